From an optimization exercise on the open Yosys and OpenROAD flow, aimed at small area; shortcuts taken in it are not production practice.
Function was checked by simulation only, so behaviour that the tests miss may differ from the original.
The runs stand in the order in which they began. Some may have run side by side, so a run need not build on the results above it, and the first need not be the original design.
The series may have gaps, and a smaller design here may also do less where the tests do not look.
Power figures rest on the tool's default switching activity, not on a simulated workload.

## flow/config.mk

```make
export PLATFORM = sky130hd
export DESIGN_NAME = soc_top
export DESIGN_NICKNAME = soc_top
export VERILOG_FILES = /design/flow/design.v
export SDC_FILE = /design/flow/constraint.sdc
export NUM_CORES = 4
export LEC_CHECK = 0
export CAP_MARGIN = 20
export CORE_MARGIN = 2
export CORE_UTILIZATION = 35
export PLACE_DENSITY = 0.5
export SLEW_MARGIN = 20
```

## flow/constraint.sdc

```tcl
create_clock -name core_clock -period 10.0 [get_ports {clk}]
set_input_delay 2.0000 -clock core_clock [delete_from_list [all_inputs] [get_ports {clk}]]
set_output_delay 2.0000 -clock core_clock [all_outputs]
set_load 0.01 [all_outputs]
```

## flow/design.v

```verilog
module timer_peripheral (
    input wire clk,
    input wire reset_n,
    input wire [15:0] addr,
    input wire [31:0] data_in,
    output reg [31:0] data_out,
    input wire write_enable,
    input wire read_enable,
    output reg interrupt,
    input wire interrupt_ack,
    output wire ready,
    output wire [7:0] timer_count
);
    reg [7:0] count_reg;
    reg [7:0] load_value;
    reg timer_enable;
    reg interrupt_enable;
    reg interrupt_flag;
    reg [15:0] prescaler;
    reg [15:0] prescaler_counter;
    localparam TIMER_COUNT_REG = 16'h0000;   
    localparam TIMER_LOAD_REG  = 16'h0004;   
    localparam TIMER_CTRL_REG  = 16'h0008;   
    localparam TIMER_CLEAR_REG = 16'h000C;   
    localparam TIMER_STATUS_REG = 16'h0010;  
    assign ready = 1'b1;
    assign timer_count = count_reg;
    always @(posedge clk or negedge reset_n) begin
        if (!reset_n) begin
            count_reg <= 8'h0F;            
            load_value <= 8'h0F;
            timer_enable <= 1'b1;          
            interrupt_enable <= 1'b1;      
            interrupt_flag <= 1'b0;
            prescaler <= 16'h00FF;         
            prescaler_counter <= 16'h0000;
            interrupt <= 1'b0;
            data_out <= 32'h00000000;
        end else begin
            if (timer_enable) begin
                if (prescaler_counter >= prescaler) begin
                    prescaler_counter <= 16'h0000;
                    if (count_reg == 8'h00) begin
                        interrupt_flag <= 1'b1;
                        if (interrupt_enable) begin
                            interrupt <= 1'b1;
                        end
                        count_reg <= load_value;  
                    end else begin
                        count_reg <= count_reg - 1'b1;
                    end
                end else begin
                    prescaler_counter <= prescaler_counter + 1'b1;
                end
            end
            if (interrupt_ack) begin
                interrupt <= 1'b0;
                interrupt_flag <= 1'b0;
            end
            if (read_enable) begin
                case (addr)
                    TIMER_COUNT_REG: begin
                        data_out <= {24'h000000, count_reg};
                    end
                    TIMER_LOAD_REG: begin
                        data_out <= {24'h000000, load_value};
                    end
                    TIMER_CTRL_REG: begin
                        data_out <= {30'h00000000, interrupt_enable, timer_enable};
                    end
                    TIMER_STATUS_REG: begin
                        data_out <= {31'h00000000, interrupt_flag};
                    end
                    default: begin
                        data_out <= 32'h00000000;
                    end
                endcase
            end else if (write_enable) begin
                case (addr)
                    TIMER_LOAD_REG: begin
                        load_value <= data_in[7:0];
                    end
                    TIMER_CTRL_REG: begin
                        timer_enable <= data_in[0];
                        interrupt_enable <= data_in[1];
                    end
                    TIMER_CLEAR_REG: begin
                        if (data_in[0]) begin
                            interrupt <= 1'b0;
                            interrupt_flag <= 1'b0;
                        end
                    end
                    default: begin
                    end
                endcase
                data_out <= 32'h00000000;
            end else begin
                data_out <= 32'h00000000;
            end
        end
    end
endmodule
module led_gpio_peripheral (
    input wire clk,
    input wire reset_n,
    input wire [15:0] addr,
    input wire [31:0] data_in,
    output reg [31:0] data_out,
    input wire write_enable,
    input wire read_enable,
    output reg [7:0] led_out,
    output wire ready
);
    reg [7:0] led_data_reg;
    reg [7:0] led_direction_reg;   
    reg [7:0] led_input_reg;       
    localparam LED_DATA_REG = 16'h0000;       
    localparam LED_DIR_REG  = 16'h0004;       
    localparam LED_INPUT_REG = 16'h0008;      
    assign ready = 1'b1;
    always @(posedge clk or negedge reset_n) begin
        if (!reset_n) begin
            led_data_reg <= 8'h00;
            led_direction_reg <= 8'hFF;     
            led_out <= 8'h00;
            data_out <= 32'h00000000;
            led_input_reg <= 8'h00;
        end else begin
            led_out <= led_data_reg & led_direction_reg;
            if (read_enable) begin
                case (addr)
                    LED_DATA_REG: begin
                        data_out <= {24'h000000, led_data_reg};
                    end
                    LED_DIR_REG: begin
                        data_out <= {24'h000000, led_direction_reg};
                    end
                    LED_INPUT_REG: begin
                        data_out <= {24'h000000, led_out};
                    end
                    default: begin
                        data_out <= 32'h00000000;
                    end
                endcase
            end else if (write_enable) begin
                case (addr)
                    LED_DATA_REG: begin
                        led_data_reg <= data_in[7:0];
                    end
                    LED_DIR_REG: begin
                        led_direction_reg <= data_in[7:0];
                    end
                    default: begin
                    end
                endcase
                data_out <= 32'h00000000;
            end else begin
                data_out <= 32'h00000000;
            end
        end
    end
endmodule
module memory_peripheral (
    input wire clk,
    input wire reset_n,
    input wire [15:0] addr,
    input wire [31:0] data_in,
    output reg [31:0] data_out,
    input wire write_enable,
    input wire read_enable,
    output wire ready
);
    reg [31:0] ram_memory [0:63];
    reg [5:0] ram_addr;
    integer i;   
    assign ready = 1'b1;
    always @(*) begin
        ram_addr = addr[7:2];   
    end
    always @(posedge clk or negedge reset_n) begin
        if (!reset_n) begin
            data_out <= 32'h00000000;
            for (i = 0; i < 64; i = i + 1) begin
                ram_memory[i] <= 32'h00000000;
            end
        end else begin
            if (write_enable) begin
                ram_memory[ram_addr] <= data_in;
                data_out <= 32'h00000000;   
            end else if (read_enable) begin
                data_out <= ram_memory[ram_addr];
            end else begin
                data_out <= 32'h00000000;
            end
        end
    end
    wire [31:0] mem_loc_0 = ram_memory[0];
    wire [31:0] mem_loc_1 = ram_memory[1];
    wire [31:0] mem_loc_2 = ram_memory[2];
    wire [31:0] mem_loc_3 = ram_memory[3];
endmodule
module soc_top (
    input wire clk,
    input wire reset_n,
    input wire [31:0] cpu_addr,
    input wire [31:0] cpu_data_out,
    input wire cpu_write_enable,
    input wire cpu_read_enable,
    input wire cpu_interrupt_ack,
    output wire [31:0] cpu_data_in,
    output wire [7:0] led_out,
    output wire timer_interrupt,
    output wire [7:0] timer_count,
    output wire [31:0] ram_data_out,
    output wire [7:0] ram_addr_debug
);
    wire timer_select;
    wire led_select;
    wire ram_select;
    wire [31:0] timer_data_out;
    wire timer_ready;
    wire [31:0] led_data_out;
    wire led_ready;
    wire [31:0] ram_data_out_int;
    wire ram_ready;
    assign timer_select = (cpu_addr[31:16] == 16'h4000);   
    assign led_select   = (cpu_addr[31:16] == 16'h4001);   
    assign ram_select   = (cpu_addr[31:16] == 16'h2000);   
    assign cpu_data_in = timer_select ? timer_data_out :
                        led_select   ? led_data_out :
                        ram_select   ? ram_data_out_int :
                        32'h00000000;
    timer_peripheral timer_inst (
        .clk(clk),
        .reset_n(reset_n),
        .addr(cpu_addr[15:0]),
        .data_in(cpu_data_out),
        .data_out(timer_data_out),
        .write_enable(cpu_write_enable & timer_select),
        .read_enable(cpu_read_enable & timer_select),
        .interrupt(timer_interrupt),
        .interrupt_ack(cpu_interrupt_ack),
        .ready(timer_ready),
        .timer_count(timer_count)
    );
    led_gpio_peripheral led_inst (
        .clk(clk),
        .reset_n(reset_n),
        .addr(cpu_addr[15:0]),
        .data_in(cpu_data_out),
        .data_out(led_data_out),
        .write_enable(cpu_write_enable & led_select),
        .read_enable(cpu_read_enable & led_select),
        .led_out(led_out),
        .ready(led_ready)
    );
    memory_peripheral ram_inst (
        .clk(clk),
        .reset_n(reset_n),
        .addr(cpu_addr[15:0]),
        .data_in(cpu_data_out),
        .data_out(ram_data_out_int),
        .write_enable(cpu_write_enable & ram_select),
        .read_enable(cpu_read_enable & ram_select),
        .ready(ram_ready)
    );
    assign ram_data_out = ram_data_out_int;
    assign ram_addr_debug = cpu_addr[7:0];
endmodule
```

## flow/run.sh

```bash
#!/bin/bash
# synth_recipe.tcl (not shown) runs the flow's synth.tcl, then flattens the netlist and writes it again
# the make line also repeats each setting of config.mk as NAME=value (left out here)
make -C /OpenROAD-flow-scripts/flow DESIGN_CONFIG=/design/flow/config.mk WORK_HOME=/design/flow/orfs CLKGATE_MAP_FILE= SYNTH_SCRIPT=/design/flow/synth_recipe.tcl finish
```

==> results of run 1 <==
==> cell families (layout without fill, tap and decap cells) <==
logic type	count (synthesis)	count (layout)
flops	2156	2156
xor+xnor	4	4
buf+inv	713	799
compound gates	1075	1075
simple gates	771	771
mux	2138	2138
other cells	0	16
fa+ha+maj	3	3
==> worst paths after layout <==
kind | endpoint | start | slack (ns) | cells past startpoint
max reg2reg | ram_inst.data_out[22] | ram_inst.ram_memory[45][22] | 7.26 | 5
min reg2reg | timer_inst.count_reg[0] | timer_inst.load_value[0] | 0.48 | 2
min in group asynchronous | ram_inst.ram_memory[50][7] | reset_n | 1.07 | 1
max | cpu_data_in[25] | cpu_addr[22] | 2.75 | 7
min | timer_inst.count_reg[0] | timer_inst.load_value[0] | 0.48 | 2
max in group asynchronous | ram_inst.ram_memory[17][28] | reset_n | 6.51 | 3
==> per-stage QoR <==
stage	power, mW	cells	cell area, um^2
after floorplan	9.036	6860	93600
after global placement	9.401	10050	98760
after detailed placement	9.408	10060	98870
after CTS	18.23	10480	106700
after global routing	18.64	10480	106800
final	18.15	10500	106800
==> Yosys cell counts (6+ instances only) <==
| cell | n |
|---|---|
| buf_2 | 253 |
| o2bb2ai_1 | 9 |
| nand4_1 | 170 |
| o21ai_0 | 41 |
| mux2_2 | 275 |
| a21oi_1 | 60 |
| a31oi_1 | 11 |
| nor2_1 | 56 |
| nor2b_1 | 7 |
| dfrtp_1 | 2138 |
| a22o_1 | 22 |
| inv_1 | 13 |
| nor3_1 | 19 |
| a22oi_1 | 790 |
| mux2i_1 | 63 |
| a2bb2oi_1 | 47 |
| clkbuf_1 | 354 |
| and3_1 | 136 |
| nand2_1 | 103 |
| o21a_1 | 6 |
| a2111oi_0 | 42 |
| buf_1 | 76 |
| buf_4 | 16 |
| nand2b_1 | 8 |
| or4_1 | 8 |
| dfstp_2 | 18 |
| mux2_1 | 1800 |
| nand3_1 | 78 |
| and4_1 | 10 |
| and2_0 | 8 |
| and4b_1 | 6 |
| a221oi_1 | 9 |
| a222oi_1 | 17 |
| and2_1 | 82 |
| nor4_1 | 56 |
==> layer usage <==
layer / wire, um / share of wire / vias to the layer above / track usage
li1: - / - / 25360 / -
met3: 35990 / 0.086 / 952 / 0.06752
met4: 22740 / 0.054 / 6 / 0.1478
met2: 185300 / 0.44 / 3487 / 0.4586
met1: 176100 / 0.42 / 35910 / 0.4163
met5: 48 / 0.00011 / - / 0
==> layout make-up <==
cell class,count,area [um^2]
tap,3533,4420
sequential,2156,53970
clock inverter,57,860.8
inverter,13,48.80
fill,24720,158700
timing repair buffer,365,3197
antenna,16,40.04
clock buffer,364,6980
multi-input combinational,3991,37310
==> power by group through the flow <==
| stage | Combinational (mW) | Clock (mW) | Sequential (mW) |
|---|---|---|---|
| floorplan | 0.150 | 0 | 8.89 |
| global placement | 0.517 | 0 | 8.88 |
| detailed placement | 0.525 | 0 | 8.88 |
| CTS | 0.526 | 8.98 | 8.72 |
| global route | 0.567 | 9.36 | 8.72 |
| finish | 0.531 | 8.89 | 8.72 |
==> worst max-delay path, delay by kind of cell <==
kind / cells / cell delay (ns)
buffers and inverters: 3 / 1.47
AND/OR/NAND/NOR: 4 / 1.74
==> impl_metrics.toml, run 1 <==
[setup_path]
worstPathArrival_ns = 5.25
worstSetupPathType = "in2out"
cp_max_fo = 13
cp_common_cell = "clkdlybuf4s50_1"
cp_cell_sequence = "clkdlybuf4s50_1, nor4_1, nand4b_1, nor4_4, buf_4, and2_1, clkdlybuf4s50_1"
cp-end-kind = "output pin"
start_kind = "input port"
critPathMaxStageDelay_ns = 0.92
cp_slowest_cell = "nor4_4"
required_ns = 8.00

[power]
internal_power_mw = 13.87
power.share.switching = 0.2358
clockPowerShare = 0.490
p_sw_mw = 4.279
peakVddDrop_v = 0.0001950
combPwrFrac = 0.029
seqPwrFrac = 0.481
p_per_area_nw_per_um2 = 169.9
p_leak_nw = 54.82

[timing]
slew_headroom = 0.1729
rsz0062_at_grt = "no"
max_freq_ghz = 0.1380
setup_viol = 0
hold_violations = 0
hold_slack_ns = 0.4820
period_share = 0.7247
fin_skew_ns = 0.07256
fin_crit_ns = 7.247
setup_tns_ns = 0
worst_pin_slew_ns = 1.241
drv_slew = 0
setup_slack_ns = 2.753

[cts]
post-cts-setup-buffers = 0
postCtsHoldBufs = 0
postCtsResizedCells = 0
cts_buffer_depth = 3
htree_num_levels = 4
root_buffer = "clkbuf_16"
cts_tree = "built"
cts_made_buffers = 231
path_clk_slew_ns = 0.06
cts_sinks = 2156
worst_skew_pair.late_latency_ns = 0.92

[logic_synthesis]
syn_avg_cell_area_um2 = 13.64
synth.area.mux_share = 0.2564
synth_top_area_share = 0.5716
synth-simple-area-share = 0.04769
yosysTopAreaCell = "dfrtp_1"
yosys.area_share.xor_xnor = 0.0003743
synth_edf_count = 0
yosys.area_share.adder = 0.0004010
ys.flop_type = "dfrtp_1"
syn_nets = 6932
yosysUniqueCellTypes = 65
netlist_area_um2 = 93600
ys_seq_area_frac = 0.5766
synth_top_family_by_area = "multiplexers"
yosys_warnings = 4
async_flop_share = 1.000
synth.area.top_cells = "dfrtp_1, mux2_1, a22oi_1"
ys_ff_latch = 2156
syn_inst = 6860
synth_compound_area_frac = 0.08584

[drt]
route.detailed.drc = 0
drt_first_iter_violations = 8397
wl_um = 420100
postRouteAntennaNets = 0
vias = 65720
vias_per_cell = 6.262
first_pass_iters = 8
wl_per_cell_um = 40.03

[final_layout]
final_common_cell = "dfrtp_1"
area_growth_pct = 14.13
largest_reg_flops = 2048
final_cell_mix = "dfrtp_1, mux2_1, a22oi_1, mux2_2, clkbuf_16"
utilization = 0.4023
fin_nets = 6830
regMostFlops = "ram_inst.ram_memory"
largestRegisters = "ram_inst.ram_memory (2048), ram_inst.data_out (32), timer_inst.prescaler_counter (16)"
post_route_cells_drive_above_1_share = 0.1503

[global_route]
grt_start_max_net_pins = 163
grt.overflow.total = 0
antenna_found_initial = 39
track_usage = 0.3050
grt_pass1_vias = 64000
grt_pass1_wl_um = 568200

[die]
die_area_um2 = 271600
initial_core_util = 0.3525
num_io_pins = 158
core_um2 = 265600
fp.dieH_um = 521.1
rows = 189
fp.dieW_um = 521.1

[min_path]
hold_path.class = "reg2reg"

[placement]
place_ws_ns = 2.821
gp_congestion = 0.8509
hpwl_um = 234400
port_buffers = 157

[flow_run]
drv_cap = 0

[run_status]
status = "finished clean"
==> run 2: changes to the inputs <==
==> flow/design.v (replaced) <==
module ram_rd_aoi3 (
    input wire [2:0] sel,
    input wire [2:0] d,
    output wire y
);
    assign y = ~|(sel & d);
endmodule
module soc_top (
    input wire clk,
    input wire reset_n,
    input wire [31:0] cpu_addr,
    input wire [31:0] cpu_data_out,
    input wire cpu_write_enable,
    input wire cpu_read_enable,
    input wire cpu_interrupt_ack,
    output wire [31:0] cpu_data_in,
    output wire [7:0] led_out,
    output wire timer_interrupt,
    output wire [7:0] timer_count,
    output wire [31:0] ram_data_out,
    output wire [7:0] ram_addr_debug
);
    integer i;
    genvar g;
    wire timer_select = (cpu_addr[31:16] == 16'h4000);
    wire led_select   = (cpu_addr[31:16] == 16'h4001);
    wire ram_select   = (cpu_addr[31:16] == 16'h2000);
    wire timer_rd = cpu_read_enable & timer_select;
    wire timer_wr = cpu_write_enable & timer_select;
    wire led_rd   = cpu_read_enable & led_select;
    wire led_wr   = cpu_write_enable & led_select;
    wire ram_rd   = cpu_read_enable & ram_select;
    wire ram_wr   = cpu_write_enable & ram_select;
    wire off_hi0 = (cpu_addr[15:5] == 11'd0) & (cpu_addr[1:0] == 2'd0);
    wire off_00 = off_hi0 & (cpu_addr[4:2] == 3'd0);
    wire off_04 = off_hi0 & (cpu_addr[4:2] == 3'd1);
    wire off_08 = off_hi0 & (cpu_addr[4:2] == 3'd2);
    wire off_0c = off_hi0 & (cpu_addr[4:2] == 3'd3);
    wire off_10 = off_hi0 & (cpu_addr[4:2] == 3'd4);
    reg [7:0] count_reg;
    reg [7:0] load_value;
    reg timer_enable;
    reg interrupt_enable;
    reg interrupt_flag;
    reg interrupt;
    reg [7:0] prescaler_counter;
    reg [7:0] timer_data_out;
    always @(posedge clk or negedge reset_n) begin
        if (!reset_n) begin
            count_reg <= 8'h0F;
            load_value <= 8'h0F;
            timer_enable <= 1'b1;
            interrupt_enable <= 1'b1;
            interrupt_flag <= 1'b0;
            prescaler_counter <= 8'h00;
            interrupt <= 1'b0;
            timer_data_out <= 8'h00;
        end else begin
            if (timer_enable) begin
                if (&prescaler_counter) begin
                    prescaler_counter <= 8'h00;
                    if (count_reg == 8'h00) begin
                        interrupt_flag <= 1'b1;
                        if (interrupt_enable)
                            interrupt <= 1'b1;
                        count_reg <= load_value;
                    end else begin
                        count_reg <= count_reg - 1'b1;
                    end
                end else begin
                    prescaler_counter <= prescaler_counter + 1'b1;
                end
            end
            if (cpu_interrupt_ack) begin
                interrupt <= 1'b0;
                interrupt_flag <= 1'b0;
            end
            if (timer_rd) begin
                timer_data_out <= ({8{off_00}} & count_reg) |
                                  ({8{off_04}} & load_value) |
                                  {6'd0, off_08 & interrupt_enable,
                                   (off_08 & timer_enable) | (off_10 & interrupt_flag)};
            end else begin
                if (timer_wr) begin
                    if (off_04)
                        load_value <= cpu_data_out[7:0];
                    if (off_08) begin
                        timer_enable <= cpu_data_out[0];
                        interrupt_enable <= cpu_data_out[1];
                    end
                    if (off_0c & cpu_data_out[0]) begin
                        interrupt <= 1'b0;
                        interrupt_flag <= 1'b0;
                    end
                end
                timer_data_out <= 8'h00;
            end
        end
    end
    assign timer_interrupt = interrupt;
    assign timer_count = count_reg;
    reg [7:0] led_data_reg;
    reg [7:0] led_direction_reg;   
    reg [7:0] led_out_reg;
    reg [7:0] led_data_out;
    always @(posedge clk or negedge reset_n) begin
        if (!reset_n) begin
            led_data_reg <= 8'h00;
            led_direction_reg <= 8'hFF;
            led_out_reg <= 8'h00;
            led_data_out <= 8'h00;
        end else begin
            led_out_reg <= led_data_reg & led_direction_reg;
            if (led_rd) begin
                led_data_out <= ({8{off_00}} & led_data_reg) |
                                ({8{off_04}} & led_direction_reg) |
                                ({8{off_08}} & led_out_reg);
            end else begin
                if (led_wr & off_00)
                    led_data_reg <= cpu_data_out[7:0];
                if (led_wr & off_04)
                    led_direction_reg <= cpu_data_out[7:0];
                led_data_out <= 8'h00;
            end
        end
    end
    assign led_out = led_out_reg;
    wire [5:0] ram_index = cpu_addr[7:2];
    reg [63:0] ram_valid;
    reg ram_read_flag;
    reg [5:0] ram_read_index;
    reg [31:0] ram_word [0:63];
    always @(posedge clk or negedge reset_n) begin
        if (!reset_n) begin
            ram_valid <= 64'd0;
            ram_read_flag <= 1'b0;
        end else begin
            ram_read_flag <= ram_rd & ~ram_wr;
            if (ram_wr)
                ram_valid[ram_index] <= 1'b1;
        end
    end
    always @(posedge clk)
        ram_read_index <= ram_index;
    generate
        for (g = 0; g < 64; g = g + 1) begin : ram_w
            always @(posedge clk)
                if (ram_wr && ram_index == g)
                    ram_word[g] <= cpu_data_out;
        end
    endgenerate
    reg [7:0] rsel_lo, rsel_hi;
    always @(*) begin
        for (i = 0; i < 8; i = i + 1) begin
            rsel_lo[i] = ram_read_index[2:0] == i;
            rsel_hi[i] = ram_read_flag & (ram_read_index[5:3] == i);
        end
    end
    wire [63:0] rsel;
    generate
        for (g = 0; g < 64; g = g + 1) begin : ram_s
            assign rsel[g] = ram_valid[g] & rsel_lo[g % 8] & rsel_hi[g / 8];
        end
    endgenerate
    wire [31:0] ram_read_data;
    generate
        for (g = 0; g < 32; g = g + 1) begin : ram_b
            wire [63:0] d;
            wire [21:0] t;
            genvar k;
            for (k = 0; k < 64; k = k + 1) begin : dk
                assign d[k] = ram_word[k][g];
            end
            for (k = 0; k < 21; k = k + 1) begin : tk
                ram_rd_aoi3 u (.sel(rsel[3*k+2:3*k]), .d(d[3*k+2:3*k]), .y(t[k]));
            end
            assign t[21] = ~(rsel[63] & d[63]);
            assign ram_read_data[g] = ~&t;
        end
    endgenerate
    assign ram_data_out = ram_read_data;
    assign ram_addr_debug = cpu_addr[7:0];
    assign cpu_data_in = {24'd0, ({8{timer_select}} & timer_data_out) |
                                 ({8{led_select}} & led_data_out)} |
                         ({32{ram_select}} & ram_read_data);
endmodule
==> flow/flow/run.sh (new file) <==
#!/bin/bash
# The standard layout (standard.sh, all steps, standard synthesis),
# with two changes to how cells are chosen:
#  - every input and output port still gets its own buffer, but a buf_1
#    rather than the larger default pick;
#  - clock tree synthesis uses clkbuf_8 sink clusters of at most 18 flops
#    within 45 um and inserts no dummy loads.
set -euo pipefail
P=sky130_fd_sc_hd__
export BUFFER_PORTS_ARGS="-buffer_cell ${P}buf_1"
export CTS_ARGS="-sink_clustering_enable -repair_clock_nets -dont_use_dummy_load -buf_list {${P}clkbuf_8} -sink_clustering_size 18 -sink_clustering_max_diameter 45"
bash standard.sh finish > flow_make.log 2>&1
==> flow/standard.sh (new file) <==
#!/bin/bash
# synth_recipe.tcl (not shown) runs the flow's synth.tcl, then flattens the netlist and writes it again
# the make line also repeats each setting of config.mk as NAME=value (left out here)
make -C /OpenROAD-flow-scripts/flow DESIGN_CONFIG=/design/flow/config.mk WORK_HOME=/design/flow/orfs CLKGATE_MAP_FILE= SYNTH_SCRIPT=/design/flow/synth_recipe.tcl "${@:-finish}"
--- a/flow/config.mk
+++ b/flow/config.mk
@@ -6,7 +6,8 @@
 export NUM_CORES = 4
 export LEC_CHECK = 0
-export CAP_MARGIN = 20
+export CAP_MARGIN = 0
 export CORE_MARGIN = 2
-export CORE_UTILIZATION = 35
-export PLACE_DENSITY = 0.5
-export SLEW_MARGIN = 20
+export CORE_UTILIZATION = 55
+export PLACE_DENSITY = 0.65
+export SLEW_MARGIN = 0
+export SYNTH_HIERARCHICAL = 1
removed: flow/run.sh
==> run 2 against run 1 <==
  * Utilization up 20 points
  * Cell count down 43%
  * Clock-buffer cell count down 181
  * Sequential share of layout area is 27 points higher
  * Synthesized cell count decreased by 46%
  * Non-clock buffer count decreased by 73
  * Global-route usage increased by 0.37 points
  * Critical endpoint is now cpu_data_in[26]
  * Largest power group is now registers
==> impl_metrics.toml, run 2 <==
[setup_path]
critPathMaxStageDelay_ns = 0.83
cp_cell_sequence = "nand2_1, nor3_1, and3_2, a222oi_1, nand4_1, or4_1, a2111o_1, nor2b_1, buf_1"
worstSetupPathType = "reg2out"
cp_max_fo = 32
rr_worst_depth = 4
start_kind = "flip-flop"
worstPathArrival_ns = 4.93
required_ns = 8.00
cp_slowest_cell = "or4_1"
cp-end-kind = "output pin"

[cts]
cts_buffer_depth = 3
worst_skew_pair.late_latency_ns = 0.94
cts_made_buffers = 183
postCtsResizedCells = 0
cts_tree = "built"
path_clk_slew_ns = 0.08
htree_num_levels = 4
post-cts-setup-buffers = 0
cts_sinks = 2187
postCtsHoldBufs = 0
root_buffer = "clkbuf_8"

[final_layout]
final_cell_mix = "edfxtp_1, a222oi_1, clkbuf_8, buf_4, nand4_1"
regMostFlops = "ram_word"
post_route_cells_drive_above_1_share = 0.1259
fillers = 9995
fin_nets = 4218
final_common_cell = "edfxtp_1"
layout.cells.non_filler = 6023
largest_reg_flops = 2048
area_growth_pct = 8.852
largestRegisters = "ram_word (2048), ram_valid (64)"

[timing]
period_share = 0.6931
slew_headroom = 0.07931
fin_crit_ns = 6.931
rsz0062_at_grt = "no"
drv_slew = 0
setup_viol = 0
max_freq_ghz = 0.1443
setup_tns_ns = 0
hold_violations = 0
fin_skew_ns = 0.05772
worst_pin_slew_ns = 1.381
setup_slack_ns = 3.069
hold_slack_ns = 0.4503

[drt]
vias_per_cell = 7.234
route.detailed.drc = 0
wl_um = 222700
wl_per_cell_um = 36.97
vias = 43570
drt_first_iter_violations = 9707
postRouteAntennaNets = 0
first_pass_iters = 9

[logic_synthesis]
ys_seq_area_frac = 0.8417
syn_nets = 3789
synth_edf_count = 2048
ys_top_cells_by_count = "edfxtp_1, a222oi_1, nand4_1"
netlist_area_um2 = 77190
synthMostInstantiatedCell = "edfxtp_1"
yosysUniqueCellTypes = 65
synth.area.top_cells = "edfxtp_1, a222oi_1, dfrtp_1"
ys.flop_type = "edfxtp_1"
syn_inst = 3712
yosysTopAreaCell = "edfxtp_1"
synth_top_area_share = 0.7967
async_flop_share = 0.06081
syn_avg_cell_area_um2 = 20.79
ys_ff_latch = 2187
yosys_warnings = 8

[placement]
port_buffers = 157
gp_congestion = 0.9308
hpwl_um = 122900
place_ws_ns = 3.785
dp.cells = 5832

[power]
p_leak_nw = 26.71
p_total_mw = 14.56
p_per_area_nw_per_um2 = 173.2
peakVddDrop_v = 0.0001157

[flow_run]
drv_cap = 0

[global_route]
track_usage = 0.3088
grt_pass1_wl_um = 308600
grt_pass1_vias = 41130
antenna_found_initial = 23
grt.overflow.total = 0
grt_start_max_net_pins = 71

[min_path]
hold_path.class = "reg2reg"
hold_depth = 1

[die]
core_um2 = 139400
rows = 137
num_io_pins = 158
fp.dieW_um = 378.6
initial_core_util = 0.5539
fp.dieH_um = 378.6
die_area_um2 = 143400

[run_status]
status = "finished clean"
[run 2: cell count changes after synthesis, moves of 62 or more]
cell / before / now
and3_1: 136 / 71
mux2_2: 275 / 29
a222oi_1: 17 / 673
clkbuf_1: 354 / 31
mux2_1: 1800 / 0
buf_1: 76 / 0
mux2i_1: 63 / 1
a22oi_1: 790 / 15
edfxtp_1: 0 / 2048
and2_1: 82 / 10
buf_2: 253 / 9
dfrtp_1: 2138 / 115
[run 2: logic make-up after synthesis]
| family | after synthesis | share of synthesized area |
|---|---|---|
| buffers and inverters | 65 | 0.003696 |
| multiplexers | 30 | 0.004360 |
| adder cells (fa/ha/maj) | 8 | 0.001297 |
| XOR/XNOR | 8 | 0.0009078 |
| flip-flops | 2187 | 0.8417 |
| AO/OA/AOI/OAI | 839 | 0.1049 |
| AND/OR/NAND/NOR | 575 | 0.04317 |
[run 2: layer usage]
metal,GRT usage,vias up,routed length (um)
met1,0.4323,22480,82670
met3,0.06234,414,26510
li1,-,17630,-
met4,0.1297,14,9864
met2,0.4782,3029,103500
met5,0,-,86
[run 2: critical path, delay by kind of cell, from the launching register on]
kind,cells,cell delay [ns]
AO/OA/AOI/OAI,2,1.16
flip-flops,1,0.40
buffers and inverters,1,0.16
AND/OR/NAND/NOR,6,2.24
[run 2: stage by stage]
| stage | utilization | area, um^2 |
|---|---|---|
| floorplan | - | 77190 |
| global placement | 0.5847 | 81480 |
| detailed placement | 0.5847 | 81480 |
| CTS | 0.6028 | 84000 |
| global route | 0.6028 | 84010 |
| finish | 0.6029 | 84020 |
[run 2: per-module statistics from Yosys, one instance, submodules excluded]
module / cell area (um^2) / flops+latches / cells
soc_top: 70460 / 2187 / 3040
ram_rd_aoi3: 10.01 / 0 / 1
[run 2: layout make-up]
| type | count | area, um^2 | share of cell area |
|---|---|---|---|
| antenna | 8 | 20.02 | 0.0002383 |
| clock buffer | 183 | 2519 | 0.02998 |
| inverter | 17 | 63.81 | 0.0007594 |
| multi-input combinational | 1460 | 12460 | 0.1483 |
| sequential | 2187 | 64970 | 0.7732 |
| tap | 1876 | 2347 | 0.02794 |
| timing repair buffer | 292 | 1647 | 0.01960 |
[run 2: worst paths after layout]
check / startpoint / end / slack [ns]
setup / recovery: ram_read_flag / cpu_data_in[26] / 3.07
hold / removal: ram_valid[53] / ram_valid[53] / 0.45
min in group asynchronous: reset_n / count_reg[5] / 1.21
hold reg to reg: ram_valid[53] / ram_valid[53] / 0.45
max in group asynchronous: reset_n / ram_valid[2] / 7.22
setup reg to reg: timer_enable / count_reg[6] / 7.89
[run 2: power by group]
part,switching (mW),internal (mW),leakage [nW],total [mW]
clock,2.68,1.63,1.32,4.31
sequential,0.00184,9.99,20.2,10.0
combinational,0.226,0.0281,5.15,0.254
==> run 3: changes to the inputs <==
==> flow/run.sh (new file) <==
#!/bin/bash
# synth_recipe.tcl (not shown) runs the flow's synth.tcl, then flattens the netlist and writes it again
# the make line also repeats each setting of config.mk as NAME=value (left out here)
make -C /OpenROAD-flow-scripts/flow DESIGN_CONFIG=/design/flow/config.mk WORK_HOME=/design/flow/orfs CLKGATE_MAP_FILE= SYNTH_SCRIPT=/design/flow/synth_recipe.tcl finish
--- a/flow/config.mk
+++ b/flow/config.mk
@@ -9,4 +9,7 @@
 export CORE_MARGIN = 2
 export CORE_UTILIZATION = 55
+export CTS_BUF_LIST = sky130_fd_sc_hd__clkbuf_16
+export CTS_CLUSTER_DIAMETER = 60
+export CTS_CLUSTER_SIZE = 30
 export PLACE_DENSITY = 0.65
 export SLEW_MARGIN = 0
removed: flow/flow/run.sh
removed: flow/standard.sh
==> run 3 against run 2 <==
  * Highest routed layer unchanged
  * Wire length up 1.4%
  * Die area unchanged
  * Setup slack worse by 0.46 ns
  * Clock skew fell by 0.042 ns
  * Area after synthesis stayed put
  * Maximum frequency decreased by 6.3%
  * First-iteration DRC count is 1.0% higher
  * Worst hold slack improved by 0.0065 ns
  * Clock-buffer cell count down 44
  * Design area increased by 3.5%
  * Cell count up 1.1%
  * Sequential power about the same
==> impl_metrics.toml, run 3 <==
[power]
p_leak_nw = 28.00
peakVddDrop_v = 0.0001787
p_total_mw = 16.32
p_per_area_nw_per_um2 = 187.6

[setup_path]
cp-end-kind = "output pin"
start_kind = "flip-flop"
cp_max_fo = 20
worstPathArrival_ns = 5.40
worstSetupPathType = "reg2out"
startpoint = "ram_read_flag"
required_ns = 8.00
r2r_start = "count_reg[0]"

[die]
die_area_um2 = 143400
rows = 137
fp.dieH_um = 378.6
fp.dieW_um = 378.6
core_um2 = 139400
initial_core_util = 0.5539
num_io_pins = 158

[drt]
postRouteAntennaNets = 0
vias_per_cell = 7.220
route.detailed.drc = 0
vias = 43970
drt_first_iter_violations = 9808
wl_per_cell_um = 37.06
wl_um = 225700
first_pass_iters = 10

[placement]
gp_congestion = 0.9721
place_area_um2 = 82340
hpwl_um = 123800
port_buffers = 157

[timing]
period_share = 0.7396
setup_viol = 0
drv_slew = 0
worst_pin_slew_ns = 1.367
rsz0062_at_grt = "no"
fin_skew_ns = 0.01530
max_freq_ghz = 0.1352
slew_headroom = 0.08871
hold_violations = 0
fin_crit_ns = 7.396
setup_tns_ns = 0

[logic_synthesis]
syn_avg_cell_area_um2 = 20.79
ys.flop_type = "edfxtp_1"
async_flop_share = 0.06081
syn_nets = 3789
yosysUniqueCellTypes = 65
netlist_area_um2 = 77190
synth.area.top_cells = "edfxtp_1, a222oi_1, dfrtp_1"
synth_edf_count = 2048
ys_top_cells_by_count = "edfxtp_1, a222oi_1, nand4_1"
synth_top_area_share = 0.7967
ys_seq_area_frac = 0.8417
synthMostInstantiatedCell = "edfxtp_1"
yosys_warnings = 8
ys_ff_latch = 2187
yosysTopAreaCell = "edfxtp_1"
syn_inst = 3712

[final_layout]
final_common_cell = "edfxtp_1"
largestRegisters = "ram_word (2048), ram_valid (64)"
multi_input_area_um2 = 12450
post_route_cells_drive_above_1_share = 0.1364
fin_nets = 4181
final_cell_mix = "edfxtp_1, a222oi_1, buf_4, clkbuf_16, nand4_1"
regMostFlops = "ram_word"
largest_reg_flops = 2048
register_area_um2 = 64970
area_growth_pct = 12.66
utilization = 0.6240
fillers = 9716
stdcell_area_um2 = 86960

[cts]
cts_tree = "built"
root_buffer = "clkbuf_16"
cts_buffer_depth = 3
path_clk_slew_ns = 0.08
cts_sinks = 2187
postCtsResizedCells = 0
worst_skew_pair.late_latency_ns = 0.80
postCtsHoldBufs = 0
cts_made_buffers = 135
htree_num_levels = 4
post-cts-setup-buffers = 0

[min_path]
hold_path.class = "reg2reg"
hp-start = "ram_valid[56]"

[global_route]
grt.overflow.total = 0
antenna_found_initial = 21
grt_start_max_net_pins = 70
grt_pass1_vias = 41040
grt_pass1_wl_um = 312500
track_usage = 0.3147

[run_status]
status = "finished clean"

[flow_run]
drv_cap = 0
## run 3: cell types whose count changed in the layout (fill, tap and decap cells not counted), moves of 10 or more
| cell | before | now |
|---|---|---|
| clkbuf_16 | 0 | 139 |
| clkinvlp_4 | 0 | 10 |
| clkbuf_8 | 183 | 0 |
| clkinv_4 | 0 | 12 |
| inv_6 | 0 | 15 |
| inv_8 | 0 | 23 |
| clkbuf_2 | 32 | 0 |
| buf_1 | 124 | 0 |
| buf_4 | 135 | 146 |
| clkdlybuf4s50_1 | 0 | 124 |
| buf_2 | 0 | 32 |
## run 3: metal layers
metal	wire, um	track usage	part of all wire	vias up
met5	145	0	0.00064	-
met1	83780	0.4364	0.37	22810
met2	105800	0.4906	0.47	2953
met4	9754	0.1273	0.043	22
met3	26240	0.06810	0.12	435
li1	-	-	-	17750
## run 3: kinds of logic (layout without fill, tap and decap cells)
| kind of cell | after synthesis | after routing | share of synthesized area |
|---|---|---|---|
| multiplexers | 30 | 30 | 0.004360 |
| AO/OA/AOI/OAI | 839 | 839 | 0.1049 |
| buffers and inverters | 65 | 561 | 0.003696 |
| AND/OR/NAND/NOR | 575 | 575 | 0.04317 |
| adder cells (fa/ha/maj) | 8 | 8 | 0.001297 |
| flip-flops | 2187 | 2187 | 0.8417 |
| other | 0 | 6 | 0 |
| XOR/XNOR | 8 | 8 | 0.0009078 |
## run 3: per-module statistics from Yosys (local to each module, per instance)
module,times used,cells,area [um^2],flops+latches
ram_rd_aoi3,672,1,10.01,0
soc_top,1,3040,70460,2187
## run 3: critical path: stages (launching register included)
cell             delay, ns
dfrtp_1               0.40
nand2b_1              0.14
nor2_1                0.17
and3_1                0.69
buf_4                 0.44
a222oi_1              0.41
nand4_1               0.52
or4_1                 0.73
a2111o_1              0.44
nor2b_1               0.14
clkdlybuf4s50_1       0.51
## run 3: path summary, 6_finish.rpt
path / end / slack (ns) / cells past startpoint
max: cpu_data_in[12] / 2.60 / 10
min: ram_valid[56] / 0.46 / 1
max reg2reg: count_reg[6] / 7.95 / 5
min reg2reg: ram_valid[56] / 0.46 / 1
max in group asynchronous: ram_valid[26] / 7.45 / 2
min in group asynchronous: led_out_reg[6] / 1.19 / 1
## run 3: cell type report
type,count,share of cell area
well taps,1876,0.02699
clock buffers,139,0.04000
diodes,6,0.0001727
flip-flops and latches,2187,0.7471
inverters,17,0.0007338
clock inverters,102,0.01293
repair buffers,303,0.02885
multi-input cells,1460,0.1432
## run 3: power by group
part           internal, mW  switching, mW
registers              9.99        0.00186
logic                0.0392          0.222
clock network          2.89           3.18
total                  12.9           3.40
## run 3: through the flow
stage | hold slack, ns | worst slack [ns] | std cells
floorplan | 0.4198 | 4.508 | 3712
global placement | 0.4296 | 3.094 | 5843
detailed placement | 0.4375 | 3.074 | 5843
CTS | 0.4551 | 2.711 | 6084
global route | 0.4680 | 2.460 | 6084
finish | 0.4568 | 2.604 | 6090
==> run 4: changes to the inputs <==
--- a/flow/design.v
+++ b/flow/design.v
@@ -45,5 +45,4 @@
     reg interrupt;
     reg [7:0] prescaler_counter;
-    reg [7:0] timer_data_out;
     always @(posedge clk or negedge reset_n) begin
         if (!reset_n) begin
@@ -55,5 +54,4 @@
             prescaler_counter <= 8'h00;
             interrupt <= 1'b0;
-            timer_data_out <= 8'h00;
         end else begin
             if (timer_enable) begin
@@ -76,10 +74,5 @@
                 interrupt_flag <= 1'b0;
             end
-            if (timer_rd) begin
-                timer_data_out <= ({8{off_00}} & count_reg) |
-                                  ({8{off_04}} & load_value) |
-                                  {6'd0, off_08 & interrupt_enable,
-                                   (off_08 & timer_enable) | (off_10 & interrupt_flag)};
-            end else begin
+            if (!timer_rd) begin
                 if (timer_wr) begin
                     if (off_04)
@@ -94,8 +87,11 @@
                     end
                 end
-                timer_data_out <= 8'h00;
             end
         end
     end
+    wire [7:0] timer_read_value = ({8{off_00}} & count_reg) |
+                                  ({8{off_04}} & load_value) |
+                                  {6'd0, off_08 & interrupt_enable,
+                                   (off_08 & timer_enable) | (off_10 & interrupt_flag)};
     assign timer_interrupt = interrupt;
     assign timer_count = count_reg;
@@ -103,5 +99,4 @@
     reg [7:0] led_direction_reg;   
     reg [7:0] led_out_reg;
-    reg [7:0] led_data_out;
     always @(posedge clk or negedge reset_n) begin
         if (!reset_n) begin
@@ -109,18 +104,30 @@
             led_direction_reg <= 8'hFF;
             led_out_reg <= 8'h00;
-            led_data_out <= 8'h00;
         end else begin
             led_out_reg <= led_data_reg & led_direction_reg;
-            if (led_rd) begin
-                led_data_out <= ({8{off_00}} & led_data_reg) |
-                                ({8{off_04}} & led_direction_reg) |
-                                ({8{off_08}} & led_out_reg);
-            end else begin
+            if (!led_rd) begin
                 if (led_wr & off_00)
                     led_data_reg <= cpu_data_out[7:0];
                 if (led_wr & off_04)
                     led_direction_reg <= cpu_data_out[7:0];
-                led_data_out <= 8'h00;
             end
+        end
+    end
+    wire [7:0] led_read_value = ({8{off_00}} & led_data_reg) |
+                                ({8{off_04}} & led_direction_reg) |
+                                ({8{off_08}} & led_out_reg);
+    reg [7:0] tl_read_data;
+    reg timer_read_flag;
+    reg led_read_flag;
+    always @(posedge clk or negedge reset_n) begin
+        if (!reset_n) begin
+            tl_read_data <= 8'h00;
+            timer_read_flag <= 1'b0;
+            led_read_flag <= 1'b0;
+        end else begin
+            tl_read_data <= ({8{timer_rd}} & timer_read_value) |
+                            ({8{led_rd}} & led_read_value);
+            timer_read_flag <= timer_rd;
+            led_read_flag <= led_rd;
         end
     end
@@ -181,6 +188,6 @@
     assign ram_data_out = ram_read_data;
     assign ram_addr_debug = cpu_addr[7:0];
-    assign cpu_data_in = {24'd0, ({8{timer_select}} & timer_data_out) |
-                                 ({8{led_select}} & led_data_out)} |
+    wire tl_read_sel = (timer_select & timer_read_flag) | (led_select & led_read_flag);
+    assign cpu_data_in = {24'd0, {8{tl_read_sel}} & tl_read_data} |
                          ({32{ram_select}} & ram_read_data);
 endmodule
==> flow/flow/run.sh (new file) <==
#!/bin/bash
# The standard layout (standard.sh, all steps, standard synthesis),
# with two changes to how cells are chosen:
#  - every input and output port still gets its own buffer, but a buf_1
#    rather than the larger default pick;
#  - clock tree synthesis uses clkbuf_8 sink clusters of at most 18 flops
#    within 45 um and inserts no dummy loads.
set -euo pipefail
P=sky130_fd_sc_hd__
export BUFFER_PORTS_ARGS="-buffer_cell ${P}buf_1"
export CTS_ARGS="-sink_clustering_enable -repair_clock_nets -dont_use_dummy_load -buf_list {${P}clkbuf_8} -sink_clustering_size 18 -sink_clustering_max_diameter 45"
bash standard.sh finish > flow_make.log 2>&1
==> flow/standard.sh (new file) <==
#!/bin/bash
# synth_recipe.tcl (not shown) runs the flow's synth.tcl, then flattens the netlist and writes it again
# the make line also repeats each setting of config.mk as NAME=value (left out here)
make -C /OpenROAD-flow-scripts/flow DESIGN_CONFIG=/design/flow/config.mk WORK_HOME=/design/flow/orfs CLKGATE_MAP_FILE= SYNTH_SCRIPT=/design/flow/synth_recipe.tcl "${@:-finish}"
--- a/flow/config.mk
+++ b/flow/config.mk
@@ -9,7 +9,4 @@
 export CORE_MARGIN = 2
 export CORE_UTILIZATION = 55
-export CTS_BUF_LIST = sky130_fd_sc_hd__clkbuf_16
-export CTS_CLUSTER_DIAMETER = 60
-export CTS_CLUSTER_SIZE = 30
 export PLACE_DENSITY = 0.65
 export SLEW_MARGIN = 0
removed: flow/run.sh
==> run 4 against run 3 <==
  * Sequential power about the same
  * First-iteration DRC count increased by 0.47%
  * Maximum frequency increased by 1.8%
  * Clock power decreased by 29%
==> impl_metrics.toml, run 4 <==
[die]
core_um2 = 139200
die_area_um2 = 142800
initial_core_util = 0.5526
rows = 137
fp.dieH_um = 378.0
fp.dieW_um = 378.0
num_io_pins = 158

[timing]
setup_slack_ns = 2.733
hold_slack_ns = 0.4565
setup_tns_ns = 0
fin_crit_ns = 7.267
drv_slew = 0
fin_skew_ns = 0.09448
period_share = 0.7267
hold_violations = 0
slew_headroom = 0.1487
setup_viol = 0
rsz0062_at_grt = "no"
max_freq_ghz = 0.1376
worst_pin_slew_ns = 1.266

[setup_path]
cp-end-kind = "output pin"
startpoint = "ram_read_index[0]"
start_kind = "flip-flop"
cp_slowest_cell = "or4_1"
required_ns = 8.00
critPathMaxStageDelay_ns = 0.90
worstPathArrival_ns = 5.27
cp_cell_sequence = "and3b_1, and3_2, a222oi_1, nand4_1, or4_1, a2111o_1, and2_1, buf_1"
r2r_end = "count_reg[6]"
cp_max_fo = 32
worstSetupPathType = "reg2out"
r2r_start = "timer_enable"
reg2reg_slack_ns = 7.81
rr_worst_depth = 4

[logic_synthesis]
async_flop_share = 0.05823
syn_nets = 3750
netlist_area_um2 = 76910
yosysTopAreaCell = "edfxtp_1"
syn_avg_cell_area_um2 = 20.95
synth_top_area_share = 0.7996
ys_top_cells_by_count = "edfxtp_1, a222oi_1, nand4_1"
ys_seq_area_frac = 0.8428
syn_inst = 3672
ys.flop_type = "edfxtp_1"
synth.area.top_cells = "edfxtp_1, a222oi_1, dfrtp_1"
synth_edf_count = 2048
ys_ff_latch = 2181
yosysUniqueCellTypes = 62
yosys_warnings = 8
synthMostInstantiatedCell = "edfxtp_1"

[drt]
wl_um = 227900
postRouteAntennaNets = 0
vias = 43830
wl_per_cell_um = 38.05
vias_per_cell = 7.320
route.detailed.drc = 0
drt_first_iter_violations = 9854
first_pass_iters = 10

[final_layout]
regMostFlops = "ram_word"
final_common_cell = "edfxtp_1"
final_cell_mix = "edfxtp_1, a222oi_1, clkbuf_8, buf_4, nand4_1"
fin_nets = 4180
largestRegisters = "ram_word (2048), ram_valid (64)"
largest_reg_flops = 2048
layout.cells.non_filler = 5988
post_route_cells_drive_above_1_share = 0.1295
area_growth_pct = 8.941
stdcell_area_um2 = 83790

[global_route]
grt.overflow.total = 0
grt_pass1_vias = 40890
grt_pass1_wl_um = 314300
antenna_found_initial = 28
track_usage = 0.3177
grt_start_max_net_pins = 70

[placement]
hpwl_um = 123900
port_buffers = 157
gp_congestion = 0.9590
place_area_um2 = 81240
dp.cells = 5793
place_ws_ns = 3.228

[flow_run]
drv_cap = 0

[cts]
htree_num_levels = 4
post-cts-setup-buffers = 0
cts_buffer_depth = 3
cts_sinks = 2181
postCtsResizedCells = 0
path_clk_slew_ns = 0.08
cts_tree = "built"
root_buffer = "clkbuf_8"
cts_made_buffers = 183
postCtsHoldBufs = 0
worst_skew_pair.late_latency_ns = 0.96

[min_path]
hold_path.class = "reg2reg"
hold_depth = 1
hp-start = "ram_valid[59]"
holdPathEnd = "ram_valid[59]"

[power]
peakVddDrop_v = 0.0001361
p_leak_nw = 26.62
p_per_area_nw_per_um2 = 173.3

[run_status]
status = "finished clean"
-- run 4: worst max path at each step --
stage                            endpoint  slack [ns]  cells after the start
after CTS                 cpu_data_in[14]        2.85                      8
after floorplan            cpu_data_in[2]        4.49                      7
after global routing      cpu_data_in[14]        2.74                      9
after detailed placement  cpu_data_in[28]        3.23                      6
after global placement    cpu_data_in[31]        3.31                      6
final                     cpu_data_in[14]        2.73                      8
-- run 4: Yosys stat by module (local to each module, per instance) --
module	copies in the design	flops+latches	area (um^2)
soc_top	1	2181	70180
ram_rd_aoi3	672	0	10.01
-- run 4: worst max-delay path: cells and delay by family, from the launching register on --
kind                   cells  cell delay (ns)
AOI/OAI and AO/OA          2             1.00
buffers and inverters      1             0.12
DFF                        1             0.44
and+or+nand+nor            5             2.70
-- run 4: kinds of logic (layout without fill, tap and decap cells) --
group	Yosys count	in the layout	share of synthesized area
DFF	2181	2181	0.8428
AOI/OAI and AO/OA	827	827	0.1051
and+or+nand+nor	554	554	0.04147
buffers and inverters	62	490	0.003742
muxes	32	32	0.004636
adders and majority gates	9	9	0.001464
xor gates and xnor gates	7	7	0.0007972
other	0	12	0
-- run 4: report_power, final --
group	total (mW)	internal, mW	leakage (nW)	switching [mW]
Clock	4.29	1.63	1.32	2.67
Combinational	0.256	0.0276	5.15	0.228
Sequential	9.97	9.97	20.2	0.00176
-- run 4: stage by stage --
step,util,power (mW)
after detailed placement,0.5837,10.43
after global placement,0.5837,10.42
after floorplan,-,10.21
final,0.6020,14.52
after global routing,0.6018,14.87
after CTS,0.6018,14.55
-- run 4: cell type report --
class	count	area [um^2]
fillers	10060	55400
clock buffers	183	2519
diodes	12	30.03
multi-input cells	1429	12340
repair buffers	299	1699
well taps	1876	2347
inverters	8	30.03
flip-flops and latches	2181	64820
-- run 4: per-layer routing --
metal	vias to the layer above	share of wire	track usage
met1	22610	0.37	0.4442
met4	14	0.036	0.1113
met3	440	0.14	0.08475
met2	3261	0.46	0.4880
li1	17510	-	-
met5	-	0.00038	0
==> run 5: changes to the inputs <==
==> flow/flow/run.sh (replaced) <==
#!/bin/bash
# The standard layout (standard.sh, all steps, standard synthesis),
# with two changes to how cells are chosen:
#  - every input and output port still gets its own buffer, but a buf_1
#    rather than the larger default pick;
#  - clock tree synthesis uses clkbuf_8 sink clusters of at most 18 flops
#    within 65 um and inserts no dummy loads.
set -euo pipefail
P=sky130_fd_sc_hd__
export BUFFER_PORTS_ARGS="-buffer_cell ${P}buf_1"
export CTS_ARGS="-sink_clustering_enable -repair_clock_nets -dont_use_dummy_load -buf_list {${P}clkbuf_8} -sink_clustering_size 18 -sink_clustering_max_diameter 65"
bash standard.sh finish > flow_make.log 2>&1
==> run 5 against run 4 <==
  * Still clean
  * Design area decreased by 0.63%
  * Clock skew increased by 0.0027 ns
  * Synthesized cell count unchanged
  * Worst hold slack improved by 0.0016 ns
  * Critical endpoint unchanged
  * Highest routed layer unchanged
==> impl_metrics.toml, run 5 <==
[power]
p_per_area_nw_per_um2 = 169.4
power.share.switching = 0.1992
peakVddDrop_v = 0.0001406
seqPwrFrac = 0.707
internal_power_mw = 11.29
clockPowerShare = 0.275
p_sw_mw = 2.810
combPwrFrac = 0.018
p_leak_nw = 26.34

[drt]
postRouteAntennaNets = 0
wl_um = 227200
vias = 43550
wl_per_cell_um = 38.19
drt_first_iter_violations = 9774
vias_per_cell = 7.317
first_pass_iters = 7
route.detailed.drc = 0

[global_route]
grt_start_max_net_pins = 70
grt_pass1_wl_um = 313500
antenna_found_initial = 25
grt.overflow.total = 0
grt_pass1_vias = 40500
track_usage = 0.3168

[setup_path]
cp-end-kind = "output pin"
required_ns = 8.00
start_kind = "flip-flop"
startpoint = "ram_read_flag"
worstSetupPathType = "reg2out"
r2r_start = "timer_enable"
cp_max_fo = 32
worstPathArrival_ns = 5.16

[timing]
setup_slack_ns = 2.843
hold_violations = 0
period_share = 0.7157
rsz0062_at_grt = "no"
slew_headroom = 0.1510
drv_slew = 0
worst_pin_slew_ns = 1.263
fin_skew_ns = 0.09713
max_freq_ghz = 0.1397
fin_crit_ns = 7.157
setup_viol = 0
setup_tns_ns = 0

[cts]
cts_made_buffers = 144
root_buffer = "clkbuf_8"
postCtsHoldBufs = 0
cts_sinks = 2181
path_clk_slew_ns = 0.08
htree_num_levels = 4
cts_buffer_depth = 3
post-cts-setup-buffers = 0
postCtsResizedCells = 0
cts_tree = "built"
worst_skew_pair.late_latency_ns = 0.91

[logic_synthesis]
ys.flop_type = "edfxtp_1"
async_flop_share = 0.05823
syn_avg_cell_area_um2 = 20.95
ys_seq_area_frac = 0.8428
syn_nets = 3750
ys_top_cells_by_count = "edfxtp_1, a222oi_1, nand4_1"
netlist_area_um2 = 76910
yosysUniqueCellTypes = 62
yosysTopAreaCell = "edfxtp_1"
synth.area.top_cells = "edfxtp_1, a222oi_1, dfrtp_1"
synthMostInstantiatedCell = "edfxtp_1"
synth_top_area_share = 0.7996
syn_inst = 3672
synth_edf_count = 2048
ys_ff_latch = 2181
yosys_warnings = 8

[die]
num_io_pins = 158
fp.dieW_um = 378.0
rows = 137
initial_core_util = 0.5526
fp.dieH_um = 378.0
core_um2 = 139200
die_area_um2 = 142800

[final_layout]
fillers = 10110
final_common_cell = "edfxtp_1"
largestRegisters = "ram_word (2048), ram_valid (64)"
final_cell_mix = "edfxtp_1, a222oi_1, clkbuf_8, buf_4, nand4_1"
stdcell_area_um2 = 83260
area_growth_pct = 8.250
regMostFlops = "ram_word"
post_route_cells_drive_above_1_share = 0.1212
fin_nets = 4141
largest_reg_flops = 2048

[placement]
hpwl_um = 123900
port_buffers = 157
place_ws_ns = 3.228
place_area_um2 = 81240
gp_congestion = 0.9590

[min_path]
hold_path.class = "reg2reg"
hp-start = "ram_valid[52]"

[flow_run]
drv_cap = 0

[run_status]
status = "finished clean"
==> run 5: area by class of cell <==
| cell class | count | area, um^2 | share of cell area |
|---|---|---|---|
| antenna | 14 | 35.03 | 0.0004208 |
| multi-input combinational | 1429 | 12340 | 0.1483 |
| timing repair buffer | 299 | 1699 | 0.02041 |
| clock buffer | 144 | 1982 | 0.02380 |
| tap | 1876 | 2347 | 0.02819 |
| sequential | 2181 | 64820 | 0.7786 |
| inverter | 8 | 30.03 | 0.0003607 |
==> run 5: routing by layer <==
layer,vias up,part of all wire,GRT usage
met3,396,0.13,0.07121
li1,17440,-,-
met2,3311,0.46,0.4844
met1,22390,0.37,0.4530
met4,12,0.038,0.1146
met5,-,0.00032,0
==> run 5: logic make-up (layout without fill, tap and decap cells) <==
family / Yosys count / after routing / synth area share
DFF: 2181 / 2181 / 0.8428
AOI/OAI and AO/OA: 827 / 827 / 0.1051
and+or+nand+nor: 554 / 554 / 0.04147
buffers and inverters: 62 / 451 / 0.003742
muxes: 32 / 32 / 0.004636
adders and majority gates: 9 / 9 / 0.001464
xor gates and xnor gates: 7 / 7 / 0.0007972
other: 0 / 14 / 0
==> run 5: path summary, 6_finish.rpt <==
kind,slack (ns),depth (start not counted),end
setup / recovery,2.84,9,cpu_data_in[14]
hold / removal,0.46,1,ram_valid[52]
setup reg to reg,7.78,4,count_reg[6]
hold reg to reg,0.46,1,ram_valid[52]
max in group asynchronous,7.32,2,ram_valid[53]
min in group asynchronous,1.24,1,tl_read_data[5]
==> run 5: stage by stage <==
stage            util  std cells  power (mW)  hold slack (ns)
2_1_floorplan       -       3672       10.21           0.4198
3_3_place_gp   0.5837       5793       10.42           0.4289
3_5_place_dp   0.5837       5793       10.43           0.4395
4_1_cts        0.5979       5937       14.14           0.4569
5_1_grt        0.5980       5940       14.44           0.4747
6_report       0.5982       5951       14.10           0.4581
==> run 5: per-module statistics from Yosys (local to each module, per instance) <==
| module | cells | flip-flops and latches | copies in the design | area [um^2] |
|---|---|---|---|---|
| ram_rd_aoi3 | 1 | 0 | 672 | 10.01 |
| soc_top | 3000 | 2181 | 1 | 70180 |
==> run 5: power by group through the flow <==
stage | Clock [mW] | Sequential, mW | Combinational, mW
after floorplan | 0 | 10.2 | 0.0328
after global placement | 0 | 10.2 | 0.245
after detailed placement | 0 | 10.2 | 0.252
after CTS | 3.92 | 9.97 | 0.252
after global routing | 4.20 | 9.97 | 0.268
final | 3.88 | 9.97 | 0.255
==> run 5: worst max-delay path: stages, from the launching register on <==
cell	delay, ns
dfrtp_1	0.40
nand2b_1	0.16
nor2_1	0.19
and3_2	0.57
a222oi_1	0.52
nand4_1	0.66
or4_1	0.89
a2111o_1	0.53
and2_1	0.19
buf_1	0.12
==> run 6: changes to the inputs <==
--- a/flow/design.v
+++ b/flow/design.v
@@ -55,7 +55,7 @@
             interrupt <= 1'b0;
         end else begin
+            prescaler_counter <= prescaler_counter + {7'd0, timer_enable};
             if (timer_enable) begin
                 if (&prescaler_counter) begin
-                    prescaler_counter <= 8'h00;
                     if (count_reg == 8'h00) begin
                         interrupt_flag <= 1'b1;
@@ -66,6 +66,4 @@
                         count_reg <= count_reg - 1'b1;
                     end
-                end else begin
-                    prescaler_counter <= prescaler_counter + 1'b1;
                 end
             end
@@ -144,14 +142,22 @@
         end else begin
             ram_read_flag <= ram_rd & ~ram_wr;
-            if (ram_wr)
-                ram_valid[ram_index] <= 1'b1;
+            for (i = 0; i < 64; i = i + 1)
+                if (wsel_lo[i % 8] & wsel_hi[i / 8])
+                    ram_valid[i] <= 1'b1;
         end
     end
     always @(posedge clk)
         ram_read_index <= ram_index;
+    reg [7:0] wsel_lo, wsel_hi;
+    always @(*) begin
+        for (i = 0; i < 8; i = i + 1) begin
+            wsel_lo[i] = ram_wr & (ram_index[2:0] == i);
+            wsel_hi[i] = ram_index[5:3] == i;
+        end
+    end
     generate
         for (g = 0; g < 64; g = g + 1) begin : ram_w
             always @(posedge clk)
-                if (ram_wr && ram_index == g)
+                if (wsel_lo[g % 8] & wsel_hi[g / 8])
                     ram_word[g] <= cpu_data_out;
         end
==> run 6 against run 5 <==
  * Critical path depth decreased by 1
  * Clock power about the same
  * Synthesized cell count decreased by 1.5%
  * Non-clock buffer count increased by 27
  * Sequential share of layout area increased by 0.19 points
  * Largest cell class unchanged
  * Global-route usage decreased by 1.1 points
  * Highest routed layer unchanged
==> impl_metrics.toml, run 6 <==
[run_status]
status = "finished clean"

[timing]
rsz0062_at_grt = "no"
hold_slack_ns = 0.4640
worst_pin_slew_ns = 1.318
setup_tns_ns = 0
slew_headroom = 0.1193
fin_skew_ns = 0.05652
hold_violations = 0
max_freq_ghz = 0.1401
drv_slew = 0
setup_viol = 0
period_share = 0.7139
fin_crit_ns = 7.139

[logic_synthesis]
ys_ff_latch = 2181
netlist_area_um2 = 76700
synth.area.mux_share = 0.006052
synth_top_area_share = 0.8018
ys.flop_type = "edfxtp_1"
synth_compound_area_frac = 0.09718
syn_inst = 3617
synth.area.top_cells = "edfxtp_1, a222oi_1, dfrtp_1"
ys_top_cells_by_count = "edfxtp_1, a222oi_1, nand4_1"
yosys.area_share.xor_xnor = 0.0005710
async_flop_share = 0.05823
yosys_warnings = 8
yosysTopAreaCell = "edfxtp_1"
synthMostInstantiatedCell = "edfxtp_1"
synth_edf_count = 2048
yosysUniqueCellTypes = 53
synth_top_family_by_area = "compound AO/OA/AOI/OAI gates"
yosys.area_share.adder = 0.0008156
syn_avg_cell_area_um2 = 21.21
syn_nets = 3691
ys_seq_area_frac = 0.8451
synth-simple-area-share = 0.04657

[placement]
hpwl_um = 116100
port_buffers = 157
place_area_um2 = 81080
dp.cells = 5771
gp_congestion = 0.8900

[die]
core_um2 = 139000
initial_core_util = 0.5517
die_area_um2 = 142500
rows = 137
fp.dieW_um = 377.4
fp.dieH_um = 377.4
num_io_pins = 158

[cts]
path_clk_slew_ns = 0.11
postCtsHoldBufs = 0
cts_tree = "built"
postCtsResizedCells = 0
root_buffer = "clkbuf_8"
cts_made_buffers = 142
cts_buffer_depth = 3
cts_sinks = 2181
worst_skew_pair.late_latency_ns = 0.89
post-cts-setup-buffers = 0
htree_num_levels = 4

[final_layout]
stdcell_area_um2 = 83050
largestRegisters = "ram_word (2048), ram_valid (64)"
regMostFlops = "ram_word"
final_common_cell = "edfxtp_1"
layout.cells.non_filler = 5920
area_growth_pct = 8.282
register_area_um2 = 64820
post_route_cells_drive_above_1_share = 0.1236
fin_nets = 4113
final_cell_mix = "edfxtp_1, a222oi_1, buf_4, clkbuf_8, nand4_1"
largest_reg_flops = 2048
fillers = 9968
multi_input_area_um2 = 11980

[power]
peakVddDrop_v = 0.0001109
p_leak_nw = 26.94
p_per_area_nw_per_um2 = 169.1
p_total_mw = 14.05

[drt]
postRouteAntennaNets = 0
route.detailed.drc = 0
drt_first_iter_violations = 9008
first_pass_iters = 10
wl_um = 218600
vias = 42540
vias_per_cell = 7.186
wl_per_cell_um = 36.92

[setup_path]
cp-end-kind = "output pin"
r2r_start = "count_reg[3]"
start_kind = "flip-flop"
rr_worst_depth = 4
worstSetupPathType = "reg2out"
r2r_end = "count_reg[4]"
required_ns = 8.00
cp_max_fo = 32
reg2reg_slack_ns = 7.96
worstPathArrival_ns = 5.14

[min_path]
hold_depth = 1
holdPathEnd = "ram_valid[1]"
hp-start = "ram_valid[1]"
hold_path.class = "reg2reg"

[global_route]
grt.overflow.total = 0
grt_pass1_wl_um = 303300
grt_pass1_vias = 40130
antenna_found_initial = 20
track_usage = 0.3060
grt_start_max_net_pins = 70

[flow_run]
drv_cap = 0
run 6: cell count changes after synthesis, sizes merged, moves of 10 or more:
cell and delta:
clkbuf -12, nand2 -12, and3 -11, nor3 +61, a21o -10, nor2 -67, a31o -16, or2 +67
o21bai -33, nand4b -12
run 6: cell families (layout without fill, tap and decap cells):
group,count (synthesis),count (layout)
compound gates,755,755
xor+xnor,5,5
fa+ha+maj,5,5
buf+inv,57,477
flops,2181,2181
mux,42,42
other cells,0,7
simple gates,572,572
run 6: worst max-delay path by stage:
stage / slack (ns) / endpoint / depth (start not counted) / start
after floorplan: 3.74 / ram_word[17][0] / 6 / cpu_addr[21]
after global placement: 3.34 / cpu_data_in[9] / 7 / cpu_addr[21]
after detailed placement: 3.28 / cpu_data_in[15] / 7 / cpu_addr[21]
after CTS: 2.91 / cpu_data_in[10] / 8 / ram_read_index[0]
after global routing: 2.71 / cpu_data_in[23] / 8 / ram_read_index[0]
final: 2.86 / cpu_data_in[23] / 8 / ram_read_index[0]
run 6: per-stage QoR:
step,setup slack [ns],util
floorplan,3.739,-
global placement,3.342,0.5832
detailed placement,3.281,0.5832
CTS,2.906,0.5973
global route,2.709,0.5973
finish,2.861,0.5974
run 6: layout make-up:
class / count / share of cell area
inverter: 9 / 0.0004068
antenna: 7 / 0.0002109
clock buffer: 142 / 0.02353
sequential: 2181 / 0.7805
multi-input combinational: 1379 / 0.1442
tap: 1876 / 0.02826
timing repair buffer: 326 / 0.02290
run 6: per-module statistics from Yosys (local to each module, per instance):
| module | area (um^2) | cells | times used | flops+latches |
|---|---|---|---|---|
| soc_top | 69970 | 2945 | 1 | 2181 |
| ram_rd_aoi3 | 10.01 | 1 | 672 | 0 |
run 6: layer usage:
layer,track usage,vias to the layer above,share of wire
met5,0,-,0.00038
met4,0.1214,12,0.042
met3,0.06943,413,0.12
met2,0.4769,2970,0.46
met1,0.4238,21890,0.37
li1,-,17260,-
run 6: where the power goes:
group	switching (mW)	total [mW]	leakage, nW	internal, mW
Combinational	0.202	0.226	5.76	0.0234
Clock	2.57	3.85	1.02	1.28
Sequential	0.00163	9.97	20.2	9.97
run 6: worst max-delay path, cell delays in order (launching register included):
cell and delay, ns:
dfxtp_1 0.44, nor3b_1 1.07, and3_2 1.15, a222oi_1 0.22, nand4_1 0.47, or4_1 0.37, a2111o_1 0.20, and2_1 0.13
buf_1 0.15
==> run 7: changes to the inputs <==
--- a/flow/design.v
+++ b/flow/design.v
@@ -132,4 +132,11 @@
     assign led_out = led_out_reg;
     wire [5:0] ram_index = cpu_addr[7:2];
+    reg [7:0] wsel_lo, wsel_hi;
+    always @(*) begin
+        for (i = 0; i < 8; i = i + 1) begin
+            wsel_lo[i] = ram_wr & (ram_index[2:0] == i);
+            wsel_hi[i] = ram_index[5:3] == i;
+        end
+    end
     reg [63:0] ram_valid;
     reg ram_read_flag;
@@ -149,11 +156,4 @@
     always @(posedge clk)
         ram_read_index <= ram_index;
-    reg [7:0] wsel_lo, wsel_hi;
-    always @(*) begin
-        for (i = 0; i < 8; i = i + 1) begin
-            wsel_lo[i] = ram_wr & (ram_index[2:0] == i);
-            wsel_hi[i] = ram_index[5:3] == i;
-        end
-    end
     generate
         for (g = 0; g < 64; g = g + 1) begin : ram_w
==> run 7 against run 6 <==
  * Worst hold slack stayed put
  * Clock-buffer cell count stayed put
  * Cell count is the same
  * Clock power about the same
  * Register-to-register slack barely moved
  * Flip-flop and latch count is the same
  * Sequential share of layout area unchanged
  * Clock skew unchanged
  * Sequential power is essentially flat
==> impl_metrics.toml, run 7 <==
[timing]
period_share = 0.7139
setup_slack_ns = 2.861
worst_pin_slew_ns = 1.318
setup_tns_ns = 0
drv_slew = 0
setup_viol = 0
fin_crit_ns = 7.139
fin_skew_ns = 0.05652
hold_violations = 0
slew_headroom = 0.1193
max_freq_ghz = 0.1401
rsz0062_at_grt = "no"

[final_layout]
final_common_cell = "edfxtp_1"
layout.cells.non_filler = 5920
area_growth_pct = 8.282
final_cell_mix = "edfxtp_1, a222oi_1, buf_4, clkbuf_8, nand4_1"
regMostFlops = "ram_word"
largestRegisters = "ram_word (2048), ram_valid (64)"
largest_reg_flops = 2048
fin_nets = 4113
post_route_cells_drive_above_1_share = 0.1236

[logic_synthesis]
ys_top_cells_by_count = "edfxtp_1, a222oi_1, nand4_1"
ys_ff_latch = 2181
syn_nets = 3691
synth_edf_count = 2048
synth.area.top_cells = "edfxtp_1, a222oi_1, dfrtp_1"
yosys_warnings = 8
ys_seq_area_frac = 0.8451
syn_inst = 3617
netlist_area_um2 = 76700
yosysUniqueCellTypes = 53
ys.flop_type = "edfxtp_1"
syn_avg_cell_area_um2 = 21.21
synthMostInstantiatedCell = "edfxtp_1"
yosysTopAreaCell = "edfxtp_1"
synth_top_area_share = 0.8018
async_flop_share = 0.05823

[cts]
postCtsHoldBufs = 0
htree_num_levels = 4
worst_skew_pair.late_latency_ns = 0.89
cts_sinks = 2181
cts_buffer_depth = 3
cts_made_buffers = 142
post-cts-setup-buffers = 0
path_clk_slew_ns = 0.11
cts_tree = "built"
root_buffer = "clkbuf_8"
postCtsResizedCells = 0

[min_path]
holdPathEnd = "ram_valid[1]"
hold_path.class = "reg2reg"
hold_depth = 1
hp-start = "ram_valid[1]"

[setup_path]
worstPathArrival_ns = 5.14
critPathMaxStageDelay_ns = 1.15
r2r_end = "count_reg[4]"
cpLargestDelayFamily = "simple AND/OR/NAND/NOR gates"
cp_cell_sequence = "nor3b_1, and3_2, a222oi_1, nand4_1, or4_1, a2111o_1, and2_1, buf_1"
cp-end-kind = "output pin"
cp_max_fo = 32
start_kind = "flip-flop"
cp_slowest_cell = "and3_2"
reg2reg_slack_ns = 7.96
cp.buffers_inverters = 1
r2r_start = "count_reg[3]"
worstSetupPathType = "reg2out"
rr_worst_depth = 4
required_ns = 8.00

[global_route]
track_usage = 0.3060
grt_pass1_wl_um = 303300
antenna_found_initial = 20
grt_pass1_vias = 40130
grt.overflow.total = 0
grt_start_max_net_pins = 70

[drt]
vias = 42540
postRouteAntennaNets = 0
route.detailed.drc = 0
wl_um = 218600
vias_per_cell = 7.186
first_pass_iters = 10
drt_first_iter_violations = 9008
wl_per_cell_um = 36.92

[die]
num_io_pins = 158
die_area_um2 = 142500
rows = 137
core_um2 = 139000
fp.dieW_um = 377.4
initial_core_util = 0.5517
fp.dieH_um = 377.4

[placement]
place_ws_ns = 3.281
port_buffers = 157
gp_congestion = 0.8900
dp.cells = 5771
hpwl_um = 116100

[power]
p_leak_nw = 26.94
p_sw_mw = 2.772
p_per_area_nw_per_um2 = 169.1
combPwrFrac = 0.016
power.share.switching = 0.1974
clockPowerShare = 0.274
peakVddDrop_v = 0.0001109
seqPwrFrac = 0.710
internal_power_mw = 11.27

[run_status]
status = "finished clean"

[flow_run]
drv_cap = 0
## run 7: cell counts in the layout (fill, tap and decap cells not counted)
No cell type changed its count.
## run 7: cell families after synthesis
group | synth area share
flip-flops | 0.8451
AO/OA/AOI/OAI | 0.09718
AND/OR/NAND/NOR | 0.04657
buffers and inverters | 0.003703
multiplexers | 0.006052
XOR/XNOR | 0.0005709
adder cells (fa/ha/maj) | 0.0008156
## run 7: worst max path at each step
| stage | end | cells past startpoint | startpoint | slack [ns] |
|---|---|---|---|---|
| CTS | cpu_data_in[10] | 8 | ram_read_index[0] | 2.91 |
| global placement | cpu_data_in[9] | 7 | cpu_addr[21] | 3.34 |
| detailed placement | cpu_data_in[15] | 7 | cpu_addr[21] | 3.28 |
| global route | cpu_data_in[23] | 8 | ram_read_index[0] | 2.71 |
| floorplan | ram_word[17][0] | 6 | cpu_addr[21] | 3.74 |
| finish | cpu_data_in[23] | 8 | ram_read_index[0] | 2.86 |
## run 7: stage by stage
stage	hold slack, ns	util	area, um^2	total power, mW
3_3_place_gp	0.4378	0.5832	81080	10.39
3_5_place_dp	0.4419	0.5832	81080	10.40
6_report	0.4640	0.5974	83050	14.05
4_1_cts	0.4655	0.5973	83030	14.09
5_1_grt	0.4815	0.5973	83040	14.41
2_1_floorplan	0.4243	-	76700	10.20
## run 7: layout make-up
| class | instances | area, um^2 |
|---|---|---|
| Sequential cell | 2181 | 64820 |
| Fill cell | 9968 | 55960 |
| Multi-Input combinational cell | 1379 | 11980 |
| Tap cell | 1876 | 2347 |
| Clock buffer | 142 | 1954 |
| Timing Repair Buffer | 326 | 1902 |
| Inverter | 9 | 33.78 |
| Antenna cell | 7 | 17.52 |
## run 7: Yosys stat by module, one instance, submodules excluded
module	cell area, um^2	cells inside	copies in the design
soc_top	69970	2945	1
ram_rd_aoi3	10.01	1	672
## run 7: layer usage
metal	up-vias	part of all wire	wire, um	GRT usage
met2	2970	0.46	101000	0.4769
met3	413	0.12	26840	0.06943
li1	17260	-	-	-
met1	21890	0.37	81470	0.4238
met4	12	0.042	9188	0.1214
met5	-	0.00038	84	0
## run 7: power groups by stage
stage                     registers, mW  logic (mW)  clock network (mW)
after floorplan                    10.2      0.0213                   0
after global placement             10.2       0.216                   0
after detailed placement           10.2       0.224                   0
after CTS                          9.97       0.224                3.89
after global routing               9.97       0.239                4.20
final                              9.97       0.226                3.85

[separate check: timing with driven ports]
Ports are ideal in the flow. The routed layouts listed here were re-timed in OpenROAD. Step 1: set_driving_cell puts a clkbuf_16 on clk and a buf_2 on each other input, an assumption about the parent block. Step 2 also shifts input and output timing later by t, the mid clock arrival at the registers, as if the neighbouring blocks saw the same clock. Three values: ideal, step 1, step 2; two values: the first two.
run | t (ns) | setup WS [ns] | hold slack, ns | latest minus earliest clock arrival (ns) | worst data-port slew with drivers (ns)
run 1 | 0.979 | 2.753 / 2.729 / 2.635 | 0.482 / 0.482 / 0.482 | 0.083 / 0.083 | 0.10
run 2 | 1.006 | 3.069 / 2.980 / 3.748 | 0.450 / 0.450 / 0.450 | 0.127 / 0.127 | 0.05
run 3 | 0.877 | 2.604 / 2.519 / 3.084 | 0.457 / 0.457 / 0.457 | 0.040 / 0.040 | 0.06
run 4 | 1.012 | 2.733 / 2.653 / 3.164 | 0.457 / 0.457 / 0.457 | 0.133 / 0.133 | 0.11
run 5 | 0.958 | 2.843 / 2.763 / 3.174 | 0.458 / 0.458 / 0.458 | 0.121 / 0.121 | 0.11
run 6 | 0.947 | 2.861 / 2.785 / 3.273 | 0.464 / 0.464 / 0.464 | 0.089 / 0.089 | 0.04
run 7 | 0.947 | 2.861 / 2.785 / 3.273 | 0.464 / 0.464 / 0.464 | 0.089 / 0.089 | 0.04
After both steps setup and hold are still met in every run listed. The setup slack of run 1, which loses most, moves by -0.024 ns with the drivers and by -0.118 ns with both steps.
